This is an optimization exercise on Yosys and OpenROAD, whose aim is small area, not a production implementation.
The RTL was checked by simulation tests, not by an equivalence proof against the original design.
The runs stand in the order in which they began. Some may have run side by side, so a run need not build on the results above it, and the first need not be the original design.
Not every run is shown, and edits may drop behaviour that the tests do not exercise.
Power is estimated from default activity; no workload was simulated.

--- design/flow/config.mk ---
export PLATFORM = sky130hd
export DESIGN_NAME = right_note_machine
export DESIGN_NICKNAME = right_note_machine
export VERILOG_FILES = /design/flow/design.v
export SDC_FILE = /design/flow/constraint.sdc
export NUM_CORES = 4
export LEC_CHECK = 0
export CAP_MARGIN = 20
export CORE_MARGIN = 2
export CORE_UTILIZATION = 40
export SLEW_MARGIN = 20
export SYNTH_MEMORY_MAX_BITS = 65536
--- design/flow/constraint.sdc ---
create_clock -name core_clock -period 10.0 [get_ports {clk}]
set_input_delay 2.0000 -clock core_clock [delete_from_list [all_inputs] [get_ports {clk}]]
set_output_delay 2.0000 -clock core_clock [all_outputs]
set_load 0.01 [all_outputs]
--- design/flow/design.v ---
`timescale 1ns / 1ps
module btn_dbc(
    input clk,
    input btn_in,
    input rst,
    input ena,
    output btn
    );
    reg [1:0] debounce;
    always @ (posedge clk) begin
        if (rst) begin
            debounce <= 0;
        end
        else begin
            case (debounce)
                0: debounce <= ena && btn_in;
                1: debounce <= ~ena ? 1 : (btn_in ? 2:0);
                2: debounce <= 3;
                3: debounce <= (ena &&~btn_in) ? 0:3;
                default: debounce <= 0;
            endcase
        end
    end
    assign btn = debounce == 2;
endmodule
module mem(
    input [3:0] songselect,
    input [8:0] A,
    input [4:0] pitchshift,
    output [9:0] romnote,
    output [4:0] rompit,
    output [3:0] bm1,
    output ge
    );
    wire s1 = songselect == 4'b0001;
    wire s2 = songselect == 4'b0010;
    wire s4 = songselect == 4'b0100;
    wire s8 = songselect == 4'b1000;
    assign ge = s1 ? A >= 9'd93 : s2 ? A >= 9'd67 : s4 ? A >= 9'd374 : s8 ? A >= 9'd10 : A >= 9'd200;
    wire n0 = A[0] ? 1'b0 : 1'b1;
    wire n1 = A[2] ? 1'b0 : n0;
    wire n2 = A[3] ? 1'b0 : n1;
    wire n3 = A[1] ? n0 : 1'b0;
    wire n4 = A[1] ? 1'b0 : n0;
    wire n5 = A[2] ? n4 : n3;
    wire n6 = A[4] ? n5 : n2;
    wire n7 = A[5] ? 1'b0 : n6;
    wire n8 = A[0] ? 1'b1 : 1'b0;
    wire n9 = A[1] ? 1'b0 : n8;
    wire n10 = A[2] ? n9 : 1'b0;
    wire n11 = A[3] ? n10 : 1'b0;
    wire n12 = A[4] ? n11 : 1'b0;
    wire n13 = A[5] ? 1'b0 : n12;
    wire n14 = A[6] ? n13 : n7;
    wire n15 = A[7] ? 1'b0 : n14;
    wire n16 = A[8] ? 1'b0 : n15;
    wire n17 = A[2] ? n3 : 1'b0;
    wire n18 = A[3] ? n17 : 1'b0;
    wire n19 = A[4] ? 1'b0 : n18;
    wire n20 = A[2] ? 1'b0 : n4;
    wire n21 = A[3] ? 1'b0 : n20;
    wire n22 = A[4] ? n21 : 1'b0;
    wire n23 = A[5] ? n22 : n19;
    wire n24 = A[6] ? 1'b0 : n23;
    wire n25 = A[7] ? 1'b0 : n24;
    wire n26 = A[8] ? 1'b0 : n25;
    wire n27 = A[2] ? 1'b0 : n3;
    wire n28 = A[3] ? 1'b0 : n27;
    wire n29 = A[4] ? n28 : n2;
    wire n30 = A[1] ? n8 : 1'b0;
    wire n31 = A[2] ? n30 : 1'b0;
    wire n32 = A[2] ? 1'b0 : n9;
    wire n33 = A[3] ? n32 : n31;
    wire n34 = A[3] ? n32 : 1'b0;
    wire n35 = A[4] ? n34 : n33;
    wire n36 = A[5] ? n35 : n29;
    wire n37 = A[1] ? n8 : n0;
    wire n38 = A[1] ? 1'b1 : n8;
    wire n39 = A[2] ? n38 : n37;
    wire n40 = A[3] ? n39 : 1'b0;
    wire n41 = A[2] ? n3 : 1'b1;
    wire n42 = A[2] ? n8 : 1'b1;
    wire n43 = A[3] ? n42 : n41;
    wire n44 = A[4] ? n43 : n40;
    wire n45 = A[1] ? n0 : n8;
    wire n46 = A[2] ? n3 : n45;
    wire n47 = A[1] ? n0 : 1'b1;
    wire n48 = A[2] ? n9 : n47;
    wire n49 = A[3] ? n48 : n46;
    wire n50 = A[1] ? 1'b1 : n0;
    wire n51 = A[2] ? 1'b1 : n50;
    wire n52 = A[3] ? n0 : n51;
    wire n53 = A[4] ? n52 : n49;
    wire n54 = A[5] ? n53 : n44;
    wire n55 = A[6] ? n54 : n36;
    wire n56 = A[2] ? n47 : 1'b0;
    wire n57 = A[3] ? n56 : 1'b0;
    wire n58 = A[1] ? 1'b0 : 1'b1;
    wire n59 = A[2] ? n58 : 1'b0;
    wire n60 = A[3] ? n59 : 1'b0;
    wire n61 = A[4] ? n60 : n57;
    wire n62 = A[2] ? n45 : 1'b0;
    wire n63 = A[3] ? 1'b0 : n62;
    wire n64 = A[2] ? 1'b0 : n45;
    wire n65 = A[3] ? n32 : n64;
    wire n66 = A[4] ? n65 : n63;
    wire n67 = A[5] ? n66 : n61;
    wire n68 = A[2] ? 1'b0 : n58;
    wire n69 = A[3] ? 1'b1 : n68;
    wire n70 = A[3] ? n62 : n4;
    wire n71 = A[4] ? n70 : n69;
    wire n72 = A[2] ? n4 : n0;
    wire n73 = A[3] ? 1'b0 : n72;
    wire n74 = A[4] ? 1'b0 : n73;
    wire n75 = A[5] ? n74 : n71;
    wire n76 = A[6] ? n75 : n67;
    wire n77 = A[7] ? n76 : n55;
    wire n78 = A[2] ? n0 : n45;
    wire n79 = A[3] ? n20 : n78;
    wire n80 = A[4] ? 1'b0 : n79;
    wire n81 = A[2] ? n4 : 1'b0;
    wire n82 = A[3] ? n62 : n81;
    wire n83 = A[4] ? n73 : n82;
    wire n84 = A[5] ? n83 : n80;
    wire n85 = A[4] ? n79 : 1'b0;
    wire n86 = A[5] ? 1'b0 : n85;
    wire n87 = A[6] ? n86 : n84;
    wire n88 = A[8] ? n87 : n77;
    wire n89 = A[3] ? n72 : 1'b0;
    wire n90 = A[3] ? 1'b0 : n32;
    wire n91 = A[4] ? n90 : n89;
    wire n92 = A[5] ? 1'b0 : n91;
    wire n93 = A[3] ? n81 : 1'b0;
    wire n94 = A[4] ? n93 : 1'b0;
    wire n95 = A[5] ? 1'b0 : n94;
    wire n96 = A[6] ? n95 : n92;
    wire n97 = A[7] ? 1'b0 : n96;
    wire n98 = A[8] ? 1'b0 : n97;
    wire n99 = A[4] ? 1'b0 : n11;
    wire n100 = A[3] ? n31 : 1'b0;
    wire n101 = A[4] ? 1'b0 : n100;
    wire n102 = A[5] ? n101 : n99;
    wire n103 = A[6] ? 1'b0 : n102;
    wire n104 = A[7] ? 1'b0 : n103;
    wire n105 = A[8] ? 1'b0 : n104;
    wire n106 = A[3] ? n31 : n20;
    wire n107 = A[4] ? n106 : n18;
    wire n108 = A[3] ? 1'b0 : n17;
    wire n109 = A[2] ? n9 : n30;
    wire n110 = A[3] ? 1'b0 : n109;
    wire n111 = A[4] ? n110 : n108;
    wire n112 = A[5] ? n111 : n107;
    wire n113 = A[6] ? n112 : 1'b0;
    wire n114 = A[2] ? 1'b0 : n30;
    wire n115 = A[3] ? n114 : n27;
    wire n116 = A[3] ? 1'b0 : n10;
    wire n117 = A[4] ? n116 : n115;
    wire n118 = A[5] ? 1'b0 : n117;
    wire n119 = A[1] ? 1'b1 : 1'b0;
    wire n120 = A[2] ? n119 : 1'b0;
    wire n121 = A[3] ? 1'b0 : n120;
    wire n122 = A[3] ? n81 : n10;
    wire n123 = A[4] ? n122 : n121;
    wire n124 = A[2] ? n4 : n9;
    wire n125 = A[3] ? n124 : 1'b0;
    wire n126 = A[4] ? n34 : n125;
    wire n127 = A[5] ? n126 : n123;
    wire n128 = A[6] ? n127 : n118;
    wire n129 = A[7] ? n128 : n113;
    wire n130 = A[3] ? n10 : n20;
    wire n131 = A[4] ? n21 : n130;
    wire n132 = A[4] ? n125 : n122;
    wire n133 = A[5] ? n132 : n131;
    wire n134 = A[4] ? n130 : n34;
    wire n135 = A[4] ? 1'b0 : n21;
    wire n136 = A[5] ? n135 : n134;
    wire n137 = A[6] ? n136 : n133;
    wire n138 = A[8] ? n137 : n129;
    wire n139 = A[4] ? n21 : n108;
    wire n140 = A[2] ? n0 : n3;
    wire n141 = A[3] ? n20 : n140;
    wire n142 = A[4] ? 1'b0 : n141;
    wire n143 = A[5] ? n142 : n139;
    wire n144 = A[3] ? n114 : 1'b0;
    wire n145 = A[4] ? n144 : 1'b0;
    wire n146 = A[5] ? 1'b0 : n145;
    wire n147 = A[6] ? n146 : n143;
    wire n148 = A[7] ? 1'b0 : n147;
    wire n149 = A[8] ? 1'b0 : n148;
    wire n150 = A[3] ? n5 : 1'b0;
    wire n151 = A[4] ? 1'b0 : n150;
    wire n152 = A[3] ? n3 : 1'b0;
    wire n153 = A[4] ? n100 : n152;
    wire n154 = A[5] ? n153 : n151;
    wire n155 = A[6] ? 1'b0 : n154;
    wire n156 = A[7] ? 1'b0 : n155;
    wire n157 = A[8] ? 1'b0 : n156;
    wire n158 = A[2] ? n50 : n3;
    wire n159 = A[2] ? 1'b0 : n8;
    wire n160 = A[3] ? n159 : n158;
    wire n161 = A[4] ? n160 : n110;
    wire n162 = A[2] ? n45 : n8;
    wire n163 = A[3] ? n162 : 1'b0;
    wire n164 = A[4] ? n163 : n150;
    wire n165 = A[5] ? n164 : n161;
    wire n166 = A[2] ? n30 : n3;
    wire n167 = A[3] ? n166 : n20;
    wire n168 = A[4] ? n116 : n167;
    wire n169 = A[3] ? n31 : n5;
    wire n170 = A[2] ? n119 : n30;
    wire n171 = A[3] ? n170 : n81;
    wire n172 = A[4] ? n171 : n169;
    wire n173 = A[5] ? n172 : n168;
    wire n174 = A[6] ? n173 : n165;
    wire n175 = A[2] ? n0 : n9;
    wire n176 = A[2] ? 1'b0 : n47;
    wire n177 = A[3] ? n176 : n175;
    wire n178 = A[3] ? n1 : n81;
    wire n179 = A[4] ? n178 : n177;
    wire n180 = A[2] ? 1'b1 : n8;
    wire n181 = A[3] ? n180 : n159;
    wire n182 = A[2] ? n0 : n4;
    wire n183 = A[3] ? n182 : n20;
    wire n184 = A[4] ? n183 : n181;
    wire n185 = A[5] ? n184 : n179;
    wire n186 = A[3] ? n159 : n17;
    wire n187 = A[4] ? n186 : n116;
    wire n188 = A[2] ? n8 : n0;
    wire n189 = A[3] ? n188 : 1'b0;
    wire n190 = A[5] ? n189 : n187;
    wire n191 = A[6] ? n190 : n185;
    wire n192 = A[7] ? n191 : n174;
    wire n193 = A[2] ? n0 : 1'b0;
    wire n194 = A[3] ? n193 : 1'b0;
    wire n195 = A[3] ? 1'b0 : n159;
    wire n196 = A[4] ? n195 : n194;
    wire n197 = A[4] ? n189 : n186;
    wire n198 = A[5] ? n197 : n196;
    wire n199 = A[4] ? n194 : n189;
    wire n200 = A[4] ? 1'b0 : n195;
    wire n201 = A[5] ? n200 : n199;
    wire n202 = A[6] ? n201 : n198;
    wire n203 = A[8] ? n202 : n192;
    wire n204 = A[3] ? n17 : n81;
    wire n205 = A[4] ? 1'b0 : n204;
    wire n206 = A[4] ? n141 : 1'b0;
    wire n207 = A[5] ? n206 : n205;
    wire n208 = A[3] ? n27 : 1'b0;
    wire n209 = A[4] ? n208 : 1'b0;
    wire n210 = A[5] ? 1'b0 : n209;
    wire n211 = A[6] ? n210 : n207;
    wire n212 = A[7] ? 1'b0 : n211;
    wire n213 = A[8] ? 1'b0 : n212;
    wire n214 = A[3] ? n159 : 1'b0;
    wire n215 = A[4] ? 1'b0 : n214;
    wire n216 = A[3] ? n4 : 1'b0;
    wire n217 = A[4] ? n18 : n216;
    wire n218 = A[5] ? n217 : n215;
    wire n219 = A[6] ? 1'b0 : n218;
    wire n220 = A[7] ? 1'b0 : n219;
    wire n221 = A[8] ? 1'b0 : n220;
    wire n222 = A[4] ? n11 : n33;
    wire n223 = A[4] ? n21 : n18;
    wire n224 = A[5] ? n223 : n222;
    wire n225 = A[4] ? n34 : 1'b0;
    wire n226 = A[5] ? 1'b0 : n225;
    wire n227 = A[6] ? n226 : n224;
    wire n228 = A[3] ? n20 : 1'b0;
    wire n229 = A[3] ? n59 : n109;
    wire n230 = A[4] ? n229 : n228;
    wire n231 = A[4] ? n33 : 1'b0;
    wire n232 = A[5] ? n231 : n230;
    wire n233 = A[3] ? 1'b0 : n68;
    wire n234 = A[4] ? 1'b0 : n233;
    wire n235 = A[3] ? n17 : n31;
    wire n236 = A[2] ? n9 : n0;
    wire n237 = A[3] ? 1'b0 : n236;
    wire n238 = A[4] ? n237 : n235;
    wire n239 = A[5] ? n238 : n234;
    wire n240 = A[6] ? n239 : n232;
    wire n241 = A[7] ? n240 : n227;
    wire n242 = A[3] ? n32 : n140;
    wire n243 = A[4] ? n242 : n144;
    wire n244 = A[2] ? n3 : n4;
    wire n245 = A[3] ? n244 : n31;
    wire n246 = A[4] ? n245 : 1'b0;
    wire n247 = A[5] ? n246 : n243;
    wire n248 = A[4] ? n144 : n237;
    wire n249 = A[4] ? 1'b0 : n242;
    wire n250 = A[5] ? n249 : n248;
    wire n251 = A[6] ? n250 : n247;
    wire n252 = A[8] ? n251 : n241;
    wire n253 = A[3] ? 1'b0 : n114;
    wire n254 = A[4] ? 1'b0 : n253;
    wire n255 = A[3] ? n140 : 1'b0;
    wire n256 = A[4] ? n21 : n255;
    wire n257 = A[5] ? n256 : n254;
    wire n258 = A[6] ? 1'b0 : n257;
    wire n259 = A[7] ? 1'b0 : n258;
    wire n260 = A[8] ? 1'b0 : n259;
    wire n261 = A[2] ? 1'b1 : 1'b0;
    wire n262 = A[3] ? 1'b0 : n261;
    wire n263 = A[3] ? n30 : 1'b0;
    wire n264 = A[4] ? n263 : n262;
    wire n265 = A[2] ? n30 : n9;
    wire n266 = A[3] ? 1'b0 : n265;
    wire n267 = A[3] ? n10 : n159;
    wire n268 = A[4] ? n267 : n266;
    wire n269 = A[5] ? n268 : n264;
    wire n270 = A[6] ? 1'b0 : n269;
    wire n271 = A[7] ? 1'b0 : n270;
    wire n272 = A[8] ? 1'b0 : n271;
    wire n273 = A[3] ? n159 : n31;
    wire n274 = A[4] ? n273 : 1'b0;
    wire n275 = A[4] ? n18 : 1'b0;
    wire n276 = A[5] ? n275 : n274;
    wire n277 = A[3] ? n114 : n81;
    wire n278 = A[4] ? 1'b0 : n277;
    wire n279 = A[5] ? n278 : n135;
    wire n280 = A[6] ? n279 : n276;
    wire n281 = A[3] ? n32 : n193;
    wire n282 = A[3] ? 1'b0 : n124;
    wire n283 = A[4] ? n282 : n281;
    wire n284 = A[3] ? n20 : n10;
    wire n285 = A[4] ? n284 : n63;
    wire n286 = A[5] ? n285 : n283;
    wire n287 = A[2] ? 1'b1 : n30;
    wire n288 = A[3] ? n287 : 1'b0;
    wire n289 = A[4] ? n21 : n288;
    wire n290 = A[2] ? n3 : n9;
    wire n291 = A[3] ? 1'b0 : n290;
    wire n292 = A[3] ? 1'b0 : n81;
    wire n293 = A[4] ? n292 : n291;
    wire n294 = A[5] ? n293 : n289;
    wire n295 = A[6] ? n294 : n286;
    wire n296 = A[7] ? n295 : n280;
    wire n297 = A[3] ? n27 : n10;
    wire n298 = A[4] ? n228 : n297;
    wire n299 = A[2] ? n4 : 1'b1;
    wire n300 = A[3] ? 1'b0 : n299;
    wire n301 = A[4] ? n291 : n300;
    wire n302 = A[5] ? n301 : n298;
    wire n303 = A[4] ? n297 : n292;
    wire n304 = A[4] ? n299 : n228;
    wire n305 = A[5] ? n304 : n303;
    wire n306 = A[6] ? n305 : n302;
    wire n307 = A[8] ? n306 : n296;
    wire n308 = A[5] ? 1'b0 : n275;
    wire n309 = A[6] ? 1'b0 : n308;
    wire n310 = A[7] ? 1'b0 : n309;
    wire n311 = A[8] ? 1'b0 : n310;
    wire n312 = A[2] ? n8 : 1'b0;
    wire n313 = A[3] ? 1'b0 : n312;
    wire n314 = A[4] ? n313 : n116;
    wire n315 = A[5] ? n314 : n223;
    wire n316 = A[3] ? 1'b0 : n193;
    wire n317 = A[4] ? 1'b0 : n316;
    wire n318 = A[5] ? 1'b0 : n317;
    wire n319 = A[6] ? n318 : n315;
    wire n320 = A[4] ? n253 : 1'b0;
    wire n321 = A[3] ? 1'b0 : n31;
    wire n322 = A[4] ? n321 : 1'b0;
    wire n323 = A[5] ? n322 : n320;
    wire n324 = A[6] ? 1'b0 : n323;
    wire n325 = A[7] ? n324 : n319;
    wire n326 = A[8] ? 1'b0 : n325;
    wire n327 = A[4] ? n255 : 1'b0;
    wire n328 = A[5] ? n327 : 1'b0;
    wire n329 = A[5] ? 1'b0 : n135;
    wire n330 = A[6] ? n329 : n328;
    wire n331 = A[7] ? 1'b0 : n330;
    wire n332 = A[8] ? 1'b0 : n331;
    wire n333 = A[2] ? n58 : n3;
    wire n334 = A[3] ? n333 : 1'b0;
    wire n335 = A[4] ? n334 : 1'b0;
    wire n336 = A[4] ? 1'b0 : n108;
    wire n337 = A[5] ? n336 : n335;
    wire n338 = A[4] ? 1'b0 : n90;
    wire n339 = A[5] ? 1'b0 : n338;
    wire n340 = A[6] ? n339 : n337;
    wire n341 = A[7] ? 1'b0 : n340;
    wire n342 = A[8] ? 1'b0 : n341;
    wire n343 = A[3] ? n109 : 1'b0;
    wire n344 = A[4] ? n100 : n343;
    wire n345 = A[3] ? 1'b0 : n5;
    wire n346 = A[4] ? n345 : n195;
    wire n347 = A[5] ? n346 : n344;
    wire n348 = A[5] ? 1'b0 : n200;
    wire n349 = A[6] ? n348 : n347;
    wire n350 = A[3] ? n1 : n32;
    wire n351 = A[4] ? n350 : 1'b0;
    wire n352 = A[3] ? n193 : n10;
    wire n353 = A[4] ? n352 : n195;
    wire n354 = A[5] ? n353 : n351;
    wire n355 = A[4] ? n313 : 1'b0;
    wire n356 = A[5] ? n355 : n12;
    wire n357 = A[6] ? n356 : n354;
    wire n358 = A[7] ? n357 : n349;
    wire n359 = A[5] ? n99 : n338;
    wire n360 = A[4] ? n90 : n313;
    wire n361 = A[5] ? 1'b0 : n360;
    wire n362 = A[6] ? n361 : n359;
    wire n363 = A[8] ? n362 : n358;
    wire n364 = A[3] ? n0 : n140;
    wire n365 = A[3] ? n20 : n0;
    wire n366 = A[4] ? n365 : n364;
    wire n367 = A[5] ? 1'b0 : n366;
    wire n368 = A[6] ? n367 : 1'b0;
    wire n369 = A[7] ? 1'b0 : n368;
    wire n370 = A[8] ? 1'b0 : n369;
    wire n371 = A[4] ? n365 : n253;
    wire n372 = A[4] ? n144 : n345;
    wire n373 = A[5] ? n372 : n371;
    wire n374 = A[4] ? 1'b0 : n28;
    wire n375 = A[5] ? 1'b0 : n374;
    wire n376 = A[6] ? n375 : n373;
    wire n377 = A[7] ? 1'b0 : n376;
    wire n378 = A[8] ? 1'b0 : n377;
    wire n379 = A[4] ? 1'b0 : n116;
    wire n380 = A[5] ? n379 : 1'b0;
    wire n381 = A[6] ? 1'b0 : n380;
    wire n382 = A[2] ? n9 : n4;
    wire n383 = A[3] ? n382 : 1'b0;
    wire n384 = A[4] ? n383 : 1'b0;
    wire n385 = A[5] ? n384 : n225;
    wire n386 = A[6] ? n385 : 1'b0;
    wire n387 = A[7] ? n386 : n381;
    wire n388 = A[4] ? 1'b0 : n34;
    wire n389 = A[5] ? n388 : n225;
    wire n390 = A[4] ? 1'b0 : n383;
    wire n391 = A[5] ? n34 : n390;
    wire n392 = A[6] ? n391 : n389;
    wire n393 = A[8] ? n392 : n387;
    wire n394 = A[3] ? n244 : n17;
    wire n395 = A[4] ? n394 : 1'b0;
    wire n396 = A[5] ? n135 : n395;
    wire n397 = A[6] ? 1'b0 : n396;
    wire n398 = A[7] ? 1'b0 : n397;
    wire n399 = A[8] ? 1'b0 : n398;
    wire n400 = A[5] ? n225 : 1'b0;
    wire n401 = A[6] ? n329 : n400;
    wire n402 = A[7] ? 1'b0 : n401;
    wire n403 = A[8] ? 1'b0 : n402;
    wire n404 = A[5] ? n135 : 1'b0;
    wire n405 = A[4] ? n20 : 1'b0;
    wire n406 = A[5] ? n405 : 1'b0;
    wire n407 = A[6] ? n406 : n404;
    wire n408 = A[8] ? n407 : 1'b0;
    wire n409 = A[2] ? n8 : n9;
    wire n410 = A[3] ? n409 : n312;
    wire n411 = A[4] ? n410 : 1'b0;
    wire n412 = A[5] ? n338 : n411;
    wire n413 = A[6] ? 1'b0 : n412;
    wire n414 = A[7] ? 1'b0 : n413;
    wire n415 = A[8] ? 1'b0 : n414;
    wire n416 = A[5] ? n355 : 1'b0;
    wire n417 = A[6] ? 1'b0 : n416;
    wire n418 = A[7] ? 1'b0 : n417;
    wire n419 = A[8] ? 1'b0 : n418;
    wire n420 = A[2] ? n58 : 1'b1;
    wire n421 = A[3] ? n420 : 1'b1;
    wire n422 = A[4] ? n421 : 1'b1;
    wire n423 = A[5] ? 1'b0 : n422;
    wire n424 = A[6] ? n423 : 1'b1;
    wire n425 = A[7] ? 1'b0 : n424;
    wire n426 = A[8] ? 1'b0 : n425;
    wire n427 = A[1] ? n8 : 1'b1;
    wire n428 = A[2] ? n427 : 1'b1;
    wire n429 = A[3] ? n428 : 1'b1;
    wire n430 = A[2] ? 1'b1 : n38;
    wire n431 = A[3] ? 1'b1 : n430;
    wire n432 = A[4] ? n431 : n429;
    wire n433 = A[2] ? n0 : 1'b1;
    wire n434 = A[3] ? 1'b1 : n433;
    wire n435 = A[4] ? n434 : 1'b1;
    wire n436 = A[5] ? n435 : n432;
    wire n437 = A[3] ? 1'b1 : n42;
    wire n438 = A[3] ? n51 : 1'b1;
    wire n439 = A[4] ? n438 : n437;
    wire n440 = A[2] ? n38 : 1'b1;
    wire n441 = A[3] ? 1'b1 : n440;
    wire n442 = A[4] ? 1'b1 : n441;
    wire n443 = A[5] ? n442 : n439;
    wire n444 = A[6] ? n443 : n436;
    wire n445 = A[2] ? n30 : 1'b1;
    wire n446 = A[2] ? 1'b1 : n119;
    wire n447 = A[3] ? n446 : n445;
    wire n448 = A[4] ? 1'b1 : n447;
    wire n449 = A[3] ? n42 : 1'b1;
    wire n450 = A[4] ? n431 : n449;
    wire n451 = A[5] ? n450 : n448;
    wire n452 = A[3] ? n430 : 1'b1;
    wire n453 = A[4] ? n452 : 1'b1;
    wire n454 = A[5] ? n453 : 1'b1;
    wire n455 = A[6] ? n454 : n451;
    wire n456 = A[7] ? n455 : n444;
    wire n457 = A[4] ? 1'b1 : n452;
    wire n458 = A[5] ? 1'b1 : n457;
    wire n459 = A[6] ? n458 : 1'b1;
    wire n460 = A[8] ? n459 : n456;
    wire n461 = A[6] ? n13 : 1'b0;
    wire n462 = A[7] ? 1'b0 : n461;
    wire n463 = A[8] ? 1'b0 : n462;
    wire n464 = A[2] ? 1'b1 : n47;
    wire n465 = A[3] ? n464 : n42;
    wire n466 = A[2] ? n4 : n427;
    wire n467 = A[3] ? n466 : n427;
    wire n468 = A[4] ? n467 : n465;
    wire n469 = A[2] ? 1'b1 : n427;
    wire n470 = A[3] ? n469 : n430;
    wire n471 = A[2] ? n47 : n38;
    wire n472 = A[3] ? 1'b1 : n471;
    wire n473 = A[4] ? n472 : n470;
    wire n474 = A[5] ? n473 : n468;
    wire n475 = A[6] ? n474 : n436;
    wire n476 = A[2] ? n50 : 1'b1;
    wire n477 = A[3] ? n476 : 1'b1;
    wire n478 = A[4] ? 1'b1 : n477;
    wire n479 = A[5] ? 1'b1 : n478;
    wire n480 = A[2] ? 1'b1 : n37;
    wire n481 = A[3] ? n480 : 1'b1;
    wire n482 = A[4] ? n421 : n481;
    wire n483 = A[4] ? n452 : n431;
    wire n484 = A[5] ? n483 : n482;
    wire n485 = A[6] ? n484 : n479;
    wire n486 = A[7] ? n485 : n475;
    wire n487 = A[2] ? n38 : n58;
    wire n488 = A[3] ? 1'b1 : n487;
    wire n489 = A[4] ? 1'b1 : n488;
    wire n490 = A[4] ? n431 : n421;
    wire n491 = A[5] ? n490 : n489;
    wire n492 = A[4] ? n488 : n452;
    wire n493 = A[5] ? 1'b1 : n492;
    wire n494 = A[6] ? n493 : n491;
    wire n495 = A[8] ? n494 : n486;
    wire n496 = A[3] ? n471 : n261;
    wire n497 = A[3] ? n51 : n0;
    wire n498 = A[4] ? n497 : n496;
    wire n499 = A[2] ? n50 : n45;
    wire n500 = A[2] ? n50 : n0;
    wire n501 = A[3] ? n500 : n499;
    wire n502 = A[2] ? n38 : 1'b0;
    wire n503 = A[3] ? n502 : n20;
    wire n504 = A[4] ? n503 : n501;
    wire n505 = A[5] ? n504 : n498;
    wire n506 = A[6] ? 1'b0 : n505;
    wire n507 = A[7] ? 1'b0 : n506;
    wire n508 = A[8] ? 1'b0 : n507;
    wire n509 = A[5] ? n355 : n223;
    wire n510 = A[4] ? n34 : n316;
    wire n511 = A[2] ? n4 : n45;
    wire n512 = A[3] ? 1'b0 : n511;
    wire n513 = A[4] ? 1'b0 : n512;
    wire n514 = A[5] ? n513 : n510;
    wire n515 = A[6] ? n514 : n509;
    wire n516 = A[3] ? n68 : n56;
    wire n517 = A[4] ? 1'b0 : n516;
    wire n518 = A[4] ? n21 : n194;
    wire n519 = A[5] ? n518 : n517;
    wire n520 = A[6] ? 1'b0 : n519;
    wire n521 = A[7] ? n520 : n515;
    wire n522 = A[8] ? 1'b0 : n521;
    wire n523 = A[4] ? n438 : 1'b1;
    wire n524 = A[3] ? 1'b1 : n39;
    wire n525 = A[4] ? 1'b1 : n524;
    wire n526 = A[5] ? n525 : n523;
    wire n527 = A[6] ? n526 : 1'b1;
    wire n528 = A[3] ? n1 : 1'b1;
    wire n529 = A[4] ? n431 : n528;
    wire n530 = A[5] ? n529 : n448;
    wire n531 = A[6] ? 1'b1 : n530;
    wire n532 = A[7] ? n531 : n527;
    wire n533 = A[8] ? 1'b1 : n532;
    wire n534 = A[3] ? n299 : 1'b1;
    wire n535 = A[4] ? n534 : 1'b1;
    wire n536 = A[5] ? 1'b0 : n535;
    wire n537 = A[6] ? n536 : 1'b1;
    wire n538 = A[7] ? 1'b0 : n537;
    wire n539 = A[8] ? 1'b0 : n538;
    wire n540 = A[5] ? n234 : 1'b1;
    wire n541 = A[3] ? n446 : 1'b0;
    wire n542 = A[4] ? n541 : 1'b0;
    wire n543 = A[5] ? 1'b1 : n542;
    wire n544 = A[6] ? n543 : n540;
    wire n545 = A[7] ? 1'b1 : n544;
    wire n546 = A[8] ? 1'b1 : n545;
    wire n547 = A[2] ? 1'b0 : 1'b1;
    wire n548 = A[3] ? n430 : n547;
    wire n549 = A[2] ? n119 : n38;
    wire n550 = A[3] ? n549 : n3;
    wire n551 = A[4] ? n550 : n548;
    wire n552 = A[2] ? n38 : n30;
    wire n553 = A[3] ? n552 : n68;
    wire n554 = A[4] ? n553 : n321;
    wire n555 = A[5] ? n554 : n551;
    wire n556 = A[6] ? 1'b1 : n555;
    wire n557 = A[7] ? 1'b1 : n556;
    wire n558 = A[8] ? 1'b1 : n557;
    wire n559 = A[3] ? n48 : 1'b1;
    wire n560 = A[2] ? n47 : 1'b1;
    wire n561 = A[3] ? n560 : n445;
    wire n562 = A[4] ? n561 : n559;
    wire n563 = A[3] ? 1'b1 : n502;
    wire n564 = A[2] ? n37 : n58;
    wire n565 = A[2] ? n119 : n47;
    wire n566 = A[3] ? n565 : n564;
    wire n567 = A[4] ? n566 : n563;
    wire n568 = A[5] ? n567 : n562;
    wire n569 = A[2] ? n37 : 1'b1;
    wire n570 = A[3] ? n569 : 1'b1;
    wire n571 = A[4] ? n570 : 1'b1;
    wire n572 = A[3] ? 1'b1 : n420;
    wire n573 = A[2] ? n47 : n119;
    wire n574 = A[3] ? n573 : 1'b1;
    wire n575 = A[4] ? n574 : n572;
    wire n576 = A[5] ? n575 : n571;
    wire n577 = A[6] ? n576 : n568;
    wire n578 = A[3] ? 1'b1 : n549;
    wire n579 = A[3] ? n446 : 1'b1;
    wire n580 = A[4] ? n579 : n578;
    wire n581 = A[2] ? n119 : 1'b1;
    wire n582 = A[3] ? n581 : 1'b1;
    wire n583 = A[4] ? n582 : n480;
    wire n584 = A[5] ? n583 : n580;
    wire n585 = A[2] ? n58 : n37;
    wire n586 = A[3] ? n585 : 1'b1;
    wire n587 = A[4] ? n586 : 1'b1;
    wire n588 = A[2] ? 1'b1 : n58;
    wire n589 = A[3] ? 1'b1 : n588;
    wire n590 = A[3] ? n569 : n446;
    wire n591 = A[4] ? n590 : n589;
    wire n592 = A[5] ? n591 : n587;
    wire n593 = A[6] ? n592 : n584;
    wire n594 = A[7] ? n593 : n577;
    wire n595 = A[3] ? 1'b1 : n58;
    wire n596 = A[3] ? 1'b1 : n581;
    wire n597 = A[4] ? n596 : n595;
    wire n598 = A[4] ? n589 : n586;
    wire n599 = A[5] ? n598 : n597;
    wire n600 = A[4] ? n595 : n590;
    wire n601 = A[4] ? 1'b1 : n596;
    wire n602 = A[5] ? n601 : n600;
    wire n603 = A[6] ? n602 : n599;
    wire n604 = A[8] ? n603 : n594;
    wire n605 = A[2] ? n119 : n58;
    wire n606 = A[3] ? n605 : 1'b1;
    wire n607 = A[4] ? 1'b1 : n606;
    wire n608 = A[2] ? n0 : n47;
    wire n609 = A[3] ? n0 : n608;
    wire n610 = A[4] ? n0 : n609;
    wire n611 = A[5] ? n610 : n607;
    wire n612 = A[4] ? n497 : n0;
    wire n613 = A[5] ? 1'b1 : n612;
    wire n614 = A[6] ? n613 : n611;
    wire n615 = A[7] ? 1'b1 : n614;
    wire n616 = A[8] ? 1'b1 : n615;
    wire n617 = A[3] ? 1'b1 : n560;
    wire n618 = A[3] ? n446 : n0;
    wire n619 = A[4] ? n618 : n617;
    wire n620 = A[2] ? n8 : n30;
    wire n621 = A[2] ? n38 : n8;
    wire n622 = A[3] ? n621 : n620;
    wire n623 = A[4] ? n622 : n501;
    wire n624 = A[5] ? n623 : n619;
    wire n625 = A[6] ? 1'b1 : n624;
    wire n626 = A[7] ? 1'b1 : n625;
    wire n627 = A[8] ? 1'b1 : n626;
    wire n628 = A[2] ? n45 : 1'b1;
    wire n629 = A[3] ? n628 : 1'b1;
    wire n630 = A[2] ? n30 : n119;
    wire n631 = A[3] ? 1'b1 : n630;
    wire n632 = A[4] ? n631 : n629;
    wire n633 = A[2] ? n30 : n8;
    wire n634 = A[3] ? 1'b1 : n633;
    wire n635 = A[2] ? n58 : n47;
    wire n636 = A[2] ? n119 : n45;
    wire n637 = A[3] ? n636 : n635;
    wire n638 = A[4] ? n637 : n634;
    wire n639 = A[5] ? n638 : n632;
    wire n640 = A[3] ? n428 : n287;
    wire n641 = A[4] ? n640 : n534;
    wire n642 = A[3] ? n51 : n68;
    wire n643 = A[4] ? n642 : n617;
    wire n644 = A[5] ? n643 : n641;
    wire n645 = A[6] ? n644 : n639;
    wire n646 = A[2] ? n50 : n38;
    wire n647 = A[3] ? n120 : n646;
    wire n648 = A[4] ? n438 : n647;
    wire n649 = A[2] ? 1'b1 : n4;
    wire n650 = A[3] ? n649 : n469;
    wire n651 = A[4] ? n477 : n650;
    wire n652 = A[5] ? n651 : n648;
    wire n653 = A[2] ? n47 : n427;
    wire n654 = A[3] ? n653 : 1'b1;
    wire n655 = A[4] ? n654 : 1'b1;
    wire n656 = A[3] ? 1'b1 : n464;
    wire n657 = A[3] ? n428 : n51;
    wire n658 = A[4] ? n657 : n656;
    wire n659 = A[5] ? n658 : n655;
    wire n660 = A[6] ? n659 : n652;
    wire n661 = A[7] ? n660 : n645;
    wire n662 = A[3] ? 1'b1 : n47;
    wire n663 = A[3] ? 1'b1 : n476;
    wire n664 = A[4] ? n663 : n662;
    wire n665 = A[4] ? n656 : n654;
    wire n666 = A[5] ? n665 : n664;
    wire n667 = A[4] ? n662 : n657;
    wire n668 = A[4] ? 1'b1 : n663;
    wire n669 = A[5] ? n668 : n667;
    wire n670 = A[6] ? n669 : n666;
    wire n671 = A[8] ? n670 : n661;
    wire n672 = A[4] ? n233 : 1'b0;
    wire n673 = A[5] ? n672 : 1'b0;
    wire n674 = A[6] ? 1'b0 : n673;
    wire n675 = A[7] ? 1'b0 : n674;
    wire n676 = A[8] ? 1'b0 : n675;
    wire n677 = A[4] ? n321 : n116;
    wire n678 = A[5] ? n677 : n22;
    wire n679 = A[4] ? 1'b0 : n321;
    wire n680 = A[5] ? 1'b0 : n679;
    wire n681 = A[6] ? n680 : n678;
    wire n682 = A[7] ? 1'b0 : n681;
    wire n683 = A[8] ? 1'b0 : n682;
    wire n684 = A[2] ? n30 : n4;
    wire n685 = A[3] ? n684 : 1'b0;
    wire n686 = A[4] ? n685 : n235;
    wire n687 = A[4] ? n144 : n321;
    wire n688 = A[5] ? n687 : n686;
    wire n689 = A[6] ? n375 : n688;
    wire n690 = A[7] ? 1'b0 : n689;
    wire n691 = A[8] ? 1'b0 : n690;
    wire n692 = A[5] ? 1'b0 : n336;
    wire n693 = A[6] ? n692 : 1'b0;
    wire n694 = A[7] ? 1'b0 : n693;
    wire n695 = A[8] ? 1'b0 : n694;
    assign romnote[0] = s1 ? n16 : s2 ? n26 : s4 ? n88 : 1'b0;
    assign romnote[1] = s1 ? n98 : s2 ? n105 : s4 ? n138 : 1'b0;
    assign romnote[2] = s1 ? n149 : s2 ? n157 : s4 ? n203 : 1'b0;
    assign romnote[3] = s1 ? n213 : s2 ? n221 : s4 ? n252 : 1'b0;
    assign romnote[4] = s1 ? n260 : s2 ? n272 : s4 ? n307 : 1'b0;
    assign romnote[5] = s1 ? 1'b0 : s2 ? n311 : s4 ? n326 : 1'b0;
    assign romnote[6] = s1 ? n332 : s2 ? n342 : s4 ? n363 : 1'b0;
    assign romnote[7] = s1 ? n370 : s2 ? n378 : s4 ? n393 : 1'b0;
    assign romnote[8] = s1 ? n399 : s2 ? n403 : s4 ? n408 : 1'b0;
    assign romnote[9] = s1 ? n415 : s2 ? n419 : s4 ? 1'b0 : 1'b0;
    assign rompit[0] = s1 ? n426 : s2 ? n311 : s4 ? n460 : (s8 & (A < 9'd10) & pitchshift[0]);
    assign rompit[1] = s1 ? n463 : s2 ? 1'b0 : s4 ? n495 : (s8 & (A < 9'd10) & pitchshift[1]);
    assign rompit[2] = s1 ? n463 : s2 ? n508 : s4 ? n522 : (s8 & (A < 9'd10) & pitchshift[2]);
    assign rompit[3] = s1 ? n463 : s2 ? n508 : s4 ? n533 : (s8 & (A < 9'd10) & pitchshift[3]);
    assign rompit[4] = s1 ? n539 : s2 ? 1'b0 : s4 ? 1'b0 : (s8 & (A < 9'd10) & pitchshift[4]);
    assign bm1[0] = s1 ? n546 : s2 ? n558 : s4 ? n604 : 1'b1;
    assign bm1[1] = s1 ? n616 : s2 ? n627 : s4 ? n671 : 1'b1;
    assign bm1[2] = s1 ? 1'b0 : s2 ? n676 : s4 ? n683 : 1'b0;
    assign bm1[3] = s1 ? 1'b0 : s2 ? n691 : s4 ? n695 : 1'b0;
endmodule
`timescale 1ns / 1ps
module right_note_machine (
    input clk,
    input rst,  
    input [9:0] rawnote,  
    input mode,  
    input pitchUP,  
    input pitchDOWN,  
    input autospeed,  
    input cycle,  
    input [3:0] songselect,
    output tx  
    );
    reg [9:0] tcnt;
    reg rst_q;
    always @(posedge clk) begin
        rst_q <= rst;
        if (rst) tcnt <= 10'd0;
        else tcnt <= tcnt + 10'd1;
    end
    wire tick = ~rst_q & (tcnt[3:0] == 4'd0);        
    wire beat_fast = tick & (tcnt[8:4] == 5'd0);     
    wire beat_slow = beat_fast & ~tcnt[9];           
    wire btnUP, btnDOWN, btnMODE;
    btn_dbc bUP(clk, pitchUP, rst, tick, btnUP);
    btn_dbc bDOWN(clk, pitchDOWN, rst, tick, btnDOWN);
    btn_dbc bMODE(clk, mode, rst, tick, btnMODE);
    reg playbackMode;
    reg [4:0] pitch;
    always @(posedge clk) begin
        if (rst) playbackMode <= 1'b0;
        else if (btnMODE) playbackMode <= ~playbackMode;
        if (rst) pitch <= 5'd7;
        else if (btnDOWN) pitch <= (pitch == 5'd0) ? 5'd0 : pitch - 5'd1;
        else if (btnUP) pitch <= (pitch == 5'd19) ? 5'd19 : pitch + 5'd1;
    end
    reg [8:0] step;   
    reg [3:0] cnt;    
    wire [9:0] romnote;
    wire [4:0] rompit;
    wire [3:0] bm1;
    wire ge;
    mem m0(songselect, step, pitch, romnote, rompit, bm1, ge);
    wire play = playbackMode & ~(ge & ~cycle);
    wire [9:0] key = play ? (romnote | rawnote) : rawnote;
    wire [4:0] ps = play ? rompit : pitch;
    wire pulse = play & (autospeed ? beat_slow : beat_fast);
    always @(posedge clk) begin
        if (rst) begin
            step <= 9'd0;
            cnt <= 4'd0;
        end else if (pulse) begin
            if (cnt == bm1) begin
                cnt <= 4'd0;
                step <= ge ? 9'd0 : step + 9'd1;  
            end else cnt <= cnt + 4'd1;
        end
    end
    reg [9:0] key_reg;
    reg [9:0] difference;
    reg [4:0] ps_reg;
    reg mstart;
    reg working;      
    wire mready = ~working;
    wire pchg = ps_reg != ps;
    wire [9:0] src = pchg ? key_reg : difference;
    wire [9:0] first = src & (~src + 10'd1);
    wire any = |src;
    reg [3:0] koff;
    always @(*) begin
        case (1'b1)
            first[0]: koff = 4'd0;
            first[1]: koff = 4'd2;
            first[2]: koff = 4'd3;
            first[3]: koff = 4'd5;
            first[4]: koff = 4'd7;
            first[5]: koff = 4'd8;
            first[6]: koff = 4'd10;
            first[7]: koff = 4'd12;
            first[8]: koff = 4'd14;
            default: koff = 4'd15;
        endcase
    end
    wire new_on = ~pchg & |(first & key);
    reg msg_on;
    reg [6:0] msg_note;
    always @(posedge clk) begin
        if (rst) begin
            difference <= 10'd0;
            key_reg <= 10'd0;
            ps_reg <= 5'd7;
            mstart <= 1'b0;
        end else begin
            difference <= key ^ key_reg;
            if (mready) begin
                ps_reg <= ps;
                if (any) begin
                    key_reg <= (key_reg & ~first) | (first & key & {10{~pchg}});
                    mstart <= 1'b1;
                end
            end else mstart <= 1'b0;
        end
        if (mready & any & ~mstart) begin
            msg_on <= new_on;
            msg_note <= 7'h32 + koff + ps_reg;
        end
    end
    reg [1:0] datasel;    
    reg tstart;
    reg running;
    reg [3:0] count;      
    reg [2:0] cd;         
    wire last = running & (cd == 3'd7) & (count == 4'd10);
    wire tready = (~running & ~tstart) | last;
    always @(posedge clk) begin
        if (rst) begin
            working <= 1'b0;
            datasel <= 2'd0;
            tstart <= 1'b0;
        end else begin
            tstart <= working & tready;
            if (mstart & ~working) begin
                working <= 1'b1;
                datasel <= 2'd0;
            end else if (working) begin
                if (tready) datasel <= datasel + 2'd1;
                else if (datasel == 2'd3) begin
                    working <= 1'b0;
                    datasel <= 2'd0;
                end
            end
        end
        if (rst) begin
            running <= 1'b0;
            cd <= 3'd0;
            count <= 4'd0;
        end else if (~running) running <= tstart;
        else if (last) begin
            running <= 1'b0;
            cd <= 3'd0;
            count <= 4'd0;
        end else {count, cd} <= {count, cd} + 7'd1;
    end
    wire [7:0] tbyte = (datasel == 2'd1) ? {3'b100, msg_on, 4'b0000} :
                       (datasel == 2'd2) ? {1'b0, msg_note} : 8'h20;
    reg bitv;
    always @(*) begin
        case (count)
            4'd0: bitv = 1'b0;
            4'd1: bitv = tbyte[0];
            4'd2: bitv = tbyte[1];
            4'd3: bitv = tbyte[2];
            4'd4: bitv = tbyte[3];
            4'd5: bitv = tbyte[4];
            4'd6: bitv = tbyte[5];
            4'd7: bitv = tbyte[6];
            4'd8: bitv = tbyte[7];
            default: bitv = 1'b1;
        endcase
    end
    assign tx = ~running | bitv;
endmodule
--- design/flow/run.sh ---
#!/bin/bash
# synth_recipe.tcl (not shown) runs the flow's synth.tcl, then flattens the netlist and writes it again
# the make line also repeats each setting of config.mk as NAME=value (left out here)
make -C /OpenROAD-flow-scripts/flow DESIGN_CONFIG=/design/flow/config.mk WORK_HOME=/design/flow/orfs CLKGATE_MAP_FILE= SYNTH_SCRIPT=/design/flow/synth_recipe.tcl finish
==> key figures, run 1 <==
Status
  • Outcome: timing/DRC/antenna clean

Global route
  • Vias in the first global route: around 10000
  • Gr ovfl total: 0
  • Antenna violations before repair: 0
  • First-pass GRT wire length: 59.9 mm
  • GRT Overall Usage: 31.7%
  • Largest net degree at the start of global routing: between 60 and 70

Logic synthesis
  • Synth Warn #: 2
  • Number of flops mapped to enable cells by yosys: 8
  • Area leader, netlist: dfxtp_1
  • Post-synth top area share: between 15 and 20%
  • Register area share after synthesis: 18.6%
  • Synth cell types: 90
  • Largest cells by area after synthesis: dfxtp_1 (16%), o21ai_0 (6.2%), a21oi_1 (6.2%)
  • Asr flop ratio synth: 0%
  • Syn_nets: 1383
  • Main synth FF type: dfxtp_1
  • Post-Syn Area: between 9000 and 10000 um^2
  • Seq cells post-synth: 82
  • Cells after Synth: about 1300
  • Post-Syn Area per Cell: ~7 um^2

Critical path
  • Worst reg-to-reg setup slack: roughly 2.9 ns
  • Reg2reg start: step[1]
  • CP Data Arrival Time: 7.71 ns
  • WS Path Type: primary input to register
  • Critical path's largest stage delay: around 0.75 ns
  • CP max FO: 34
  • Setup crit start kind: primary input
  • Setup crit end: msg_note[5]
  • Setup crit start: songselect[1]
  • Critical Path End Type: register
  • CP max-delay cell: a31oi_4
  • R2R depth: 18
  • R2R Path End: msg_note[5]
  • WP data required: 10.10 ns
  • Critical-path cell list: clkdlybuf4s50_1 > or4b_4 > or4_1 > o21a_1 > o2111ai_2 > and2_1 > nor3_2 > a31oi_4 > mux2i_1 > o21ai_0 > o21ai_0 > ha_1 > fa_1 > a21oi_1 > nor2_1 > nor2_1 > xnor2_1

Floorplanning
  • IO Pins: 22
  • DIE WIDTH: 156 um
  • Cell Rows: 55
  • Initial Utilization: between 40% and 50%
  • DIE HEIGHT: approximately 160 um
  • CORE AREA: approximately 23000 um^2
  • DIE AREA: roughly 24000 um^2

Clock network
  • Clk buf depth: 2
  • Worst skew pair latency: between 0.3 and 0.4 ns
  • Num CTS Buffers: 9
  • Sink Count: a little over 80
  • CTS tree: yes
  • # Post-CTS Setup Buffers: 0
  • Deepest level of the CTS H-tree: 3
  • Clock root buffer master: clkbuf_16
  • Clk slew on worst S/H paths: 0.06 ns
  • Post-CTS resize count: 0
  • CTS Hold Buffers Added: 0

Detailed routing
  • DRT Pass-1 Iters: 6
  • Via count: 10700
  • Post-route ant nets: 0
  • Detailed-route vias per instance: approximately 7
  • WL per Instance: approximately 25 um
  • Initial DRC Count: around 1800
  • Post-Route WL: ~39 mm
  • Remaining DRCs: 0

Power and ir drop
  • Switching share of power: around a third
  • Sequential Power Share: between 40% and 50%
  • Psw: around 340 uW
  • Power Density: between 100 and 150 nW/um^2
  • Clock power frac: 31.5%
  • Combinational share of power: about 28%
  • Int Power: approximately 660 uW
  • VDD IR max: 0.0906 mV
  • Leakage power: 3.29 nW

Final layout
  • Layout cells sized above 1: 6.41%
  • Area Overhead vs Synth: 6.00%
  • Layout Nets: 1318
  • Diode count: 0
  • Finished Layout Cells: between 1500 and 2000

Place
  • HPWL Detailed: approximately 27 mm
  • Worst slack, placed: ~2.1 ns
  • Placed cells: between 1500 and 2000
  • IO buf count: 21
  • RD Place Congestion: 1.02

Timing
  • Fin Setup TNS: 0 ns
  • Peak Freq: approximately 130 MHz
  • Slew HR: between 20 and 25%
  • Final min period: around 7.6 ns
  • Final setup margin: around 2.4 ns
  • Crit share post-route: 76.1%
  • Final hold viol count: 0
  • Setup violations, final: 0
  • Final slew viol count: 0
  • Slew @ Worst Pin: 1.14 ns
  • RSZ-0062 raised after global routing: no
  • Clk_skew: roughly 0.012 ns

Hold path
  • Tightest Hold Check Type: register to register
  • Hold wc startpoint: tcnt[0]
  • Worst Hold Depth: 1

Run
  • # Max-Cap Violations: 0
stage by stage:
stage	utilization (%)	total power, mW	area (um^2)	hold WS (ns)
after floorplan	-	0.610	9280	0.426
after global placement	42.1	0.683	9550	0.440
after detailed placement	42.1	0.687	9550	0.445
after CTS	43.3	1.00	9830	0.459
after global routing	43.3	1.06	9830	0.480
final	43.3	0.999	9830	0.450
per-layer routing:
| layer | track usage (%) | share of wire, % | vias up |
|---|---|---|---|
| met5 | 0 | 0 | - |
| met4 | 19.1 | 7.0 | 0 |
| met3 | 7.59 | 11 | 217 |
| met2 | 46.2 | 41 | 744 |
| met1 | 42.1 | 40 | 4962 |
| li1 | - | - | 4818 |
cell usage after synthesis, drive strengths merged, types with 21 or more instances:
cell	count
buf	38
nand2b	34
clkbuf	86
xor2	25
nor2	119
a21oi	114
nor3	40
nand2	109
ha	37
a31oi	23
inv	37
nand3	47
o21ai	115
nor2b	26
dfxtp	74
mux2i	31
a211oi	21
logic make-up (layout without fill, tap and decap cells):
| family | after synthesis | count (layout) | synth area share [%] |
|---|---|---|---|
| compound gates | 456 | 456 | 32.5 |
| xor+xnor | 43 | 43 | 4.06 |
| fa+ha+maj | 38 | 38 | 5.21 |
| buf+inv | 164 | 104 | 7.05 |
| flops | 82 | 82 | 18.6 |
| mux | 36 | 36 | 4.07 |
| simple gates | 505 | 505 | 28.6 |
critical path: cells and delay by family:
kind	cells	cell delay, ns
compound gates	6	1.81
xor+xnor	1	0.07
fa+ha+maj	2	0.78
buf+inv	1	0.58
mux	1	0.52
simple gates	6	1.96
how the worst min path moves through the flow:
stage,to
global route,tcnt[0]
detailed placement,tcnt[0]
finish,tcnt[0]
CTS,tcnt[0]
floorplan,tcnt[0]
global placement,tcnt[0]
power groups by stage:
stage	clock, mW	combinational, mW	sequential [mW]
after floorplan	0	0.213	0.396
after global placement	0	0.269	0.414
after detailed placement	0	0.272	0.415
after CTS	0.323	0.275	0.407
after global routing	0.335	0.308	0.412
final	0.315	0.277	0.408
area by class of cell:
class / instances / area (um^2)
clock buffer: 11 / 233
clock inverter: 5 / 40.0
fill: 2372 / 12900
inverter: 40 / 150
multi-input combinational: 1078 / 6910
sequential: 82 / 1730
tap: 285 / 357
timing repair buffer: 48 / 408
layout by cell type, fill, tap and decap left out, types with 12 or more instances in the layout:
cell and instances:
a31oi_1 22, xnor2_1 18, o21ai_0 115, a21oi_1 114, a311oi_1 12, nand3_1 47, mux2i_1 31, and3_1 17
dfxtp_1 69, nor2_1 119, buf_4 27, o22ai_1 13, nor3_1 39, xor2_1 25, nand2_1 108, a211oi_1 21
ha_1 37, clkdlybuf4s50_1 20, nand2b_1 34, nand4_1 13, and2_1 14, nor2b_1 26, inv_1 37, o211ai_1 19
or3_1 13
==> run 2: changes to the inputs <==
==> design/flow/design.v (replaced) <==
`timescale 1ns / 1ps
module btn_dbc(
    input clk,
    input btn_in,
    input rst,
    input ena,
    output btn
    );
    reg [1:0] debounce;
    always @ (posedge clk) begin
        if (rst) begin
            debounce <= 2'b00;
        end
        else begin
            case (debounce)
                2'b00: debounce <= (ena && btn_in) ? 2'b01 : 2'b00;
                2'b01: debounce <= ~ena ? 2'b01 : (btn_in ? 2'b11 : 2'b00);
                2'b11: debounce <= 2'b10;
                default: debounce <= (ena && ~btn_in) ? 2'b00 : 2'b10;
            endcase
        end
    end
    assign btn = debounce == 2'b11;
endmodule
module mem(
    input [3:0] songselect,
    input [8:0] A,
    input [4:0] pitchshift,
    output [9:0] romnote,
    output [4:0] rompit,
    output [3:0] bm1,
    output ge
    );
    wire s1 = songselect == 4'b0001;
    wire s2 = songselect == 4'b0010;
    wire s4 = songselect == 4'b0100;
    wire s8 = songselect == 4'b1000;
    assign ge = s1 ? A >= 9'd93 : s2 ? A >= 9'd67 : s4 ? A >= 9'd374 : s8 ? A >= 9'd10 : A >= 9'd200;
    wire n0 = A[3] ? 1'b0 : 1'b1;
    wire n1 = A[2] ? 1'b0 : n0;
    wire n2 = A[0] ? 1'b0 : n1;
    wire n3 = A[2] ? 1'b1 : 1'b0;
    wire n4 = A[2] ? 1'b0 : 1'b1;
    wire n5 = A[1] ? n4 : n3;
    wire n6 = A[0] ? 1'b0 : n5;
    wire n7 = A[4] ? n6 : n2;
    wire n8 = A[5] ? 1'b0 : n7;
    wire n9 = A[3] ? 1'b1 : 1'b0;
    wire n10 = A[2] ? n9 : 1'b0;
    wire n11 = A[1] ? 1'b0 : n10;
    wire n12 = A[0] ? n11 : 1'b0;
    wire n13 = A[4] ? n12 : 1'b0;
    wire n14 = A[5] ? 1'b0 : n13;
    wire n15 = A[6] ? n14 : n8;
    wire n16 = A[7] ? 1'b0 : n15;
    wire n17 = A[8] ? 1'b0 : n16;
    wire n18 = A[1] ? n10 : 1'b0;
    wire n19 = A[0] ? 1'b0 : n18;
    wire n20 = A[4] ? 1'b0 : n19;
    wire n21 = A[1] ? 1'b0 : n1;
    wire n22 = A[0] ? 1'b0 : n21;
    wire n23 = A[4] ? n22 : 1'b0;
    wire n24 = A[5] ? n23 : n20;
    wire n25 = A[6] ? 1'b0 : n24;
    wire n26 = A[7] ? 1'b0 : n25;
    wire n27 = A[8] ? 1'b0 : n26;
    wire n28 = A[1] ? n1 : 1'b0;
    wire n29 = A[0] ? 1'b0 : n28;
    wire n30 = A[4] ? n29 : n2;
    wire n31 = A[2] ? 1'b0 : n9;
    wire n32 = A[2] ? n0 : 1'b0;
    wire n33 = A[1] ? n32 : n31;
    wire n34 = A[0] ? n33 : 1'b0;
    wire n35 = A[1] ? 1'b0 : n31;
    wire n36 = A[0] ? n35 : 1'b0;
    wire n37 = A[4] ? n36 : n34;
    wire n38 = A[5] ? n37 : n30;
    wire n39 = A[1] ? n10 : n31;
    wire n40 = A[1] ? n9 : n10;
    wire n41 = A[0] ? n40 : n39;
    wire n42 = A[2] ? n0 : 1'b1;
    wire n43 = A[1] ? n42 : n4;
    wire n44 = A[2] ? n9 : 1'b1;
    wire n45 = A[0] ? n44 : n43;
    wire n46 = A[4] ? n45 : n41;
    wire n47 = A[1] ? n42 : n31;
    wire n48 = A[1] ? 1'b0 : n44;
    wire n49 = A[0] ? n48 : n47;
    wire n50 = A[1] ? n0 : n32;
    wire n51 = A[0] ? n50 : 1'b1;
    wire n52 = A[4] ? n51 : n49;
    wire n53 = A[5] ? n52 : n46;
    wire n54 = A[6] ? n53 : n38;
    wire n55 = A[0] ? n11 : n10;
    wire n56 = A[4] ? n11 : n55;
    wire n57 = A[1] ? n32 : 1'b0;
    wire n58 = A[1] ? 1'b0 : n32;
    wire n59 = A[0] ? n58 : n57;
    wire n60 = A[1] ? 1'b0 : n4;
    wire n61 = A[0] ? n60 : n28;
    wire n62 = A[4] ? n61 : n59;
    wire n63 = A[5] ? n62 : n56;
    wire n64 = A[1] ? n9 : n44;
    wire n65 = A[1] ? n10 : n0;
    wire n66 = A[0] ? n11 : n65;
    wire n67 = A[4] ? n66 : n64;
    wire n68 = A[1] ? n1 : n0;
    wire n69 = A[0] ? 1'b0 : n68;
    wire n70 = A[4] ? 1'b0 : n69;
    wire n71 = A[5] ? n70 : n67;
    wire n72 = A[6] ? n71 : n63;
    wire n73 = A[7] ? n72 : n54;
    wire n74 = A[2] ? n0 : n9;
    wire n75 = A[1] ? n0 : n74;
    wire n76 = A[0] ? n21 : n75;
    wire n77 = A[4] ? 1'b0 : n76;
    wire n78 = A[1] ? n10 : n32;
    wire n79 = A[0] ? n11 : n78;
    wire n80 = A[4] ? n69 : n79;
    wire n81 = A[5] ? n80 : n77;
    wire n82 = A[4] ? n76 : 1'b0;
    wire n83 = A[5] ? 1'b0 : n82;
    wire n84 = A[6] ? n83 : n81;
    wire n85 = A[8] ? n84 : n73;
    wire n86 = A[1] ? n31 : n9;
    wire n87 = A[0] ? 1'b0 : n86;
    wire n88 = A[0] ? n21 : 1'b0;
    wire n89 = A[4] ? n88 : n87;
    wire n90 = A[5] ? 1'b0 : n89;
    wire n91 = A[0] ? 1'b0 : n11;
    wire n92 = A[4] ? n91 : 1'b0;
    wire n93 = A[5] ? 1'b0 : n92;
    wire n94 = A[6] ? n93 : n90;
    wire n95 = A[7] ? 1'b0 : n94;
    wire n96 = A[8] ? 1'b0 : n95;
    wire n97 = A[4] ? 1'b0 : n12;
    wire n98 = A[0] ? n18 : 1'b0;
    wire n99 = A[4] ? 1'b0 : n98;
    wire n100 = A[5] ? n99 : n97;
    wire n101 = A[6] ? 1'b0 : n100;
    wire n102 = A[7] ? 1'b0 : n101;
    wire n103 = A[8] ? 1'b0 : n102;
    wire n104 = A[0] ? n18 : n21;
    wire n105 = A[4] ? n104 : n19;
    wire n106 = A[0] ? 1'b0 : n57;
    wire n107 = A[1] ? n1 : n32;
    wire n108 = A[0] ? n107 : 1'b0;
    wire n109 = A[4] ? n108 : n106;
    wire n110 = A[5] ? n109 : n105;
    wire n111 = A[6] ? n110 : 1'b0;
    wire n112 = A[1] ? n31 : 1'b0;
    wire n113 = A[0] ? n112 : n28;
    wire n114 = A[0] ? n58 : 1'b0;
    wire n115 = A[4] ? n114 : n113;
    wire n116 = A[5] ? 1'b0 : n115;
    wire n117 = A[0] ? n58 : n11;
    wire n118 = A[4] ? n117 : n57;
    wire n119 = A[0] ? n35 : n11;
    wire n120 = A[4] ? n36 : n119;
    wire n121 = A[5] ? n120 : n118;
    wire n122 = A[6] ? n121 : n116;
    wire n123 = A[7] ? n122 : n111;
    wire n124 = A[0] ? n11 : n21;
    wire n125 = A[4] ? n22 : n124;
    wire n126 = A[4] ? n119 : n117;
    wire n127 = A[5] ? n126 : n125;
    wire n128 = A[4] ? n124 : n36;
    wire n129 = A[4] ? 1'b0 : n22;
    wire n130 = A[5] ? n129 : n128;
    wire n131 = A[6] ? n130 : n127;
    wire n132 = A[8] ? n131 : n123;
    wire n133 = A[4] ? n22 : n106;
    wire n134 = A[0] ? 1'b0 : n75;
    wire n135 = A[4] ? 1'b0 : n134;
    wire n136 = A[5] ? n135 : n133;
    wire n137 = A[0] ? n112 : 1'b0;
    wire n138 = A[4] ? n137 : 1'b0;
    wire n139 = A[5] ? 1'b0 : n138;
    wire n140 = A[6] ? n139 : n136;
    wire n141 = A[7] ? 1'b0 : n140;
    wire n142 = A[8] ? 1'b0 : n141;
    wire n143 = A[1] ? n31 : n10;
    wire n144 = A[0] ? 1'b0 : n143;
    wire n145 = A[4] ? 1'b0 : n144;
    wire n146 = A[1] ? n9 : 1'b0;
    wire n147 = A[0] ? 1'b0 : n146;
    wire n148 = A[4] ? n98 : n147;
    wire n149 = A[5] ? n148 : n145;
    wire n150 = A[6] ? 1'b0 : n149;
    wire n151 = A[7] ? 1'b0 : n150;
    wire n152 = A[8] ? 1'b0 : n151;
    wire n153 = A[1] ? n74 : n31;
    wire n154 = A[0] ? n153 : n50;
    wire n155 = A[4] ? n154 : n108;
    wire n156 = A[0] ? n86 : n18;
    wire n157 = A[4] ? n156 : n144;
    wire n158 = A[5] ? n157 : n155;
    wire n159 = A[1] ? n31 : n1;
    wire n160 = A[0] ? n18 : n159;
    wire n161 = A[4] ? n114 : n160;
    wire n162 = A[0] ? n18 : n107;
    wire n163 = A[0] ? n146 : n78;
    wire n164 = A[4] ? n163 : n162;
    wire n165 = A[5] ? n164 : n161;
    wire n166 = A[6] ? n165 : n158;
    wire n167 = A[0] ? n60 : n74;
    wire n168 = A[1] ? n31 : n74;
    wire n169 = A[0] ? 1'b0 : n168;
    wire n170 = A[4] ? n169 : n167;
    wire n171 = A[0] ? n44 : n10;
    wire n172 = A[1] ? n10 : n44;
    wire n173 = A[0] ? 1'b0 : n172;
    wire n174 = A[4] ? n173 : n171;
    wire n175 = A[5] ? n174 : n170;
    wire n176 = A[0] ? n31 : n57;
    wire n177 = A[4] ? n176 : n114;
    wire n178 = A[0] ? n10 : n31;
    wire n179 = A[5] ? n178 : n177;
    wire n180 = A[6] ? n179 : n175;
    wire n181 = A[7] ? n180 : n166;
    wire n182 = A[0] ? 1'b0 : n10;
    wire n183 = A[0] ? n1 : 1'b0;
    wire n184 = A[4] ? n183 : n182;
    wire n185 = A[4] ? n178 : n176;
    wire n186 = A[5] ? n185 : n184;
    wire n187 = A[4] ? n182 : n178;
    wire n188 = A[4] ? 1'b0 : n183;
    wire n189 = A[5] ? n188 : n187;
    wire n190 = A[6] ? n189 : n186;
    wire n191 = A[8] ? n190 : n181;
    wire n192 = A[0] ? 1'b0 : n78;
    wire n193 = A[4] ? 1'b0 : n192;
    wire n194 = A[4] ? n134 : 1'b0;
    wire n195 = A[5] ? n194 : n193;
    wire n196 = A[0] ? 1'b0 : n112;
    wire n197 = A[4] ? n196 : 1'b0;
    wire n198 = A[5] ? 1'b0 : n197;
    wire n199 = A[6] ? n198 : n195;
    wire n200 = A[7] ? 1'b0 : n199;
    wire n201 = A[8] ? 1'b0 : n200;
    wire n202 = A[0] ? n31 : 1'b0;
    wire n203 = A[4] ? 1'b0 : n202;
    wire n204 = A[1] ? 1'b0 : n9;
    wire n205 = A[0] ? 1'b0 : n204;
    wire n206 = A[4] ? n19 : n205;
    wire n207 = A[5] ? n206 : n203;
    wire n208 = A[6] ? 1'b0 : n207;
    wire n209 = A[7] ? 1'b0 : n208;
    wire n210 = A[8] ? 1'b0 : n209;
    wire n211 = A[4] ? n12 : n34;
    wire n212 = A[4] ? n22 : n19;
    wire n213 = A[5] ? n212 : n211;
    wire n214 = A[4] ? n36 : 1'b0;
    wire n215 = A[5] ? 1'b0 : n214;
    wire n216 = A[6] ? n215 : n213;
    wire n217 = A[0] ? 1'b0 : n35;
    wire n218 = A[1] ? n1 : n3;
    wire n219 = A[0] ? n218 : n11;
    wire n220 = A[4] ? n219 : n217;
    wire n221 = A[4] ? n34 : 1'b0;
    wire n222 = A[5] ? n221 : n220;
    wire n223 = A[4] ? 1'b0 : n21;
    wire n224 = A[0] ? n57 : n18;
    wire n225 = A[0] ? n58 : n1;
    wire n226 = A[4] ? n225 : n224;
    wire n227 = A[5] ? n226 : n223;
    wire n228 = A[6] ? n227 : n222;
    wire n229 = A[7] ? n228 : n216;
    wire n230 = A[0] ? n35 : n50;
    wire n231 = A[4] ? n230 : n137;
    wire n232 = A[0] ? n57 : n39;
    wire n233 = A[4] ? n232 : 1'b0;
    wire n234 = A[5] ? n233 : n231;
    wire n235 = A[4] ? n137 : n225;
    wire n236 = A[4] ? 1'b0 : n230;
    wire n237 = A[5] ? n236 : n235;
    wire n238 = A[6] ? n237 : n234;
    wire n239 = A[8] ? n238 : n229;
    wire n240 = A[0] ? n28 : 1'b0;
    wire n241 = A[4] ? 1'b0 : n240;
    wire n242 = A[0] ? 1'b0 : n40;
    wire n243 = A[4] ? n22 : n242;
    wire n244 = A[5] ? n243 : n241;
    wire n245 = A[6] ? 1'b0 : n244;
    wire n246 = A[7] ? 1'b0 : n245;
    wire n247 = A[8] ? 1'b0 : n246;
    wire n248 = A[0] ? n146 : 1'b0;
    wire n249 = A[4] ? n248 : n32;
    wire n250 = A[1] ? n32 : n1;
    wire n251 = A[0] ? n250 : 1'b0;
    wire n252 = A[2] ? n9 : n0;
    wire n253 = A[1] ? n1 : n252;
    wire n254 = A[0] ? n253 : 1'b0;
    wire n255 = A[4] ? n254 : n251;
    wire n256 = A[5] ? n255 : n249;
    wire n257 = A[6] ? 1'b0 : n256;
    wire n258 = A[7] ? 1'b0 : n257;
    wire n259 = A[8] ? 1'b0 : n258;
    wire n260 = A[0] ? n153 : 1'b0;
    wire n261 = A[4] ? n260 : 1'b0;
    wire n262 = A[4] ? n19 : 1'b0;
    wire n263 = A[5] ? n262 : n261;
    wire n264 = A[0] ? n112 : n58;
    wire n265 = A[4] ? 1'b0 : n264;
    wire n266 = A[5] ? n265 : n129;
    wire n267 = A[6] ? n266 : n263;
    wire n268 = A[0] ? n35 : n32;
    wire n269 = A[0] ? n21 : n58;
    wire n270 = A[4] ? n269 : n268;
    wire n271 = A[0] ? n58 : n35;
    wire n272 = A[4] ? n271 : n59;
    wire n273 = A[5] ? n272 : n270;
    wire n274 = A[0] ? n40 : n10;
    wire n275 = A[4] ? n22 : n274;
    wire n276 = A[0] ? n21 : n57;
    wire n277 = A[0] ? 1'b0 : n58;
    wire n278 = A[4] ? n277 : n276;
    wire n279 = A[5] ? n278 : n275;
    wire n280 = A[6] ? n279 : n273;
    wire n281 = A[7] ? n280 : n267;
    wire n282 = A[0] ? n58 : n112;
    wire n283 = A[4] ? n217 : n282;
    wire n284 = A[0] ? n1 : n68;
    wire n285 = A[4] ? n276 : n284;
    wire n286 = A[5] ? n285 : n283;
    wire n287 = A[4] ? n282 : n277;
    wire n288 = A[1] ? n4 : 1'b1;
    wire n289 = A[0] ? n4 : n288;
    wire n290 = A[4] ? n289 : n217;
    wire n291 = A[5] ? n290 : n287;
    wire n292 = A[6] ? n291 : n286;
    wire n293 = A[8] ? n292 : n281;
    wire n294 = A[5] ? 1'b0 : n262;
    wire n295 = A[6] ? 1'b0 : n294;
    wire n296 = A[7] ? 1'b0 : n295;
    wire n297 = A[8] ? 1'b0 : n296;
    wire n298 = A[0] ? n32 : 1'b0;
    wire n299 = A[4] ? n298 : n114;
    wire n300 = A[5] ? n299 : n212;
    wire n301 = A[0] ? 1'b0 : n32;
    wire n302 = A[4] ? 1'b0 : n301;
    wire n303 = A[5] ? 1'b0 : n302;
    wire n304 = A[6] ? n303 : n300;
    wire n305 = A[4] ? n240 : 1'b0;
    wire n306 = A[0] ? n57 : 1'b0;
    wire n307 = A[4] ? n306 : 1'b0;
    wire n308 = A[5] ? n307 : n305;
    wire n309 = A[6] ? 1'b0 : n308;
    wire n310 = A[7] ? n309 : n304;
    wire n311 = A[8] ? 1'b0 : n310;
    wire n312 = A[4] ? n242 : 1'b0;
    wire n313 = A[5] ? n312 : 1'b0;
    wire n314 = A[5] ? 1'b0 : n129;
    wire n315 = A[6] ? n314 : n313;
    wire n316 = A[7] ? 1'b0 : n315;
    wire n317 = A[8] ? 1'b0 : n316;
    wire n318 = A[0] ? n11 : n143;
    wire n319 = A[4] ? n318 : 1'b0;
    wire n320 = A[4] ? 1'b0 : n106;
    wire n321 = A[5] ? n320 : n319;
    wire n322 = A[4] ? 1'b0 : n88;
    wire n323 = A[5] ? 1'b0 : n322;
    wire n324 = A[6] ? n323 : n321;
    wire n325 = A[7] ? 1'b0 : n324;
    wire n326 = A[8] ? 1'b0 : n325;
    wire n327 = A[0] ? n143 : 1'b0;
    wire n328 = A[4] ? n98 : n327;
    wire n329 = A[0] ? 1'b0 : n107;
    wire n330 = A[4] ? n329 : n183;
    wire n331 = A[5] ? n330 : n328;
    wire n332 = A[5] ? 1'b0 : n188;
    wire n333 = A[6] ? n332 : n331;
    wire n334 = A[0] ? n21 : n31;
    wire n335 = A[4] ? n334 : 1'b0;
    wire n336 = A[0] ? n58 : n10;
    wire n337 = A[4] ? n336 : n183;
    wire n338 = A[5] ? n337 : n335;
    wire n339 = A[4] ? n298 : 1'b0;
    wire n340 = A[5] ? n339 : n13;
    wire n341 = A[6] ? n340 : n338;
    wire n342 = A[7] ? n341 : n333;
    wire n343 = A[5] ? n97 : n322;
    wire n344 = A[4] ? n88 : n298;
    wire n345 = A[5] ? 1'b0 : n344;
    wire n346 = A[6] ? n345 : n343;
    wire n347 = A[8] ? n346 : n342;
    wire n348 = A[2] ? 1'b1 : n9;
    wire n349 = A[1] ? 1'b1 : n348;
    wire n350 = A[0] ? 1'b0 : n349;
    wire n351 = A[1] ? n0 : n42;
    wire n352 = A[0] ? 1'b0 : n351;
    wire n353 = A[4] ? n352 : n350;
    wire n354 = A[5] ? 1'b0 : n353;
    wire n355 = A[6] ? n354 : 1'b0;
    wire n356 = A[7] ? 1'b0 : n355;
    wire n357 = A[8] ? 1'b0 : n356;
    wire n358 = A[4] ? n352 : n240;
    wire n359 = A[4] ? n137 : n329;
    wire n360 = A[5] ? n359 : n358;
    wire n361 = A[4] ? 1'b0 : n29;
    wire n362 = A[5] ? 1'b0 : n361;
    wire n363 = A[6] ? n362 : n360;
    wire n364 = A[7] ? 1'b0 : n363;
    wire n365 = A[8] ? 1'b0 : n364;
    wire n366 = A[4] ? 1'b0 : n114;
    wire n367 = A[5] ? n366 : 1'b0;
    wire n368 = A[6] ? 1'b0 : n367;
    wire n369 = A[0] ? n11 : n35;
    wire n370 = A[4] ? n369 : 1'b0;
    wire n371 = A[5] ? n370 : n214;
    wire n372 = A[6] ? n371 : 1'b0;
    wire n373 = A[7] ? n372 : n368;
    wire n374 = A[4] ? 1'b0 : n36;
    wire n375 = A[5] ? n374 : n214;
    wire n376 = A[4] ? 1'b0 : n369;
    wire n377 = A[5] ? n36 : n376;
    wire n378 = A[6] ? n377 : n375;
    wire n379 = A[8] ? n378 : n373;
    wire n380 = A[1] ? n3 : n31;
    wire n381 = A[0] ? 1'b0 : n380;
    wire n382 = A[4] ? n381 : 1'b0;
    wire n383 = A[5] ? n129 : n382;
    wire n384 = A[6] ? 1'b0 : n383;
    wire n385 = A[7] ? 1'b0 : n384;
    wire n386 = A[8] ? 1'b0 : n385;
    wire n387 = A[5] ? n214 : 1'b0;
    wire n388 = A[6] ? n314 : n387;
    wire n389 = A[7] ? 1'b0 : n388;
    wire n390 = A[8] ? 1'b0 : n389;
    wire n391 = A[5] ? n129 : 1'b0;
    wire n392 = A[0] ? 1'b0 : n60;
    wire n393 = A[4] ? n392 : 1'b0;
    wire n394 = A[5] ? n393 : 1'b0;
    wire n395 = A[6] ? n394 : n391;
    wire n396 = A[8] ? n395 : 1'b0;
    wire n397 = A[1] ? n3 : n348;
    wire n398 = A[0] ? n397 : 1'b0;
    wire n399 = A[4] ? n398 : 1'b0;
    wire n400 = A[5] ? n322 : n399;
    wire n401 = A[6] ? 1'b0 : n400;
    wire n402 = A[7] ? 1'b0 : n401;
    wire n403 = A[8] ? 1'b0 : n402;
    wire n404 = A[5] ? n339 : 1'b0;
    wire n405 = A[6] ? 1'b0 : n404;
    wire n406 = A[7] ? 1'b0 : n405;
    wire n407 = A[8] ? 1'b0 : n406;
    wire n408 = A[1] ? n42 : 1'b1;
    wire n409 = A[4] ? n408 : 1'b1;
    wire n410 = A[5] ? 1'b0 : n409;
    wire n411 = A[6] ? n410 : 1'b1;
    wire n412 = A[7] ? 1'b0 : n411;
    wire n413 = A[8] ? 1'b0 : n412;
    wire n414 = A[0] ? 1'b1 : n408;
    wire n415 = A[0] ? 1'b1 : n349;
    wire n416 = A[4] ? n415 : n414;
    wire n417 = A[0] ? n44 : 1'b1;
    wire n418 = A[4] ? n417 : 1'b1;
    wire n419 = A[5] ? n418 : n416;
    wire n420 = A[0] ? 1'b1 : n44;
    wire n421 = A[2] ? 1'b1 : n0;
    wire n422 = A[1] ? 1'b1 : n421;
    wire n423 = A[0] ? n422 : 1'b1;
    wire n424 = A[4] ? n423 : n420;
    wire n425 = A[1] ? 1'b1 : n44;
    wire n426 = A[0] ? 1'b1 : n425;
    wire n427 = A[4] ? 1'b1 : n426;
    wire n428 = A[5] ? n427 : n424;
    wire n429 = A[6] ? n428 : n419;
    wire n430 = A[1] ? n44 : n252;
    wire n431 = A[1] ? 1'b1 : n252;
    wire n432 = A[0] ? n431 : n430;
    wire n433 = A[4] ? 1'b1 : n432;
    wire n434 = A[0] ? 1'b1 : n42;
    wire n435 = A[4] ? n415 : n434;
    wire n436 = A[5] ? n435 : n433;
    wire n437 = A[0] ? 1'b1 : n422;
    wire n438 = A[4] ? n437 : 1'b1;
    wire n439 = A[5] ? n438 : 1'b1;
    wire n440 = A[6] ? n439 : n436;
    wire n441 = A[7] ? n440 : n429;
    wire n442 = A[4] ? 1'b1 : n437;
    wire n443 = A[5] ? 1'b1 : n442;
    wire n444 = A[6] ? n443 : 1'b1;
    wire n445 = A[8] ? n444 : n441;
    wire n446 = A[6] ? n14 : 1'b0;
    wire n447 = A[7] ? 1'b0 : n446;
    wire n448 = A[8] ? 1'b0 : n447;
    wire n449 = A[1] ? n421 : 1'b1;
    wire n450 = A[0] ? n449 : n44;
    wire n451 = A[1] ? 1'b0 : 1'b1;
    wire n452 = A[0] ? n42 : n451;
    wire n453 = A[4] ? n452 : n450;
    wire n454 = A[1] ? n421 : n348;
    wire n455 = A[0] ? 1'b1 : n454;
    wire n456 = A[1] ? n44 : 1'b1;
    wire n457 = A[0] ? n456 : n349;
    wire n458 = A[4] ? n457 : n455;
    wire n459 = A[5] ? n458 : n453;
    wire n460 = A[6] ? n459 : n419;
    wire n461 = A[1] ? 1'b1 : n42;
    wire n462 = A[0] ? n461 : 1'b1;
    wire n463 = A[4] ? 1'b1 : n462;
    wire n464 = A[5] ? 1'b1 : n463;
    wire n465 = A[0] ? n422 : n449;
    wire n466 = A[4] ? n408 : n465;
    wire n467 = A[4] ? n437 : n415;
    wire n468 = A[5] ? n467 : n466;
    wire n469 = A[6] ? n468 : n464;
    wire n470 = A[7] ? n469 : n460;
    wire n471 = A[1] ? n348 : n44;
    wire n472 = A[1] ? n348 : 1'b1;
    wire n473 = A[0] ? n472 : n471;
    wire n474 = A[4] ? 1'b1 : n473;
    wire n475 = A[4] ? n415 : n408;
    wire n476 = A[5] ? n475 : n474;
    wire n477 = A[4] ? n473 : n437;
    wire n478 = A[5] ? 1'b1 : n477;
    wire n479 = A[6] ? n478 : n476;
    wire n480 = A[8] ? n479 : n470;
    wire n481 = A[1] ? n348 : n3;
    wire n482 = A[1] ? n74 : n348;
    wire n483 = A[0] ? n482 : n481;
    wire n484 = A[0] ? n40 : 1'b1;
    wire n485 = A[4] ? n484 : n483;
    wire n486 = A[1] ? n3 : n1;
    wire n487 = A[0] ? n486 : n349;
    wire n488 = A[1] ? n10 : n1;
    wire n489 = A[0] ? n10 : n488;
    wire n490 = A[4] ? n489 : n487;
    wire n491 = A[5] ? n490 : n485;
    wire n492 = A[6] ? 1'b0 : n491;
    wire n493 = A[7] ? 1'b0 : n492;
    wire n494 = A[8] ? 1'b0 : n493;
    wire n495 = A[5] ? n339 : n212;
    wire n496 = A[4] ? n36 : n301;
    wire n497 = A[0] ? n21 : n107;
    wire n498 = A[4] ? 1'b0 : n497;
    wire n499 = A[5] ? n498 : n496;
    wire n500 = A[6] ? n499 : n495;
    wire n501 = A[1] ? n32 : n74;
    wire n502 = A[1] ? 1'b0 : n74;
    wire n503 = A[0] ? n502 : n501;
    wire n504 = A[4] ? 1'b0 : n503;
    wire n505 = A[4] ? n22 : n182;
    wire n506 = A[5] ? n505 : n504;
    wire n507 = A[6] ? 1'b0 : n506;
    wire n508 = A[7] ? n507 : n500;
    wire n509 = A[8] ? 1'b0 : n508;
    wire n510 = A[4] ? n423 : 1'b1;
    wire n511 = A[0] ? n349 : n471;
    wire n512 = A[4] ? 1'b1 : n511;
    wire n513 = A[5] ? n512 : n510;
    wire n514 = A[6] ? n513 : 1'b1;
    wire n515 = A[0] ? n0 : n42;
    wire n516 = A[4] ? n415 : n515;
    wire n517 = A[5] ? n516 : n433;
    wire n518 = A[6] ? 1'b1 : n517;
    wire n519 = A[7] ? n518 : n514;
    wire n520 = A[8] ? 1'b1 : n519;
    wire n521 = A[0] ? n42 : n408;
    wire n522 = A[4] ? n521 : 1'b1;
    wire n523 = A[5] ? 1'b0 : n522;
    wire n524 = A[6] ? n523 : 1'b1;
    wire n525 = A[7] ? 1'b0 : n524;
    wire n526 = A[8] ? 1'b0 : n525;
    wire n527 = A[5] ? n223 : 1'b1;
    wire n528 = A[4] ? n40 : 1'b0;
    wire n529 = A[5] ? 1'b1 : n528;
    wire n530 = A[6] ? n529 : n527;
    wire n531 = A[7] ? 1'b1 : n530;
    wire n532 = A[8] ? 1'b1 : n531;
    wire n533 = A[0] ? n44 : n430;
    wire n534 = A[1] ? 1'b1 : 1'b0;
    wire n535 = A[1] ? n9 : n31;
    wire n536 = A[0] ? n535 : n534;
    wire n537 = A[4] ? n536 : n533;
    wire n538 = A[1] ? n9 : n252;
    wire n539 = A[0] ? n538 : n488;
    wire n540 = A[4] ? n539 : n306;
    wire n541 = A[5] ? n540 : n537;
    wire n542 = A[6] ? 1'b1 : n541;
    wire n543 = A[7] ? 1'b1 : n542;
    wire n544 = A[8] ? 1'b1 : n543;
    wire n545 = A[1] ? n0 : 1'b1;
    wire n546 = A[0] ? n545 : n42;
    wire n547 = A[1] ? n42 : n44;
    wire n548 = A[0] ? n547 : n44;
    wire n549 = A[4] ? n548 : n546;
    wire n550 = A[1] ? n348 : n9;
    wire n551 = A[0] ? n348 : n550;
    wire n552 = A[1] ? n9 : n42;
    wire n553 = A[1] ? n3 : n4;
    wire n554 = A[0] ? n553 : n552;
    wire n555 = A[4] ? n554 : n551;
    wire n556 = A[5] ? n555 : n549;
    wire n557 = A[0] ? n461 : n408;
    wire n558 = A[4] ? n557 : 1'b1;
    wire n559 = A[1] ? n42 : n421;
    wire n560 = A[0] ? n559 : n422;
    wire n561 = A[4] ? n560 : n456;
    wire n562 = A[5] ? n561 : n558;
    wire n563 = A[6] ? n562 : n556;
    wire n564 = A[1] ? 1'b1 : n9;
    wire n565 = A[0] ? n425 : n564;
    wire n566 = A[4] ? n422 : n565;
    wire n567 = A[1] ? n3 : 1'b1;
    wire n568 = A[1] ? 1'b1 : n3;
    wire n569 = A[0] ? n568 : n567;
    wire n570 = A[4] ? n461 : n569;
    wire n571 = A[5] ? n570 : n566;
    wire n572 = A[0] ? n559 : n545;
    wire n573 = A[4] ? n572 : 1'b1;
    wire n574 = A[1] ? n42 : n348;
    wire n575 = A[1] ? 1'b1 : n74;
    wire n576 = A[0] ? n575 : n574;
    wire n577 = A[4] ? n576 : n472;
    wire n578 = A[5] ? n577 : n573;
    wire n579 = A[6] ? n578 : n571;
    wire n580 = A[7] ? n579 : n563;
    wire n581 = A[1] ? n9 : 1'b1;
    wire n582 = A[4] ? n425 : n581;
    wire n583 = A[4] ? n472 : n572;
    wire n584 = A[5] ? n583 : n582;
    wire n585 = A[4] ? n581 : n576;
    wire n586 = A[4] ? 1'b1 : n425;
    wire n587 = A[5] ? n586 : n585;
    wire n588 = A[6] ? n587 : n584;
    wire n589 = A[8] ? n588 : n580;
    wire n590 = A[1] ? n421 : n42;
    wire n591 = A[4] ? 1'b1 : n590;
    wire n592 = A[0] ? n21 : 1'b1;
    wire n593 = A[0] ? 1'b0 : 1'b1;
    wire n594 = A[4] ? n593 : n592;
    wire n595 = A[5] ? n594 : n591;
    wire n596 = A[4] ? n484 : n593;
    wire n597 = A[5] ? 1'b1 : n596;
    wire n598 = A[6] ? n597 : n595;
    wire n599 = A[7] ? 1'b1 : n598;
    wire n600 = A[8] ? 1'b1 : n599;
    wire n601 = A[0] ? n456 : 1'b1;
    wire n602 = A[0] ? n40 : n422;
    wire n603 = A[4] ? n602 : n601;
    wire n604 = A[0] ? n349 : n18;
    wire n605 = A[4] ? n604 : n487;
    wire n606 = A[5] ? n605 : n603;
    wire n607 = A[6] ? 1'b1 : n606;
    wire n608 = A[7] ? 1'b1 : n607;
    wire n609 = A[8] ? 1'b1 : n608;
    wire n610 = A[0] ? n408 : n461;
    wire n611 = A[1] ? n44 : n9;
    wire n612 = A[0] ? n564 : n611;
    wire n613 = A[4] ? n612 : n610;
    wire n614 = A[0] ? n425 : n9;
    wire n615 = A[1] ? n44 : n0;
    wire n616 = A[1] ? n10 : n42;
    wire n617 = A[0] ? n616 : n615;
    wire n618 = A[4] ? n617 : n614;
    wire n619 = A[5] ? n618 : n613;
    wire n620 = A[0] ? n349 : n482;
    wire n621 = A[4] ? n620 : n521;
    wire n622 = A[0] ? n538 : n64;
    wire n623 = A[4] ? n622 : n601;
    wire n624 = A[5] ? n623 : n621;
    wire n625 = A[6] ? n624 : n619;
    wire n626 = A[1] ? n421 : n32;
    wire n627 = A[1] ? n421 : n1;
    wire n628 = A[0] ? n627 : n626;
    wire n629 = A[4] ? n423 : n628;
    wire n630 = A[0] ? n421 : n567;
    wire n631 = A[4] ? n462 : n630;
    wire n632 = A[5] ? n631 : n629;
    wire n633 = A[0] ? n408 : n449;
    wire n634 = A[4] ? n633 : 1'b1;
    wire n635 = A[0] ? n472 : 1'b1;
    wire n636 = A[0] ? n349 : n408;
    wire n637 = A[4] ? n636 : n635;
    wire n638 = A[5] ? n637 : n634;
    wire n639 = A[6] ? n638 : n632;
    wire n640 = A[7] ? n639 : n625;
    wire n641 = A[0] ? n581 : 1'b1;
    wire n642 = A[0] ? n425 : 1'b1;
    wire n643 = A[4] ? n642 : n641;
    wire n644 = A[4] ? n635 : n633;
    wire n645 = A[5] ? n644 : n643;
    wire n646 = A[4] ? n641 : n636;
    wire n647 = A[4] ? 1'b1 : n642;
    wire n648 = A[5] ? n647 : n646;
    wire n649 = A[6] ? n648 : n645;
    wire n650 = A[8] ? n649 : n640;
    wire n651 = A[4] ? n21 : 1'b0;
    wire n652 = A[5] ? n651 : 1'b0;
    wire n653 = A[6] ? 1'b0 : n652;
    wire n654 = A[7] ? 1'b0 : n653;
    wire n655 = A[8] ? 1'b0 : n654;
    wire n656 = A[4] ? n306 : n114;
    wire n657 = A[5] ? n656 : n23;
    wire n658 = A[4] ? 1'b0 : n306;
    wire n659 = A[5] ? 1'b0 : n658;
    wire n660 = A[6] ? n659 : n657;
    wire n661 = A[7] ? 1'b0 : n660;
    wire n662 = A[8] ? 1'b0 : n661;
    wire n663 = A[0] ? n18 : n35;
    wire n664 = A[4] ? n663 : n224;
    wire n665 = A[4] ? n137 : n306;
    wire n666 = A[5] ? n665 : n664;
    wire n667 = A[6] ? n362 : n666;
    wire n668 = A[7] ? 1'b0 : n667;
    wire n669 = A[8] ? 1'b0 : n668;
    wire n670 = A[5] ? 1'b0 : n320;
    wire n671 = A[6] ? n670 : 1'b0;
    wire n672 = A[7] ? 1'b0 : n671;
    wire n673 = A[8] ? 1'b0 : n672;
    assign romnote[0] = s1 ? n17 : s2 ? n27 : s4 ? n85 : 1'b0;
    assign romnote[1] = s1 ? n96 : s2 ? n103 : s4 ? n132 : 1'b0;
    assign romnote[2] = s1 ? n142 : s2 ? n152 : s4 ? n191 : 1'b0;
    assign romnote[3] = s1 ? n201 : s2 ? n210 : s4 ? n239 : 1'b0;
    assign romnote[4] = s1 ? n247 : s2 ? n259 : s4 ? n293 : 1'b0;
    assign romnote[5] = s1 ? 1'b0 : s2 ? n297 : s4 ? n311 : 1'b0;
    assign romnote[6] = s1 ? n317 : s2 ? n326 : s4 ? n347 : 1'b0;
    assign romnote[7] = s1 ? n357 : s2 ? n365 : s4 ? n379 : 1'b0;
    assign romnote[8] = s1 ? n386 : s2 ? n390 : s4 ? n396 : 1'b0;
    assign romnote[9] = s1 ? n403 : s2 ? n407 : s4 ? 1'b0 : 1'b0;
    assign rompit[0] = s1 ? n413 : s2 ? n297 : s4 ? n445 : (s8 & (A < 9'd10) & pitchshift[0]);
    assign rompit[1] = s1 ? n448 : s2 ? 1'b0 : s4 ? n480 : (s8 & (A < 9'd10) & pitchshift[1]);
    assign rompit[2] = s1 ? n448 : s2 ? n494 : s4 ? n509 : (s8 & (A < 9'd10) & pitchshift[2]);
    assign rompit[3] = s1 ? n448 : s2 ? n494 : s4 ? n520 : (s8 & (A < 9'd10) & pitchshift[3]);
    assign rompit[4] = s1 ? n526 : s2 ? 1'b0 : s4 ? 1'b0 : (s8 & (A < 9'd10) & pitchshift[4]);
    assign bm1[0] = s1 ? n532 : s2 ? n544 : s4 ? n589 : 1'b1;
    assign bm1[1] = s1 ? n600 : s2 ? n609 : s4 ? n650 : 1'b1;
    assign bm1[2] = s1 ? 1'b0 : s2 ? n655 : s4 ? n662 : 1'b0;
    assign bm1[3] = s1 ? 1'b0 : s2 ? n669 : s4 ? n673 : 1'b0;
endmodule
`timescale 1ns / 1ps
module right_note_machine (
    input clk,
    input rst,  
    input [9:0] rawnote,  
    input mode,  
    input pitchUP,  
    input pitchDOWN,  
    input autospeed,  
    input cycle,  
    input [3:0] songselect,
    output tx  
    );
    reg [9:0] tcnt;
    reg rst_q;
    always @(posedge clk) begin
        rst_q <= rst;
        if (rst) tcnt <= 10'd0;
        else tcnt <= tcnt + 10'd1;
    end
    wire tick = ~rst_q & (tcnt[3:0] == 4'd0);        
    wire beat_fast = tick & (tcnt[8:4] == 5'd0);     
    wire beat_slow = beat_fast & ~tcnt[9];           
    wire btnUP, btnDOWN, btnMODE;
    btn_dbc bUP(clk, pitchUP, rst, tick, btnUP);
    btn_dbc bDOWN(clk, pitchDOWN, rst, tick, btnDOWN);
    btn_dbc bMODE(clk, mode, rst, tick, btnMODE);
    reg playbackMode;
    reg [4:0] pitch;
    always @(posedge clk) begin
        if (rst) playbackMode <= 1'b0;
        else if (btnMODE) playbackMode <= ~playbackMode;
        if (rst) pitch <= 5'd7;
        else if (btnDOWN) pitch <= (pitch == 5'd0) ? 5'd0 : pitch - 5'd1;
        else if (btnUP) pitch <= (pitch == 5'd19) ? 5'd19 : pitch + 5'd1;
    end
    reg [8:0] step;   
    reg [3:0] cnt;    
    wire [9:0] romnote;
    wire [4:0] rompit;
    wire [3:0] bm1;
    wire ge;
    mem m0(songselect, step, pitch, romnote, rompit, bm1, ge);
    wire play = playbackMode & ~(ge & ~cycle);
    wire [9:0] key = play ? (romnote | rawnote) : rawnote;
    wire [4:0] ps = play ? rompit : pitch;
    wire pulse = play & (autospeed ? beat_slow : beat_fast);
    always @(posedge clk) begin
        if (rst) begin
            step <= 9'd0;
            cnt <= 4'd0;
        end else if (pulse) begin
            if (cnt == bm1) begin
                cnt <= 4'd0;
                step <= ge ? 9'd0 : step + 9'd1;  
            end else cnt <= cnt + 4'd1;
        end
    end
    reg [9:0] key_reg;
    reg [9:0] difference;
    reg [4:0] ps_reg;
    reg mstart;
    wire working;     
    wire mready = ~working;
    wire pchg = ps_reg != ps;
    wire [9:0] first_k = key_reg & (~key_reg + 10'd1);
    wire [9:0] first_d = difference & (~difference + 10'd1);
    wire [9:0] first = pchg ? first_k : first_d;
    wire any = pchg ? |key_reg : |difference;
    wire [3:0] koff;
    assign koff[0] = first[2] | first[3] | first[4] | first[9];
    assign koff[1] = first[1] | first[2] | first[4] | first[6] | first[8] | first[9];
    assign koff[2] = first[3] | first[4] | first[7] | first[8] | first[9];
    assign koff[3] = first[5] | first[6] | first[7] | first[8] | first[9];
    wire new_on = ~pchg & |(first & key);
    reg msg_on;
    reg [6:0] msg_note;
    always @(posedge clk) begin
        if (rst) begin
            difference <= 10'd0;
            key_reg <= 10'd0;
            ps_reg <= 5'd7;
            mstart <= 1'b0;
        end else begin
            difference <= key ^ key_reg;
            if (mready) begin
                ps_reg <= ps;
                if (any) begin
                    key_reg <= (key_reg & ~first) | (first & key & {10{~pchg}});
                    mstart <= 1'b1;
                end
            end else mstart <= 1'b0;
        end
        if (mready & any & ~mstart) begin
            msg_on <= new_on;
            msg_note <= 7'h32 + koff + ps_reg;
        end
    end
    reg [1:0] mst;
    reg [3:0] count;
    reg [2:0] cd;
    assign working = (mst != 2'd0) | (count == 4'd13);
    wire idle = count == 4'd15;
    wire last = (count == 4'd10) & (cd == 3'd7);
    wire tready = idle | last;
    always @(posedge clk) begin
        if (rst) mst <= 2'd0;
        else if (mstart & ~working) mst <= 2'd1;
        else if (tready & (mst != 2'd0)) mst <= mst + 2'd1;
        if (rst) begin
            count <= 4'd15;
            cd <= 3'd0;
        end else if (tready) begin
            count <= (mst == 2'd3) ? 4'd13 : (mst != 2'd0) ? 4'd14 : 4'd15;
            cd <= 3'd0;
        end else if ((count == 4'd13) | (count == 4'd14)) count <= 4'd0;
        else {count, cd} <= {count, cd} + 7'd1;
    end
    wire [7:0] tbyte = (mst == 2'd2) ? {3'b100, msg_on, 4'b0000} :
                       (mst == 2'd3) ? {1'b0, msg_note} : 8'h20;
    reg bitv;
    always @(*) begin
        case (count)
            4'd0: bitv = 1'b0;
            4'd1: bitv = tbyte[0];
            4'd2: bitv = tbyte[1];
            4'd3: bitv = tbyte[2];
            4'd4: bitv = tbyte[3];
            4'd5: bitv = tbyte[4];
            4'd6: bitv = tbyte[5];
            4'd7: bitv = tbyte[6];
            4'd8: bitv = tbyte[7];
            default: bitv = 1'b1;
        endcase
    end
    assign tx = bitv;
endmodule
==> design/flow/flow/run.sh (new file) <==
#!/bin/bash
# The standard layout, with these changes:
# - synthesis maps the logic for area: flow/synth.tcl runs ABC with flow/area.script,
#   which restructures the logic with &deepsyn and maps it with area recovery, and
#   adders are left to ABC (no full/half-adder extraction, no Kogge-Stone carry map);
# - the port buffers are buf_1;
# - the clock tree uses clkbuf_8 and no dummy loads.
# Each ORFS step writes its own log under orfs/logs; make's output goes to flow_make.log.
set -euo pipefail
cd "$(dirname "$0")/.."
WORK=$(pwd)
export AREA_ABC_SCRIPT=$WORK/flow/area.script
bash standard.sh \
  SYNTH_SCRIPT=$WORK/flow/synth.tcl \
  ADDER_MAP_FILE= \
  SYNTH_OPERATIONS_ARGS=-nofsm \
  "BUFFER_PORTS_ARGS=-buffer_cell sky130_fd_sc_hd__buf_1" \
  "CTS_ARGS=-sink_clustering_enable -repair_clock_nets -dont_use_dummy_load -buf_list sky130_fd_sc_hd__clkbuf_8" \
  finish > $WORK/flow_make.log 2>&1
==> design/flow/flow/area.script (new file) <==
&get -n
&st
&deepsyn -T 40 -S 1
&deepsyn -T 40 -S 2
&deepsyn -T 40 -S 3
&deepsyn -T 40 -S 4
&deepsyn -T 40 -S 5
&dch
&nf -R 1000
&put
topo
==> design/flow/flow/synth.tcl (new file) <==
# The standard synthesis (synth_recipe.tcl), with one change: ABC maps the logic with
# flow/area.script, an area-oriented script (&deepsyn, then mapping with area recovery), in place of ORFS's speed script. Flip-flops
# are mapped before ABC runs, so the registers are the standard synthesis's.
proc synth {args} { yosys synth -nofsm -noshare {*}$args }
proc abc {args} {
  set new {}
  set skip 0
  foreach a $args {
    if {$skip} { lappend new $::env(AREA_ABC_SCRIPT); set skip 0; continue }
    if {$a eq "-script"} { lappend new -script; set skip 1; continue }
    lappend new $a
  }
  puts "abc with the area script: $new"
  yosys abc {*}$new
}
source $::env(SCRIPTS_DIR)/synth.tcl
# left out here: clear keep_hierarchy, flatten, clean up, hide names made inside functions, write 1_2_yosys.v
==> design/flow/standard.sh (new file) <==
#!/bin/bash
# synth_recipe.tcl (not shown) runs the flow's synth.tcl, then flattens the netlist and writes it again
# the make line also repeats each setting of config.mk as NAME=value (left out here)
make -C /OpenROAD-flow-scripts/flow DESIGN_CONFIG=/design/flow/config.mk WORK_HOME=/design/flow/orfs CLKGATE_MAP_FILE= SYNTH_SCRIPT=/design/flow/synth_recipe.tcl "${@:-finish}"
--- a/design/flow/config.mk
+++ b/design/flow/config.mk
@@ -9,3 +9,4 @@
 export CORE_MARGIN = 2
-export CORE_UTILIZATION = 40
+export CORE_UTILIZATION = 50
+export GPL_TIMING_DRIVEN = 0
 export SLEW_MARGIN = 20
removed: design/flow/run.sh
==> run 2 against run 1 <==
Against the previous run:
- routed wire length decreased by 21%
- design area shrank 29%
- sequential share of layout area rose by 6.3 points
- clock power decreased by 41%
- critical endpoint is now msg_note[6]
==> key figures, run 2 <==
Status
  • Outcome: timing/DRC/antenna clean

Logic synthesis
  • Seq cells post-synth: 79 (-3.7%)
  • Count leader, synth: nor2_1
  • Post-synth top area share: 22.2% (+6.2 points)
  • Main synth FF type: dfxtp_1
  • Register area share after synthesis: 25.9% (+7.4 points)
  • Area leader, netlist: dfxtp_1
  • Cells after Synth: 959 (-28%)
  • Post-Syn Area per Cell: 6.68 um^2 (-4.7%)
  • Synth cell types: 59 (-34%)
  • Synth Warn #: 2 (unchanged)
  • Largest cells by area after synthesis: dfxtp_1 (22%), nor2_1 (9.3%), nand2_1 (7.5%)
  • Top post-synthesis cells by count: nor2_1 (158), nand2_1 (128), a21oi_1 (93)
  • Asr flop ratio synth: 0% (unchanged)
  • Syn_nets: 980 (-29%)
  • Post-Syn Area: 6410 um^2 (-31%)
  • Number of flops mapped to enable cells by yosys: 8 (unchanged)

Place
  • Post-DP Area: 6840 um^2 (-28%)
  • HPWL Detailed: 21.8 mm (-18%)
  • IO buf count: 21 (unchanged)
  • RD Place Congestion: 1.11 (+8.5%)
  • Worst slack, placed: 0.213 ns (-1.87 ns)

Clock network
  • Clk buf depth: 2 (unchanged)
  • CTS tree: yes
  • Clock root buffer master: clkbuf_8
  • Num CTS Buffers: 9 (unchanged)
  • Clk slew on worst S/H paths: 0.08 ns (+0.02 ns)
  • # Post-CTS Setup Buffers: 0 (unchanged)
  • CTS Hold Buffers Added: 0 (unchanged)
  • Sink Count: 79 (-3.7%)
  • Worst skew pair latency: 0.38 ns (+0.02 ns)
  • Deepest level of the CTS H-tree: 3 (unchanged)
  • Post-CTS resize count: 0 (unchanged)

Final layout
  • Final core utilization: 55.5% (+12 points)
  • Layout Nets: 1018 (-23%)
  • Layout cells sized above 1: 2.61% (-3.8 points)
  • Diode count: 0 (unchanged)
  • Post-route cell area: 6970 um^2 (-29%)
  • Most frequent cells in the layout: nor2_1 (157), nand2_1 (128), a21oi_1 (93)
  • Area Overhead vs Synth: 8.85%
  • Commonest non-fill, non-tap cell in the layout: nor2_1

Power and ir drop
  • Power Density: 112 nW/um^2 (+10%)
  • Power Total: 780 uW (-22%)
  • VDD IR max: 0.0895 mV (-1.1%)
  • Leakage power: 2.34 nW (-29%)

Floorplanning
  • DIE HEIGHT: 117 um (-25%)
  • Cell Rows: 41 (-25%)
  • Initial Utilization: 51.0% (+10 points)
  • CORE AREA: 12600 um^2 (-45%)
  • DIE AREA: 13700 um^2 (-44%)
  • IO Pins: 22 (unchanged)
  • DIE WIDTH: 117 um (-25%)

Global route
  • Antenna violations before repair: 0 (unchanged)
  • GRT Overall Usage: 44.1% (+12 points)
  • Vias in the first global route: 7836 (-22%)
  • Gr ovfl total: 0 (unchanged)
  • First-pass GRT wire length: 44.9 mm (-25%)
  • Largest net degree at the start of global routing: 50 (-26%)

Critical path
  • WS Path Type: primary input to register
  • R2R depth: 28 (+10)
  • CP max FO: 10 (-71%)
  • Worst path top cell family by delay: simple AND/OR/NAND/NOR gates
  • Setup crit start: songselect[0]
  • Setup crit end: msg_note[6]
  • Worst path most repeated cell: nor2_1
  • Critical Path End Type: register
  • CP Data Arrival Time: 9.43 ns (+1.72 ns)
  • Reg2reg start: step[2]
  • WP data required: 10.09 ns (about the same)
  • CP max-delay cell: nor4_2
  • Worst Path Buf+Inv: 3 (+2)
  • Crit. path cell count: 29 (+12)
  • Worst reg-to-reg setup slack: 0.91 ns (-1.94 ns)
  • Setup crit start kind: primary input
  • Critical path's largest stage delay: 0.69 ns (-0.06 ns)
  • R2R Path End: msg_note[6]

Detailed routing
  • Initial DRC Count: 1755 (-0.79%)
  • DRT Pass-1 Iters: 8 (+2)
  • Remaining DRCs: 0 (unchanged)
  • Detailed-route vias per instance: 7.46 (+7.5%)
  • Via count: 8702 (-19%)
  • WL per Instance: 26.1 um (+4.4%)
  • Post-route ant nets: 0 (unchanged)
  • Post-Route WL: 30.5 mm (-21%)

Hold path
  • Tightest Hold Check Type: register to register

Timing
  • Fin Setup TNS: 0 ns (unchanged)
  • RSZ-0062 raised after global routing: no
  • Final slew viol count: 0 (unchanged)
  • Clk_skew: 0.0337 ns (+0.0212 ns)
  • Setup violations, final: 0 (unchanged)
  • Crit share post-route: 93.4% (+17 points)
  • Final hold viol count: 0 (unchanged)
  • Peak Freq: 107 MHz (-19%)
  • Final setup margin: 0.657 ns (-1.73 ns)
  • Slew @ Worst Pin: 1.18 ns (+0.0374 ns)
  • Final min period: 9.34 ns (+1.73 ns)
  • Slew HR: 21.5% (-1.5 points)

Run
  • # Max-Cap Violations: 0 (unchanged)
[run 2: cell types whose count changed in the layout (fill, tap and decap cells not counted), moves of 20 or more]
cell / before / now
a21oi_1: 114 / 93
buf_1: 0 / 20
buf_4: 27 / 1
clkdlybuf4s50_1: 20 / 0
ha_1: 37 / 0
inv_1: 37 / 0
mux2i_1: 31 / 1
nand2_1: 108 / 128
nor2_1: 119 / 157
o21ai_0: 115 / 81
[run 2: worst min-delay path by stage]
stage,from,slack [ns],to,cells past startpoint
after CTS,bUP.debounce[1],0.47,bUP.debounce[0],1
after global routing,bDOWN.debounce[1],0.49,bDOWN.debounce[0],1
after detailed placement,bUP.debounce[1],0.45,bUP.debounce[0],1
after global placement,bMODE.debounce[1],0.43,bMODE.debounce[0],1
final,bUP.debounce[1],0.47,bUP.debounce[0],1
after floorplan,bUP.debounce[1],0.42,bUP.debounce[0],1
[run 2: final cells by class]
| cell class | count | area (um^2) |
|---|---|---|
| well taps | 172 | 215 |
| flip-flops and latches | 79 | 1670 |
| inverters | 16 | 60.1 |
| multi-input cells | 864 | 4700 |
| fillers | 1212 | 5600 |
| clock buffers | 9 | 124 |
| repair buffers | 27 | 201 |
[run 2: power by group]
part / switching [mW] / internal [mW] / total [mW]
clock network: 0.106 / 0.0804 / 0.187
registers: 0.0357 / 0.368 / 0.404
logic: 0.126 / 0.0637 / 0.190
[run 2: worst reg2reg max path: cells and delay by family, from the launching register on]
kind | cells | cell delay [ns]
buf+inv | 2 | 0.30
flops | 1 | 1.10
compound gates | 6 | 1.54
mux | 1 | 0.29
simple gates | 17 | 4.74
fa+ha+maj | 2 | 0.81
[run 2: cells by family after synthesis]
logic type / share of synthesized area [%]
AND/OR/NAND/NOR: 38.3
multiplexers: 0.156
flip-flops: 25.9
adder cells (fa/ha/maj): 0.313
buffers and inverters: 0.938
XOR/XNOR: 3.69
AO/OA/AOI/OAI: 30.7
[run 2: through the flow]
| step | hold WS (ns) | instances |
|---|---|---|
| 6_report | 0.468 | 1167 |
| 5_1_grt | 0.494 | 1167 |
| 4_1_cts | 0.466 | 1167 |
| 3_5_place_dp | 0.449 | 1158 |
| 3_3_place_gp | 0.432 | 1152 |
| 2_1_floorplan | 0.422 | 959 |
[run 2: routing by layer]
layer / global-route usage, % / part of all wire [%] / up-vias
li1: - / - / 3684
met1: 50.2 / 34 / 3882
met2: 66.8 / 42 / 874
met3: 18.5 / 14 / 262
met4: 30.6 / 9.0 / 0
met5: 0 / 0 / -
==> run 3: changes to the inputs <==
--- a/design/flow/flow/run.sh
+++ b/design/flow/flow/run.sh
@@ -6,3 +6,4 @@
 # - the port buffers are buf_1;
-# - the clock tree uses clkbuf_8 and no dummy loads.
+# - the clock tree uses clkbuf_8 and no dummy loads;
+# - after global routing, gates off the critical paths are downsized (RECOVER_POWER).
 # Each ORFS step writes its own log under orfs/logs; make's output goes to flow_make.log.
@@ -16,2 +17,3 @@
   SYNTH_OPERATIONS_ARGS=-nofsm \
+  RECOVER_POWER=100 \
   "BUFFER_PORTS_ARGS=-buffer_cell sky130_fd_sc_hd__buf_1" \
--- a/design/flow/flow/area.script
+++ b/design/flow/flow/area.script
@@ -8,3 +8,3 @@
 &dch
-&nf -R 1000
+&nf -R 1000 -E 100 -C 32 -F 8 -A 8
 &put
--- a/design/flow/config.mk
+++ b/design/flow/config.mk
@@ -11,2 +11,3 @@
 export GPL_TIMING_DRIVEN = 0
+export SETUP_SLACK_MARGIN = 0.6
 export SLEW_MARGIN = 20
==> run 3 against run 2 <==
Against the previous run:
- the layout now fails its checks (max-capacitance violations, max-slew violations)
- flip-flop and latch count is the same
- first-iteration DRC count grew 8.6%
- worst hold slack lost 0.0078 ns
==> key figures, run 3 <==
Status
  • Outcome: finished with violations
  • Failed layout checks: max-capacitance violations, max-slew violations

Critical path
  • Worst reg-to-reg setup slack: 1.39 ns (+0.48 ns)
  • R2R depth: 28 (unchanged)
  • Setup crit start kind: primary input
  • Critical Path End Type: register
  • CP Data Arrival Time: 9.00 ns (-0.43 ns)
  • Reg2reg start: step[1]
  • WP data required: 10.12 ns (+0.03 ns)
  • CP max FO: 14 (+4)
  • WS Path Type: primary input to register
  • R2R Path End: msg_note[5]

Detailed routing
  • Initial DRC Count: 1906 (+8.6%)
  • Detailed-route vias per instance: 7.60 (+1.9%)
  • Post-route ant nets: 0 (unchanged)
  • WL per Instance: 25.5 um (-2.3%)
  • Via count: 8417 (-3.3%)
  • DRT Pass-1 Iters: 11 (+3)
  • Post-Route WL: 28.3 mm (-7.3%)
  • Remaining DRCs: 0 (unchanged)

Timing
  • Clk_skew: 0.0356 ns (+0.00189 ns)
  • RSZ-0062 raised after global routing: no
  • Setup violations, final: 0 (unchanged)
  • Slew @ Worst Pin: 1.55 ns (+0.378 ns)
  • Slew HR: -3.57% (-25 points)
  • Peak Freq: 113 MHz (+5.2%)
  • Final slew viol count: 27 (+27)
  • Final min period: 8.88 ns (-0.459 ns)
  • Crit share post-route: 88.8% (-4.6 points)
  • Fin Setup TNS: 0 ns (unchanged)
  • Final hold viol count: 0 (unchanged)

Logic synthesis
  • Post-Synth XOR/XNOR Area: 4.06% (+0.37 points)
  • Largest family of logic cells by synthesized area: compound AO/OA/AOI/OAI gates
  • Cells after Synth: 905 (-5.6%)
  • Register area share after synthesis: 26.5% (+0.61 points)
  • Number of flops mapped to enable cells by yosys: 8 (unchanged)
  • Main synth FF type: dfxtp_1
  • Synth Warn #: 2 (unchanged)
  • Compound-Gate Fraction of Synth Area: 34.7% (+4.0 points)
  • Synth cell types: 56 (-5.1%)
  • Seq cells post-synth: 79 (unchanged)
  • Post-Syn Area: 6260 um^2 (-2.3%)
  • Area leader, netlist: dfxtp_1
  • Asr flop ratio synth: 0% (unchanged)
  • Post-synthesis mux area share: 0% (-0.16 points)
  • Post-Syn Area per Cell: 6.92 um^2 (+3.5%)
  • Post-synthesis simple-gate area fraction: 33.7% (-4.6 points)
  • Post-Synth Adder-Cell Area: 0.160% (-0.15 points)
  • Top post-synthesis cells by count: nor2_1 (126), nand2_1 (114), a21oi_1 (96)
  • Syn_nets: 926 (-5.5%)
  • Post-synth top area share: 22.7% (+0.52 points)
  • Largest cells by area after synthesis: dfxtp_1 (23%), a21oi_1 (7.7%), nor2_1 (7.6%)
  • Count leader, synth: nor2_1

Final layout
  • Diode count: 0 (unchanged)
  • Storage cell area: 1670 um^2 (about the same)
  • Layout cells sized above 1: 2.55% (-0.060 points)
  • Commonest non-fill, non-tap cell in the layout: nor2_1
  • Most frequent cells in the layout: nor2_1 (124), nand2_1 (114), a21oi_1 (96)
  • Finished Layout Cells: 1108 (-5.1%)
  • Layout Nets: 963 (-5.4%)
  • Multi-input combinational cell area: 4560 um^2 (-3.0%)
  • Filler cells: 1154 (-4.8%)
  • Area Overhead vs Synth: 9.04%

Global route
  • Vias in the first global route: 7644 (-2.5%)
  • Largest net degree at the start of global routing: 31 (-38%)
  • Antenna violations before repair: 0 (unchanged)
  • GRT Overall Usage: 41.9% (-2.2 points)
  • Gr ovfl total: 0 (unchanged)
  • First-pass GRT wire length: 42.5 mm (-5.4%)

Power and ir drop
  • Leakage power: 2.20 nW (-6.1%)
  • VDD IR max: 0.0990 mV (+11%)
  • Power Density: 124 nW/um^2 (+11%)

Clock network
  • CTS Hold Buffers Added: 0 (unchanged)
  • Clk buf depth: 2 (unchanged)
  • Clock root buffer master: clkbuf_8
  • Post-CTS resize count: 0 (unchanged)
  • Sink Count: 79 (unchanged)
  • CTS tree: yes
  • Deepest level of the CTS H-tree: 3 (unchanged)
  • Worst skew pair latency: 0.38 ns (about the same)
  • Num CTS Buffers: 9 (unchanged)
  • # Post-CTS Setup Buffers: 0 (unchanged)
  • Clk slew on worst S/H paths: 0.08 ns (about the same)

Place
  • RD Place Congestion: 1.17 (+5.4%)
  • Placed cells: 1099 (-5.1%)
  • HPWL Detailed: 19.9 mm (-8.8%)
  • IO buf count: 21 (unchanged)

Hold path
  • Worst Hold Depth: 1 (unchanged)
  • WHS Endpoint: bMODE.debounce[0]
  • Hold wc startpoint: bMODE.debounce[1]
  • Tightest Hold Check Type: register to register

Floorplanning
  • Initial Utilization: 51.7% (+0.70 points)
  • CORE AREA: 12100 um^2 (-3.6%)
  • DIE WIDTH: 116 um (-1.1%)
  • DIE AREA: 13400 um^2 (-2.2%)
  • IO Pins: 22 (unchanged)
  • DIE HEIGHT: 116 um (-1.1%)
  • Cell Rows: 40 (-2.4%)

Run
  • # Max-Cap Violations: 1 (+1)
run 3: worst max path at each step:
stage,from,end,cells after the start
floorplan,songselect[3],msg_note[5],27
global placement,step[0],msg_note[5],28
detailed placement,songselect[3],msg_note[5],28
CTS,songselect[3],msg_note[5],28
global route,songselect[3],msg_note[5],28
finish,songselect[3],msg_note[5],28
run 3: routing by layer:
layer	share of wire [%]	GRT usage [%]	vias to the layer above	routed length, um
met1	35	48.7	3816	10000
met3	15	20.5	272	4270
met2	40	61.6	755	11500
li1	-	-	3574	-
met5	0	0	-	0
met4	8.9	26.2	0	2530
run 3: layout make-up:
type	instances	area share [%]
clock buffer	9	1.82
sequential	79	24.4
inverter	14	0.770
multi-input combinational	812	66.8
tap	168	3.08
timing repair buffer	26	3.06
run 3: worst max-delay path: stages:
cell      delay [ns]
buf_1           0.11
nor4b_1         0.82
nand2_1         0.61
o221ai_1        0.32
o21ai_0         0.18
o21a_1          0.48
o21ai_0         0.30
a21oi_1         0.08
a21oi_1         0.29
nor2_1          0.07
a21oi_1         0.15
nand4_1         0.24
nor4_1          0.45
nor3b_1         0.34
nand2b_1        0.14
nor3_1          0.35
nor4bb_1        0.28
a21oi_1         0.14
and2_0          0.19
nand4_1         0.15
and2_0          0.24
nor2_1          0.11
xor2_1          0.17
a21oi_1         0.27
maj3_1          0.27
clkinv_1        0.08
nand2_1         0.07
o21ai_0         0.07
run 3: stage by stage:
step           worst slack, ns  hold slack, ns  util [%]  instance area, um^2  power (mW)
3_5_place_dp              1.04           0.447      55.3                 6700       0.653
2_1_floorplan             2.98           0.421         -                 6260       0.572
6_report                  1.12           0.460      56.3                 6820       0.844
5_1_grt                  0.621           0.488      56.3                 6820       0.887
4_1_cts                   1.31           0.457      56.3                 6820       0.834
3_3_place_gp              1.21           0.431      54.1                 6550       0.642
run 3: cell families after synthesis:
kind of cell,after synthesis
flip-flops,79
XOR/XNOR,29
AO/OA/AOI/OAI,340
buffers and inverters,14
adder cells (fa/ha/maj),1
AND/OR/NAND/NOR,442
run 3: power by group:
part	switching, mW	internal (mW)
Sequential	0.0442	0.370
Combinational	0.171	0.0765
Clock	0.103	0.0803
Total	0.318	0.527
==> run 4: changes to the inputs <==
--- a/design/flow/flow/area.script
+++ b/design/flow/flow/area.script
@@ -7,2 +7,5 @@
 &deepsyn -T 40 -S 5
+&deepsyn -T 40 -S 6
+&deepsyn -T 40 -S 7
+&deepsyn -T 40 -S 8
 &dch
==> run 4 against run 3 <==
Against the previous run:
- flip-flop and latch count did not move
- global-route usage is 1.5 points higher
- sequential share of layout area rose by 0.26 points
- the layout still fails its checks (max-capacitance violations, max-slew violations)
- first-iteration DRC count down 0.21%
- final cell count down 0.45%
- critical path depth unchanged
- clock skew fell by 0.0054 ns
- via count grew 0.48%
- critical path type unchanged
- largest power group unchanged
==> key figures, run 4 <==
Detailed routing
  • Post-route ant nets: 0 (unchanged)
  • WL per Instance: 26.4 um (+3.3%)
  • Via count: 8457 (+0.48%)
  • Detailed-route vias per instance: 7.67 (+0.93%)
  • Post-Route WL: 29.1 mm (+2.8%)
  • DRT Pass-1 Iters: 15 (+4)
  • Initial DRC Count: 1902 (-0.21%)
  • Remaining DRCs: 0 (unchanged)

Power and ir drop
  • VDD IR max: 0.131 mV (+32%)
  • Power Density: 132 nW/um^2 (+6.7%)
  • Power Total: 891 uW (+5.6%)
  • Leakage power: 2.18 nW (-1.2%)

Place
  • Post-DP Area: 6630 um^2 (-0.97%)
  • Placed cells: 1094 (-0.45%)
  • Worst slack, placed: 0.418 ns (-0.625 ns)
  • RD Place Congestion: 1.12 (-3.8%)
  • IO buf count: 21 (unchanged)
  • HPWL Detailed: 20.4 mm (+2.4%)

Final layout
  • Finished Layout Cells: 1103 (-0.45%)
  • Storage cell area: 1670 um^2 (unchanged)
  • Final core utilization: 56.0% (-0.37 points)
  • Post-route cell area: 6750 um^2 (-1.1%)
  • Layout cells sized above 1: 2.35% (-0.20 points)
  • Layout Nets: 958 (-0.52%)
  • Area Overhead vs Synth: 8.53%
  • Filler cells: 1140 (-1.2%)
  • Diode count: 0 (unchanged)
  • Commonest non-fill, non-tap cell in the layout: nand2_1
  • Most frequent cells in the layout: nand2_1 (125), nor2_1 (115), a21oi_1 (94)
  • Multi-input combinational cell area: 4490 um^2 (-1.6%)

Timing
  • Slew @ Worst Pin: 1.59 ns (+0.0402 ns)
  • Clk_skew: 0.0302 ns (-0.00543 ns)
  • Worst hold slack: 0.482 ns (+0.0218 ns)
  • Crit share post-route: 92.6% (+3.8 points)
  • Setup violations, final: 0 (unchanged)
  • RSZ-0062 raised after global routing: no
  • Final hold viol count: 0 (unchanged)
  • Slew HR: -6.25% (-2.7 points)
  • Peak Freq: 108 MHz (-4.1%)
  • Final slew viol count: 27 (unchanged)
  • Final min period: 9.26 ns (+0.379 ns)
  • Fin Setup TNS: 0 ns (unchanged)
  • Final setup margin: 0.737 ns (-0.379 ns)

Clock network
  • # Post-CTS Setup Buffers: 0 (unchanged)
  • Clk buf depth: 2 (unchanged)
  • CTS tree: yes
  • Clock root buffer master: clkbuf_8
  • Post-CTS resize count: 0 (unchanged)
  • Clk slew on worst S/H paths: 0.06 ns (-0.02 ns)
  • CTS Hold Buffers Added: 0 (unchanged)
  • Deepest level of the CTS H-tree: 3 (unchanged)
  • Num CTS Buffers: 9 (unchanged)
  • Worst skew pair latency: 0.39 ns (about the same)
  • Sink Count: 79 (unchanged)

Critical path
  • WP data required: 10.10 ns (-0.02 ns)
  • WS Path Type: primary input to register
  • Critical Path End Type: register
  • Setup crit start kind: primary input
  • Worst path top cell family by delay: simple AND/OR/NAND/NOR gates
  • CP Data Arrival Time: 9.37 ns (+0.37 ns)
  • CP max-delay cell: or4b_1
  • Worst Path Buf+Inv: 3 (+1)
  • CP max FO: 14 (unchanged)
  • Critical path's largest stage delay: 0.60 ns (-0.22 ns)

Global route
  • Largest net degree at the start of global routing: 38 (+23%)
  • First-pass GRT wire length: 44.0 mm (+3.5%)
  • Gr ovfl total: 0 (unchanged)
  • Antenna violations before repair: 0 (unchanged)
  • GRT Overall Usage: 43.4% (+1.5 points)
  • Vias in the first global route: 7849 (+2.7%)

Floorplanning
  • Initial Utilization: 51.6% (-0.097 points)
  • DIE AREA: 13400 um^2 (-0.58%)
  • DIE HEIGHT: 116 um (-0.29%)
  • Cell Rows: 40 (unchanged)
  • IO Pins: 22 (unchanged)
  • CORE AREA: 12100 um^2 (-0.41%)
  • DIE WIDTH: 116 um (-0.29%)

Logic synthesis
  • Register area share after synthesis: 26.7% (+0.16 points)
  • Number of flops mapped to enable cells by yosys: 8 (unchanged)
  • Synth Warn #: 2 (unchanged)
  • Post-synth top area share: 22.8% (+0.14 points)
  • Post-synthesis mux area share: 0% (unchanged)
  • Seq cells post-synth: 79 (unchanged)
  • Largest cells by area after synthesis: dfxtp_1 (23%), a21oi_1 (7.6%), nand2_1 (7.5%)
  • Syn_nets: 922 (-0.43%)
  • Count leader, synth: nand2_1
  • Post-Syn Area: 6220 um^2 (-0.60%)
  • Post-Synth XOR/XNOR Area: 4.36% (+0.31 points)
  • Synth cell types: 53 (-5.4%)
  • Cells after Synth: 901 (-0.44%)
  • Largest family of logic cells by synthesized area: compound AO/OA/AOI/OAI gates
  • Main synth FF type: dfxtp_1
  • Area leader, netlist: dfxtp_1
  • Post-Syn Area per Cell: 6.90 um^2 (-0.16%)
  • Top post-synthesis cells by count: nand2_1 (125), nor2_1 (115), a21oi_1 (94)
  • Compound-Gate Fraction of Synth Area: 34.2% (-0.47 points)
  • Post-Synth Adder-Cell Area: 0.322% (+0.16 points)
  • Asr flop ratio synth: 0% (unchanged)
  • Post-synthesis simple-gate area fraction: 32.8% (-0.88 points)

Status
  • Outcome: finished with violations
  • Failed layout checks: max-capacitance violations, max-slew violations

Run
  • # Max-Cap Violations: 1 (unchanged)

Hold path
  • Tightest Hold Check Type: register to register
==> run 4: cell count changes after synthesis, moves of 7 or more <==
cell	previous run	this run
nand2_1	114	125
clkinv_1	14	26
nor4_1	7	14
nor2_1	126	115
nor2b_1	20	12
nand3_1	32	44
==> run 4: worst paths after layout <==
kind                        start              end  slack (ns)  cells past startpoint
setup reg to reg          step[3]      msg_note[6]        0.75                     27
hold / removal    bUP.debounce[1]  bUP.debounce[0]        0.48                      1
hold reg to reg   bUP.debounce[1]  bUP.debounce[0]        0.48                      1
setup / recovery    songselect[3]      msg_note[6]        0.74                     28
==> run 4: routing by layer <==
metal  vias up  global-route usage [%]  part of all wire (%)
met5         -                       0                     0
met4         0                    31.6                   9.9
met3       286                    14.5                    14
met2       809                    66.2                    42
met1      3833                    50.9                    35
li1       3529                       -                     -
==> run 4: power breakdown <==
| part | switching (mW) | internal [mW] |
|---|---|---|
| combinational | 0.195 | 0.0866 |
| sequential | 0.0507 | 0.372 |
| clock | 0.106 | 0.0803 |
| total | 0.352 | 0.539 |
==> run 4: layout make-up <==
| type | instances | area share, % |
|---|---|---|
| Timing Repair Buffer | 25 | 2.46 |
| Clock buffer | 9 | 1.83 |
| Sequential cell | 79 | 24.7 |
| Inverter | 26 | 1.45 |
| Multi-Input combinational cell | 796 | 66.4 |
| Tap cell | 168 | 3.11 |
==> run 4: logic make-up after synthesis <==
| kind of cell | Yosys count |
|---|---|
| compound gates | 329 |
| xor+xnor | 31 |
| fa+ha+maj | 2 |
| buf+inv | 26 |
| flops | 79 |
| simple gates | 434 |
==> run 5: changes to the inputs <==
--- a/design/flow/flow/run.sh
+++ b/design/flow/flow/run.sh
@@ -6,4 +6,3 @@
 # - the port buffers are buf_1;
-# - the clock tree uses clkbuf_8 and no dummy loads;
-# - after global routing, gates off the critical paths are downsized (RECOVER_POWER).
+# - the clock tree uses clkbuf_8 and no dummy loads.
 # Each ORFS step writes its own log under orfs/logs; make's output goes to flow_make.log.
@@ -17,3 +16,2 @@
   SYNTH_OPERATIONS_ARGS=-nofsm \
-  RECOVER_POWER=100 \
   "BUFFER_PORTS_ARGS=-buffer_cell sky130_fd_sc_hd__buf_1" \
==> run 5 against run 4 <==
Against the previous run:
- now clean on timing, DRC and antenna
- register-to-register slack improved by 0.59 ns
- via count rose by 0.22%
- utilization rose by 0.083 points
- clock skew increased by 0.0015 ns
- critical path depth unchanged
- synthesized area did not move
- sequential share of layout area barely moved
- power is 0.17% higher
- setup slack better by 0.27 ns
- critical path type unchanged
- critical endpoint unchanged
==> key figures, run 5 <==
Critical path
  • Setup crit start kind: primary input
  • WS Path Type: primary input to register
  • Critical Path End Type: register
  • CP Data Arrival Time: 9.10 ns (-0.27 ns)
  • Worst reg-to-reg setup slack: 1.34 ns (+0.59 ns)
  • CP max FO: 14 (unchanged)
  • Reg2reg start: step[5]
  • Setup crit start: songselect[3]
  • WP data required: 10.10 ns (about the same)

Clock network
  • Clock root buffer master: clkbuf_8
  • Clk slew on worst S/H paths: 0.06 ns (about the same)
  • Clk buf depth: 2 (unchanged)
  • Num CTS Buffers: 9 (unchanged)
  • Deepest level of the CTS H-tree: 3 (unchanged)
  • Sink Count: 79 (unchanged)
  • Worst skew pair latency: 0.39 ns (about the same)
  • CTS tree: yes

Power and ir drop
  • Psw: 353 uW (+0.24%)
  • Power Total: 893 uW (+0.17%)
  • Leakage power: 2.18 nW (+0.25%)
  • VDD IR max: 0.133 mV (+1.9%)
  • Combinational share of power: 31.6% (about the same)
  • Power Density: 132 nW/um^2 (about the same)
  • Int Power: 540 uW (+0.13%)
  • Switching share of power: 39.6% (about the same)
  • Sequential Power Share: 47.4% (about the same)
  • Clock power frac: 21.0% (about the same)

Logic synthesis
  • Largest cells by area after synthesis: dfxtp_1 (23%), a21oi_1 (7.6%), nand2_1 (7.5%)
  • Post-Syn Area per Cell: 6.90 um^2 (unchanged)
  • Area leader, netlist: dfxtp_1
  • Register area share after synthesis: 26.7% (unchanged)
  • Synth cell types: 53 (unchanged)
  • Asr flop ratio synth: 0% (unchanged)
  • Syn_nets: 922 (unchanged)
  • Synth Warn #: 2 (unchanged)
  • Number of flops mapped to enable cells by yosys: 8 (unchanged)
  • Count leader, synth: nand2_1
  • Main synth FF type: dfxtp_1
  • Post-Syn Area: 6220 um^2 (unchanged)
  • Seq cells post-synth: 79 (unchanged)
  • Top post-synthesis cells by count: nand2_1 (125), nor2_1 (115), a21oi_1 (94)
  • Cells after Synth: 901 (unchanged)
  • Post-synth top area share: 22.8% (unchanged)

Timing
  • Final slew viol count: 0 (-100%)
  • Slew HR: 19.1% (+25 points)
  • Final hold viol count: 0 (unchanged)
  • Clk_skew: 0.0316 ns (+0.00149 ns)
  • Crit share post-route: 90.0% (-2.7 points)
  • Slew @ Worst Pin: 1.20 ns (-0.390 ns)
  • Setup violations, final: 0 (unchanged)
  • Final setup margin: 1.00 ns (+0.267 ns)
  • RSZ-0062 raised after global routing: no
  • Peak Freq: 111 MHz (+3.0%)
  • Final min period: 9.00 ns (-0.267 ns)
  • Worst hold slack: 0.484 ns (+0.00179 ns)
  • Fin Setup TNS: 0 ns (unchanged)

Detailed routing
  • Remaining DRCs: 0 (unchanged)
  • Post-route ant nets: 0 (unchanged)
  • WL per Instance: 26.4 um (-0.12%)
  • Detailed-route vias per instance: 7.68 (+0.22%)
  • DRT Pass-1 Iters: 14 (-1)
  • Post-Route WL: 29.1 mm (-0.12%)
  • Via count: 8476 (+0.22%)
  • Initial DRC Count: 1833 (-3.6%)

Global route
  • First-pass GRT wire length: 44.0 mm (unchanged)
  • Vias in the first global route: 7849 (unchanged)
  • Antenna violations before repair: 0 (unchanged)
  • GRT Overall Usage: 43.4% (unchanged)
  • Gr ovfl total: 0 (unchanged)
  • Largest net degree at the start of global routing: 38 (unchanged)

Floorplanning
  • Cell Rows: 40 (unchanged)
  • DIE HEIGHT: 116 um (unchanged)
  • DIE WIDTH: 116 um (unchanged)
  • DIE AREA: 13400 um^2 (unchanged)
  • Initial Utilization: 51.6% (unchanged)
  • IO Pins: 22 (unchanged)
  • CORE AREA: 12100 um^2 (unchanged)

Final layout
  • Post-route cell area: 6760 um^2 (+0.15%)
  • Layout cells sized above 1: 2.78% (+0.43 points)
  • Most frequent cells in the layout: nand2_1 (125), nor2_1 (115), a21oi_1 (94)
  • Diode count: 0 (unchanged)
  • Area Overhead vs Synth: 8.69%
  • Commonest non-fill, non-tap cell in the layout: nand2_1
  • Layout Nets: 958 (unchanged)

Place
  • IO buf count: 21 (unchanged)
  • HPWL Detailed: 20.4 mm (unchanged)
  • Post-DP Area: 6630 um^2 (unchanged)
  • RD Place Congestion: 1.12 (unchanged)
  • Worst slack, placed: 0.418 ns (unchanged)

Hold path
  • Hold wc startpoint: bUP.debounce[1]
  • Tightest Hold Check Type: register to register

Run
  • # Max-Cap Violations: 0 (-1)

Status
  • Outcome: timing/DRC/antenna clean
==> run 5: worst paths after layout <==
| path | to | depth (start not counted) |
|---|---|---|
| setup reg to reg | msg_note[6] | 29 |
| setup / recovery | msg_note[6] | 28 |
| hold / removal | bUP.debounce[0] | 1 |
| hold reg to reg | bUP.debounce[0] | 1 |
==> run 5: metal layers <==
| layer | up-vias | GRT usage (%) | share of wire [%] |
|---|---|---|---|
| met1 | 3897 | 50.9 | 35 |
| met3 | 266 | 14.5 | 13 |
| li1 | 3532 | - | - |
| met5 | - | 0 | 0 |
| met4 | 0 | 31.6 | 9.8 |
| met2 | 781 | 66.2 | 42 |
==> run 5: kinds of logic after synthesis <==
| family | count (synthesis) | share of synthesized area, % |
|---|---|---|
| flip-flops | 79 | 26.7 |
| AO/OA/AOI/OAI | 329 | 34.2 |
| buffers and inverters | 26 | 1.57 |
| AND/OR/NAND/NOR | 434 | 32.8 |
| XOR/XNOR | 31 | 4.36 |
| adder cells (fa/ha/maj) | 2 | 0.322 |
==> run 5: timing repair <==
item | 4_1_cts | 5_1_grt
endpoints found under the hold margin | 0 | 0
setup buffers | 0 | 0
setup endpoints to repair | 0 | 3
gates resized for setup | 0 | 2
hold buffers | 0 | 0
==> run 5: power by group through the flow <==
stage / clock network (mW) / registers, mW / logic (mW)
after floorplan: 0 / 0.412 / 0.187
after global placement: 0 / 0.425 / 0.252
after detailed placement: 0 / 0.427 / 0.268
after CTS: 0.190 / 0.419 / 0.270
after global routing: 0.199 / 0.427 / 0.306
final: 0.188 / 0.423 / 0.282
==> run 5: stage by stage <==
step,utilization (%),cells
global route,56.1,1103
floorplan,-,901
global placement,54.0,1090
detailed placement,55.0,1094
CTS,56.0,1103
finish,56.1,1103
==> run 5: area by class of cell <==
| cell class | count | area [um^2] |
|---|---|---|
| Fill cell | 1135 | 5300 |
| Multi-Input combinational cell | 796 | 4490 |
| Sequential cell | 79 | 1670 |
| Tap cell | 168 | 210 |
| Timing Repair Buffer | 25 | 168 |
| Clock buffer | 9 | 124 |
| Inverter | 26 | 97.6 |
==> run 5: worst max-delay path, cell delays in order <==
cell	delay [ns]
buf_1	0.10
or4b_1	0.60
nor3_2	0.41
nand2b_1	0.42
nand2_1	0.24
nor2_1	0.05
o21ai_0	0.25
o21a_2	0.40
o21ai_0	0.23
o21ai_0	0.24
clkinv_1	0.15
a22oi_1	0.22
nand4b_1	0.22
or3_1	0.46
nor4_1	0.31
nand2b_1	0.17
nor3_1	0.30
nand2_1	0.14
nor2_1	0.13
a32oi_1	0.11
nand2_1	0.21
clkinv_1	0.09
nand4_1	0.15
and2_0	0.24
nor2_1	0.10
maj3_1	0.39
maj3_1	0.42
or3_1	0.35
==> run 6: changes to the inputs <==
--- a/design/flow/flow/area.script
+++ b/design/flow/flow/area.script
@@ -10,2 +10,6 @@
 &deepsyn -T 40 -S 8
+&deepsyn -T 40 -S 9
+&deepsyn -T 40 -S 10
+&deepsyn -T 40 -S 11
+&deepsyn -T 40 -S 12
 &dch
==> run 6 against run 5 <==
Against the previous run:
- design area down 2.2%
- synthesized cell count down 1.6%
- global-route usage down 0.47 points
- flip-flop and latch count unchanged
- via count down 2.8%
- setup slack better by 0.13 ns
- maximum frequency up 1.5%
- clock skew down 0.0033 ns
- utilization down 1.0 points
- combinational power up 8.2%
- die area down 1.1%
- power up 2.5%
==> key figures, run 6 <==
Status
  • Outcome: timing/DRC/antenna clean

Global route
  • Antenna violations before repair: 0 (unchanged)
  • Vias in the first global route: 7753 (-1.2%)
  • First-pass GRT wire length: 43.1 mm (-1.9%)
  • Largest net degree at the start of global routing: 44 (+16%)
  • GRT Overall Usage: 42.9% (-0.47 points)
  • Gr ovfl total: 0 (unchanged)

Clock network
  • CTS Hold Buffers Added: 0 (unchanged)
  • Deepest level of the CTS H-tree: 3 (unchanged)
  • Sink Count: 79 (unchanged)
  • Worst skew pair latency: 0.37 ns (-0.02 ns)
  • CTS tree: yes
  • Clock root buffer master: clkbuf_8
  • Clk buf depth: 2 (unchanged)
  • Clk slew on worst S/H paths: 0.08 ns (+0.02 ns)
  • Num CTS Buffers: 9 (unchanged)

Floorplanning
  • CORE AREA: 12000 um^2 (-0.42%)
  • IO Pins: 22 (unchanged)
  • DIE HEIGHT: 115 um (-0.53%)
  • Initial Utilization: 51.2% (-0.35 points)
  • DIE AREA: 13200 um^2 (-1.1%)
  • DIE WIDTH: 115 um (-0.53%)
  • Cell Rows: 40 (unchanged)

Logic synthesis
  • Largest cells by area after synthesis: dfxtp_1 (23%), nor2_1 (7.4%), a21oi_1 (7.2%)
  • Post-Syn Area: 6150 um^2 (-1.1%)
  • Top post-synthesis cells by count: nor2_1 (122), nand2_1 (103), a21oi_1 (88)
  • Count leader, synth: nor2_1
  • Number of flops mapped to enable cells by yosys: 8 (unchanged)
  • Post-synth top area share: 23.1% (+0.25 points)
  • Register area share after synthesis: 27.0% (+0.29 points)
  • Seq cells post-synth: 79 (unchanged)
  • Synth cell types: 56 (+5.7%)
  • Syn_nets: 908 (-1.5%)
  • Cells after Synth: 887 (-1.6%)
  • Synth Warn #: 2 (unchanged)
  • Asr flop ratio synth: 0% (unchanged)
  • Main synth FF type: dfxtp_1
  • Area leader, netlist: dfxtp_1
  • Post-Syn Area per Cell: 6.94 um^2 (+0.48%)

Critical path
  • WS Path Type: primary input to register
  • CP Data Arrival Time: 8.96 ns (-0.14 ns)
  • CP max-delay cell: o21a_1
  • Critical path's largest stage delay: 0.58 ns (-0.02 ns)
  • Setup crit start kind: primary input
  • CP max FO: 14 (unchanged)
  • WP data required: 10.10 ns (about the same)
  • Critical Path End Type: register

Timing
  • Final setup margin: 1.14 ns (+0.133 ns)
  • Peak Freq: 113 MHz (+1.5%)
  • Fin Setup TNS: 0 ns (unchanged)
  • Crit share post-route: 88.6% (-1.3 points)
  • Clk_skew: 0.0283 ns (-0.00331 ns)
  • Setup violations, final: 0 (unchanged)
  • Slew @ Worst Pin: 1.15 ns (-0.0554 ns)
  • RSZ-0062 raised after global routing: no
  • Final min period: 8.86 ns (-0.133 ns)
  • Final hold viol count: 0 (unchanged)
  • Final slew viol count: 0 (unchanged)
  • Slew HR: 23.4% (+4.2 points)

Power and ir drop
  • Int Power: 543 uW (+0.60%)
  • Combinational share of power: 33.4% (+1.8 points)
  • Switching share of power: 40.7% (+1.1 points)
  • VDD IR max: 0.0760 mV (-43%)
  • Psw: 373 uW (+5.5%)
  • Leakage power: 2.20 nW (+0.64%)
  • Clock power frac: 20.5% (-0.5 points)
  • Sequential Power Share: 46.1% (-1.3 points)
  • Power Density: 138 nW/um^2 (+4.8%)

Final layout
  • Area Overhead vs Synth: 7.48%
  • Diode count: 0 (unchanged)
  • Layout cells sized above 1: 2.18% (-0.60 points)
  • Commonest non-fill, non-tap cell in the layout: nor2_1
  • Most frequent cells in the layout: nor2_1 (122), nand2_1 (103), a21oi_1 (88)
  • Post-route cell area: 6610 um^2 (-2.2%)
  • Layout Nets: 942 (-1.7%)

Detailed routing
  • Post-route ant nets: 0 (unchanged)
  • DRT Pass-1 Iters: 10 (-4)
  • Initial DRC Count: 1829 (-0.22%)
  • Detailed-route vias per instance: 7.73 (+0.57%)
  • Via count: 8238 (-2.8%)
  • Post-Route WL: 28.6 mm (-1.6%)
  • WL per Instance: 26.8 um (+1.8%)
  • Remaining DRCs: 0 (unchanged)

Place
  • RD Place Congestion: 1.14 (+1.4%)
  • HPWL Detailed: 20.3 mm (-0.59%)
  • Worst slack, placed: 1.05 ns (+0.630 ns)
  • Post-DP Area: 6480 um^2 (-2.3%)
  • IO buf count: 21 (unchanged)

Hold path
  • Tightest Hold Check Type: register to register

Run
  • # Max-Cap Violations: 0 (unchanged)
## run 6: changes by cell type after synthesis, sizes merged, moves of 6 or more
cell,delta
a21oi,-6
nand2,-22
nand3,-7
nor2,+7
nor3,+13
o211ai,+8
## run 6: cell type report
| cell class | instances | area, um^2 |
|---|---|---|
| Clock buffer | 9 | 124 |
| Fill cell | 1170 | 5400 |
| Inverter | 24 | 90.1 |
| Multi-Input combinational cell | 784 | 4420 |
| Sequential cell | 79 | 1670 |
| Tap cell | 147 | 184 |
| Timing Repair Buffer | 23 | 128 |
## run 6: power by group through the flow
stage               sequential, mW  combinational [mW]  clock (mW)
global placement             0.424               0.269           0
global route                 0.426               0.324       0.202
floorplan                    0.411               0.198           0
finish                       0.422               0.305       0.188
CTS                          0.418               0.286       0.189
detailed placement           0.425               0.285           0
## run 6: repair_timing
item,4_1_cts,5_1_grt
endpoints found under the setup margin,0,1
setup buffers,0,0
resized for setup,0,1
## run 6: metrics by stage
| stage | cells | utilization (%) | hold WS, ns | power [mW] |
|---|---|---|---|---|
| 6_report | 1066 | 55.1 | 0.466 | 0.915 |
| 5_1_grt | 1066 | 55.1 | 0.491 | 0.952 |
| 4_1_cts | 1066 | 54.9 | 0.461 | 0.894 |
| 3_5_place_dp | 1057 | 53.9 | 0.452 | 0.710 |
| 3_3_place_gp | 1055 | 53.4 | 0.428 | 0.692 |
| 2_1_floorplan | 887 | - | 0.416 | 0.609 |
## run 6: final timing paths
path	start	end	slack [ns]	cells after the start
hold / removal	bUP.debounce[1]	bUP.debounce[0]	0.47	1
hold reg to reg	bUP.debounce[1]	bUP.debounce[0]	0.47	1
setup reg to reg	step[2]	msg_note[5]	1.52	28
setup / recovery	songselect[3]	msg_note[5]	1.14	29
## run 6: critical path, delay by kind of cell
family,cells,cell delay [ns]
compound gates,9,2.27
xor+xnor,1,0.17
simple gates,14,3.44
buf+inv,3,0.27
fa+ha+maj,2,0.78
## run 6: kinds of logic after synthesis
family	count (synthesis)	synth area share, %
DFF	79	27.0
xor gates and xnor gates	29	4.13
buffers and inverters	24	1.46
adders and majority gates	2	0.325
and+or+nand+nor	423	32.4
AOI/OAI and AO/OA	330	34.7
## run 6: per-layer routing
layer	share of wire [%]	wire (um)	global-route usage, %
met3	15	4360	19.0
met2	41	11600	64.0
met4	8.5	2450	25.9
met1	36	10200	50.9
met5	0	0	0

==> port drivers added, routing unchanged <==
In the flow no input, the clock included, has a driving cell. The finished layouts below were timed again as built, in two steps.
Step 1 (the two cells are an assumption about what drives the block):
set clk [get_ports {clk}]
set_driving_cell -lib_cell sky130_fd_sc_hd__clkbuf_16 $clk
set_driving_cell -lib_cell sky130_fd_sc_hd__buf_2 [delete_from_list [all_inputs] $clk]
Step 2 adds t to the input delays and takes it off the output delays; t is the mean of the earliest and latest rising clock arrival at the registers after step 1. Input paths then give back, and output paths get back, about the clock's delay inside the block.
Slacks: no drivers / after step 1 / after step 2; pairs: no drivers / after step 1.
| run | t (ns) | setup slack, ns | worst setup path at the end | pins driven straight from the clock port |
|---|---|---|---|---|
| run 1 | 0.393 | 2.390 / 2.394 / 2.001 | input to register | 1 |
| run 2 | 0.402 | 0.657 / 0.671 / 0.269 | input to register | 1 |
| run 3 | 0.399 | 1.117 / 1.133 / 0.734 | input to register | 1 |
| run 4 | 0.407 | 0.737 / 0.751 / 0.345 | input to register | 1 |
| run 5 | 0.410 | 1.004 / 1.021 / 0.611 | input to register | 1 |
| run 6 | 0.396 | 1.137 / 1.156 / 0.760 | input to register | 1 |
The setup slack of run 5, which loses most, moves by +0.017 ns with the drivers and by -0.393 ns with both steps.
